What follows belongs to an exercise in optimizing a design on an open flow for small area and a short achievable clock period; a production flow would make more cautious choices.
The RTL was checked by simulation tests, not by an equivalence proof against the original design.
The runs stand in the order in which they began. Some may have run side by side, so a run need not build on the results above it, and the first need not be the original design.
Some runs may be left out. An edit can pass the tests and still lose a function that they never use.
No activity file was given, so power comes from the tool's default toggle rates.

<file path="flow/run.sh">
#!/bin/bash
# synth_recipe.tcl (not shown) runs the flow's synth.tcl, then flattens the netlist and writes it again
# the make line also repeats each setting of config.mk as NAME=value (left out here)
make -C /OpenROAD-flow-scripts/flow DESIGN_CONFIG=/design/flow/config.mk WORK_HOME=/design/flow/orfs CLKGATE_MAP_FILE= SYNTH_SCRIPT=/design/flow/synth_recipe.tcl finish
</file>
<file path="flow/config.mk">
export PLATFORM = sky130hd
export DESIGN_NAME = mips
export DESIGN_NICKNAME = mips
export VERILOG_FILES = /design/flow/design.v
export SDC_FILE = /design/flow/constraint.sdc
export NUM_CORES = 4
export LEC_CHECK = 0
export CAP_MARGIN = 20
export CORE_MARGIN = 2
export CORE_UTILIZATION = 40
export SLEW_MARGIN = 20
</file>
<file path="flow/constraint.sdc">
create_clock -name core_clock -period 27.0 [get_ports {clk}]
set_input_delay 5.4000 -clock core_clock [delete_from_list [all_inputs] [get_ports {clk}]]
set_output_delay 5.4000 -clock core_clock [all_outputs]
set_load 0.01 [all_outputs]
</file>
<file path="flow/design.v">
`timescale 1ns / 1ps
module fulladder(
    input wire A,
    input wire B,
    input wire Cin,
    output wire Sum,
    output wire Cout
    );
    wire t1, t2, t3;
    xor x1(t1, A, B);
    xor x2(Sum, Cin, t1);
    and a1(t2, t1, Cin);
    and a2(t3, A, B);
    or o1(Cout, t2, t3);
endmodule
`timescale 1ns / 1ps
module adder #(parameter N=32) (
    input wire [N-1:0] A, B,
    input wire Cin,
    output wire [N-1:0] Sum,
    output wire FlagN, FlagC, FlagV
    );
    wire [N:0] carry;
    wire carry0;
    wire carry1;
    wire carry2;
    wire carry3;
    wire carry4;
    wire carry5;
    wire carry6;
    wire carry7;
    wire carry8;
    wire carry9;
    wire carry10;
    wire carry11;
    wire carry12;
    wire carry13;
    wire carry14;
    wire carry15;
    wire carry16;
    wire carry17;
    wire carry18;
    wire carry19;
    wire carry20;
    wire carry21;
    wire carry22;
    wire carry23;
    wire carry24;
    wire carry25;
    wire carry26;
    wire carry27;
    wire carry28;
    wire carry29;
    wire carry30;
    wire carry31;
    wire carry32;
    assign carry0 = Cin;
    assign FlagN = Sum[N-1];
    assign FlagC = carry[N];
    assign FlagV = carry[N] ^ carry[N-1];
    fulladder a0 (A[0], B[0], carry0, Sum[0], carry1);
    fulladder a1 (A[1], B[1], carry1, Sum[1], carry2);
    fulladder a2 (A[2], B[2], carry2, Sum[2], carry3);
    fulladder a3 (A[3], B[3], carry3, Sum[3], carry4);
    fulladder a4 (A[4], B[4], carry4, Sum[4], carry5);
    fulladder a5 (A[5], B[5], carry5, Sum[5], carry6);
    fulladder a6 (A[6], B[6], carry6, Sum[6], carry7);
    fulladder a7 (A[7], B[7], carry7, Sum[7], carry8);
    fulladder a8 (A[8], B[8], carry8, Sum[8], carry9);
    fulladder a9 (A[9], B[9], carry9, Sum[9], carry10);
    fulladder a10 (A[10], B[10], carry10, Sum[10], carry11);
    fulladder a11 (A[11], B[11], carry11, Sum[11], carry12);
    fulladder a12 (A[12], B[12], carry12, Sum[12], carry13);
    fulladder a13 (A[13], B[13], carry13, Sum[13], carry14);
    fulladder a14 (A[14], B[14], carry14, Sum[14], carry15);
    fulladder a15 (A[15], B[15], carry15, Sum[15], carry16);
    fulladder a16 (A[16], B[16], carry16, Sum[16], carry17);
    fulladder a17 (A[17], B[17], carry17, Sum[17], carry18);
    fulladder a18 (A[18], B[18], carry18, Sum[18], carry19);
    fulladder a19 (A[19], B[19], carry19, Sum[19], carry20);
    fulladder a20 (A[20], B[20], carry20, Sum[20], carry21);
    fulladder a21 (A[21], B[21], carry21, Sum[21], carry22);
    fulladder a22 (A[22], B[22], carry22, Sum[22], carry23);
    fulladder a23 (A[23], B[23], carry23, Sum[23], carry24);
    fulladder a24 (A[24], B[24], carry24, Sum[24], carry25);
    fulladder a25 (A[25], B[25], carry25, Sum[25], carry26);
    fulladder a26 (A[26], B[26], carry26, Sum[26], carry27);
    fulladder a27 (A[27], B[27], carry27, Sum[27], carry28);
    fulladder a28 (A[28], B[28], carry28, Sum[28], carry29);
    fulladder a29 (A[29], B[29], carry29, Sum[29], carry30);
    fulladder a30 (A[30], B[30], carry30, Sum[30], carry31);
    fulladder a31 (A[31], B[31], carry31, Sum[31], carry32);
    assign carry[32:0] = {carry32, carry31, carry30, carry29, carry28, carry27, carry26, carry25, carry24, carry23, carry22, carry21, carry20, carry19, carry18, carry17, carry16, carry15, carry14, carry13, carry12, carry11, carry10, carry9, carry8, carry7, carry6, carry5, carry4, carry3, carry2, carry1, carry0};
endmodule
`timescale 1ns / 1ps
module addsub #(parameter N=32) (
    input wire [N-1:0] A, B,
    input wire Subtract,
    output wire [N-1:0] Result,
    output wire FlagN, FlagC, FlagV
    );
    wire [N-1:0] ToBornottoB = {N{Subtract}} ^ B;
    adder #(N) add(A, ToBornottoB, Subtract, Result, FlagN, FlagC, FlagV);
endmodule
`timescale 1ns / 1ps
module logical #(parameter N=32) (
    input wire [N-1:0] A, B,
    input wire [1:0] op,
    output wire [N-1:0] R
    );
    assign R =      (op == 2'b00) ? (A & B) :
                    (op == 2'b01) ? (A | B) :
                    (op == 2'b10) ? (A ^ B) :
                    (op == 2'b11) ? ((A ~^ B) - (A & B)) : {N{1'b1}};
endmodule
`timescale 1ns / 1ps
module comparator(
    input wire FlagN, FlagV, FlagC, bool0,
    output wire comparison
    );
    assign comparison = (bool0 == 1) ? (~FlagC) : (FlagN ^ FlagV);
endmodule
`timescale 1ns / 1ps
module shifter #(parameter N=32) (
    input wire signed [N-1:0] IN,
    input wire [$clog2(N)-1:0] shamt,        
    input wire left, logical,
    output wire [N-1:0] OUT
    );
    assign OUT = left ? (IN << shamt) :
                    (logical ? IN >> shamt : IN >>> shamt);
endmodule
`timescale 1ns / 1ps
module ALU #(parameter N=32) (
    input wire [N-1:0] A, B,
    output wire [N-1:0] R,
    input wire [4:0] ALUfn,
    output wire FlagZ
    );
    wire FlagN, FlagC, FlagV;
    wire subtract, bool1, bool0, shft, math;
    assign {subtract, bool1, bool0, shft, math} = ALUfn[4:0];        
    wire [N-1:0] addsubResult, shiftResult, logicalResult;           
    wire comparatorResult;
    addsub #(N) AS(A, B, subtract, addsubResult, FlagN, FlagC, FlagV);
    shifter #(N) S(B, A[$clog2(N)-1:0], ~bool1, ~bool0, shiftResult);
    logical #(N) L(A, B, {bool1, bool0}, logicalResult);
    comparator C(FlagN, FlagV, FlagC, bool0, comparatorResult);
    assign R = (~shft & math) ? addsubResult :                       
               (shft & ~math) ? shiftResult :
               (~shft & ~math) ? logicalResult : {{(N-1){1'b0}}, comparatorResult};
    assign FlagZ = ~|R;                                                 
endmodule
`timescale 1ns / 1ps
`default_nettype none
module register_file #(
   parameter Nloc = 32,                       
   parameter Dbits = 32                       
)(
   input wire clock,
   input wire wr,                             
   input wire [$clog2(Nloc)-1 : 0] ReadAddr1, ReadAddr2, WriteAddr, 	
   input wire [Dbits-1 : 0] WriteData,        
   output wire [Dbits-1 : 0] ReadData1, ReadData2
   );
   logic [Dbits-1 : 0] rf [Nloc-1 : 0];       
   always_ff @(posedge clock)                 
      if(wr)
         rf[WriteAddr] <= WriteData;
   assign ReadData1 = (ReadAddr1 == 0) ? 0 : rf[ReadAddr1];      
   assign ReadData2 = (ReadAddr2 == 0) ? 0 : rf[ReadAddr2];      
endmodule
`timescale 1ns / 1ps
`default_nettype none
module controller(
   input  wire enable,
   input  wire [5:0] op, 
   input  wire [5:0] func,
   input  wire Z,
   output wire [1:0] pcsel,
   output wire [1:0] wasel, 
   output wire sext,
   output wire bsel,
   output wire [1:0] wdsel, 
   output logic [4:0] alufn,       
   output wire wr,
   output wire werf, 
   output wire [1:0] asel
   ); 
  assign pcsel = ((op == 6'b0) & (func == 6'b 001000)) ? 2'b11    
               : ((op == 6'b 000010) | (op == 6'b 000011)) ? 2'b10      
               : (((op == 6'b 000100) & Z) | ((op == 6'b 000101) & (~Z))) ? 2'b01                                      
               : 2'b00;
  logic [9:0] controls;                 
  wire _werf_, _wr_;                    
  assign werf = _werf_ & enable;        
  assign wr = _wr_ & enable;            
  assign {_werf_, wdsel[1:0], wasel[1:0], asel[1:0], bsel, sext, _wr_} = controls[9:0];
  always_comb
     case(op)                                      
        6'b 100011: controls = 10'b 1_10_01_00_1_1_0;      
        6'b 101011: controls = 10'b 0_00_00_00_1_1_1;      
        6'b 001000,                                         
        6'b 001001,                                         
        6'b 001010,
        6'b 001011: controls = 10'b 1_01_01_00_1_1_0;     
        6'b 001101: controls = 10'b 1_01_01_00_1_0_0;
        6'b 001111: controls = 10'b 1_01_01_10_1_0_0;
        6'b 001100,
        6'b 001110: controls = 10'b 1_01_01_00_1_0_0;
        6'b 000100,
        6'b 000101: controls = 10'b 0_00_00_00_0_1_0;
        6'b 000010: controls = 10'b 0_00_00_00_0_0_0;
        6'b 000011: controls = 10'b 1_00_10_00_0_0_0;
      6'b000000:                                    
         case(func)                               
            6'b 100000,
            6'b 100001,
            6'b 100010,
            6'b 100100,
            6'b 100101,
            6'b 100110,
            6'b 100111,
            6'b 101010,
            6'b 101011,
            6'b 000100: controls = 10'b 1_01_00_00_0_0_0;
            6'b 000000,
            6'b 000010,
            6'b 000011: controls = 10'b 1_01_00_01_0_0_0;
            6'b 001000: controls = 10'b 0_00_00_00_0_0_0;
            default:   controls = 10'b 0_00_00_00_0_0_0;  
         endcase
      default: controls = 10'b 0_00_00_00_0_0_0;          
    endcase
  always_comb
    case(op)                         
        6'b 100011,                           
        6'b 101011,                           
        6'b 001000,                           
        6'b 001001: alufn = 5'b 00001;       
        6'b 001010: alufn = 5'b 10011;       
        6'b 001011: alufn = 5'b 10111;
        6'b 000100,                           
        6'b 000101: alufn = 5'b 10001;              
        6'b 001101: alufn = 5'b 00100;
        6'b 001111: alufn = 5'b 00010;
        6'b 001100: alufn = 5'b 00000;
        6'b 001110: alufn = 5'b 01000;
      6'b000000:                      
         case(func)                  
            6'b 100000,
            6'b 100001: alufn = 5'b 00001;  
            6'b 100010: alufn = 5'b 10001;  
            6'b 100100: alufn = 5'b 00000;
            6'b 100101: alufn = 5'b 00100;
            6'b 100110: alufn = 5'b 01000;
            6'b 100111: alufn = 5'b 01100;
            6'b 101010: alufn = 5'b 10011;
            6'b 101011: alufn = 5'b 10111;
            6'b 000000,
            6'b 000100: alufn = 5'b 00010;
            6'b 000010: alufn = 5'b 01010;
            6'b 000011: alufn = 5'b 01110;
            default:   alufn = 5'b 00000;  
         endcase
      default: alufn = 5'b 00000;          
    endcase
endmodule
`timescale 1ns / 1ps
`default_nettype none
module datapath #(
    parameter Nreg = 32,
    parameter Dbits = 16
)(
    input wire clk,
    input wire reset,
    input wire enable,
    /*verilator lint_off UNUSED*/
    input wire [31:0] instr,
    input wire [1:0] pcsel,
    input wire [1:0] wasel,
    input wire sext,
    input wire bsel,
    input wire [1:0] wdsel,
    input wire [4:0] alufn,
    input wire werf,
    input wire [1:0] asel,
    input wire [31:0] mem_readdata,
    output logic [31:0] pc,
    output wire Z,
    output wire [31 : 0] mem_addr,
    output wire [31:0] mem_writedata
    );
    wire [31:0] JT;
    wire [25:0] J;
    wire [31:0] BT;
    wire [31:0] pcPlus4;
    wire [4:0] Rd, Rt, Rs;
    wire [$clog2(Nreg)-1 : 0] reg_writeaddr;
    wire [Dbits-1:0] reg_writedata;
    wire [Dbits-1:0] ReadData1, ReadData2, alu_result;
    wire [15:0] Imm;
    wire [31:0] signImm;
    wire [Dbits-1:0] aluA, aluB;
    wire [4:0] shamt;
    wire [31:0] newPC; 
    assign newPC = (pcsel == 2'b00) ? pcPlus4:
                   (pcsel == 2'b01) ? BT:
                   (pcsel == 2'b10) ? {pc[31:28], J[25:0], 2'b00}:
                    JT;  
    assign J = instr[25:0];
    assign pcPlus4 = pc + 4;
    assign Rd = instr[15:11];
    assign Rt = instr[20:16];
    assign Rs = instr[25:21];
    assign reg_writeaddr = (wasel == 2'b00) ? Rd:
                           (wasel == 2'b01) ? Rt:
                           (wasel == 2'b10) ? 5'b 11111 :  
                           5'b 00000;
    assign Imm = instr[15:0];
    assign signImm = sext ? {{16{Imm[15]}}, Imm} : {{16{1'b0}}, Imm};
    assign JT = ReadData1;
    assign BT = pcPlus4 + (signImm << 2);
    assign shamt[4:0] = instr[10:6];
    assign aluA = (asel == 2'b00) ? ReadData1:
                  (asel == 2'b01) ? {27'b0, shamt}:
                   32'b 0000_0001_0000;  
    assign aluB = bsel ? signImm : ReadData2;
    assign mem_addr = alu_result;
    assign reg_writedata = (wdsel == 2'b00) ? pcPlus4:
                           (wdsel == 2'b01) ? alu_result:
                           (wdsel == 2'b10) ? mem_readdata:
                            32'b0;
    assign mem_writedata = ReadData2;
    always_ff@(posedge clk)
        pc <= reset ? 32'h00400000:
                (~enable) ? pc:  
                    newPC;
    register_file #(.Nloc(Nreg), .Dbits(Dbits)) RF (
        .clock(clk), 
        .wr(werf), 
        .ReadAddr1(Rs), 
        .ReadAddr2(Rt),
        .WriteAddr(reg_writeaddr),
        .WriteData(reg_writedata),
        .ReadData1(ReadData1),
        .ReadData2(ReadData2)
    );
    ALU #(.N(Dbits)) ALU (
        .A(aluA),
        .B(aluB),
        .R(alu_result),
        .ALUfn(alufn),
        .FlagZ(Z)
    );
endmodule
`timescale 1ns / 1ps
`default_nettype none
module mips#(
    parameter Dbits=32,                         
    parameter Nreg=32                           
)(
    input wire clk, 
    input wire reset,
    input wire enable,
    output wire [31:0] pc, 
    input wire [31:0] instr, 
    output wire mem_wr, 
    output wire [31:0] mem_addr,
    output wire [31:0] mem_writedata, 
    input wire [31:0] mem_readdata,
    output wire werf
    );
   wire [1:0] pcsel;
   wire [1:0] wdsel, wasel;
   wire [4:0] alufn;
   wire Z, sext, bsel;  
   wire [1:0] asel; 
   controller c(.enable(enable), .op(instr[31:26]), .func(instr[5:0]), .Z(Z),
                  .pcsel(pcsel), .wasel(wasel[1:0]), .sext(sext), .bsel(bsel), 
                  .wdsel(wdsel), .alufn(alufn), .wr(mem_wr), .werf(werf), .asel(asel));
   datapath #(.Nreg(Nreg), .Dbits(Dbits)) dp(.clk(clk), .reset(reset), .enable(enable),
                  .pc(pc), .instr(instr),
                  .pcsel(pcsel), .wasel(wasel[1:0]), .sext(sext), .bsel(bsel), 
                  .wdsel(wdsel), .alufn(alufn), .werf(werf), .asel(asel),
                  .Z(Z), .mem_addr(mem_addr), .mem_writedata(mem_writedata), .mem_readdata(mem_readdata));
endmodule
</file>
==> results.sh, run 1 <==
export IMPL_outcome="finished clean"
export IMPL_path_class="in2out"
export IMPL_place_congestion=1.061
export IMPL_max_clock_freq_mhz=37.69
export IMPL_vias=47263
export IMPL_cp_arrival_ns=21.13
export IMPL_instances_no_fill=7051
export IMPL_cp_required_ns=21.60
export IMPL_die_width_um=397.7
export IMPL_final_common_cell="edfxtp_1"
export IMPL_relSlewSlack_pct=17.74
export IMPL_ys_seq_area_share_pct=50.63
export IMPL_multi_input_area_um2=29100
export IMPL_viasPerCell=6.703
export IMPL_globalRouteOverflowTotal=0
export IMPL_grt_pass1_vias=46002
export IMPL_start_util_pct=40.24
export IMPL_portBuffers=164
export IMPL_ir_drop_v=0.00004488
export IMPL_path_common_cell="fa_2"
export IMPL_synth_ff_type="edfxtp_1"
export IMPL_regArea_um2=31390
export IMPL_drcViolationCount=0
export IMPL_htreeDepth=3
export IMPL_timing_rr_end="dp.pc[22]"
export IMPL_cap_violations=0
export IMPL_critPathMaxStageDelay_ns=0.53
export IMPL_place_inst=6848
export IMPL_fp_dieH_um=397.7
export IMPL_path_clk_slew_ns=0.06
export IMPL_layout_common_cells="edfxtp_1, mux2i_1, mux4_2, buf_4, nand2_1"
export IMPL_cts_buffers=106
export IMPL_core_area_um2=154000
export IMPL_area_growth_pct=14.88
export IMPL_leakage_uw=0.02506
export IMPL_final_util_pct=46.23
export IMPL_cp_max_fo=11
export IMPL_worst_slew_pin_slew_ns=1.224
export IMPL_r2r_slack_ns=7.69
export IMPL_clock_sinks=1056
export IMPL_syn_nets=4894
export IMPL_synth_warnings=3
export IMPL_synthArstFlopShare_pct=0
export IMPL_ant_nets=0
export IMPL_clk_latency_ns=0.75
export IMPL_reg2reg_depth=57
export IMPL_final_max_slew_viol_count=0
export IMPL_place_hpwl_um=173600
export IMPL_p_total_uw=4255
export IMPL_cts_root_buf="clkbuf_16"
export IMPL_final_setup_viol_count=0
export IMPL_syn_area_um2=61990
export IMPL_hold_path_class="reg2reg"
export IMPL_crit_path_end="mem_addr[31]"
export IMPL_fin_crit_sh_pct=98.25
export IMPL_firstDrtPassIters=9
export IMPL_fin_nets=5141
export IMPL_cts_buffer_depth=3
export IMPL_drt_iter0_drc=6500
export IMPL_ys_seq_elements=1056
export IMPL_synth_cells=4668
export IMPL_drive_gt1_share_pct=22.16
export IMPL_fill_cells=13673
export IMPL_die_area_um2=158100
export IMPL_reg2reg_from="dp.RF.rf[7][0]"
export IMPL_hold_slack_ns=0.5103
export IMPL_hold_violations=0
export IMPL_synth_edf_count=1024
export IMPL_netlist_cell_type_count=103
export IMPL_rows=144
export IMPL_tns_ns=0
export IMPL_grt_max_degree=120
export IMPL_grtUsageTotal_pct=32.27
export IMPL_end_kind="primary output"
export IMPL_post_drt_wl_per_cell_um=36.89
export IMPL_min_period_ns=26.53
export IMPL_wirelength_um=260100
export IMPL_critPathSlowestCell="mux4_2"
export IMPL_antenna_found_initial=14
export IMPL_num_io_pins=165
export IMPL_cts_tree="yes"
export IMPL_crit_start="instr[16]"
export IMPL_start_kind="primary input"
export IMPL_powerDensity_nw_per_um2=59.74
export IMPL_finClkSkew_ns=0.04725
export IMPL_rsz0062_at_grt="false"
export IMPL_grt_pass1_wl_um=358200
export IMPL_synth_area_per_cell_um2=13.28
-- cell families after synthesis --
| group | synth area share (%) |
|---|---|
| fa+ha+maj | 3.609 |
| flops | 50.63 |
| simple gates | 7.191 |
| mux | 21.11 |
| xor+xnor | 1.483 |
| compound gates | 12.46 |
| buf+inv | 3.520 |
-- cell type report --
| cell class | count | share of cell area [%] |
|---|---|---|
| Timing Repair Buffer | 485 | 5.822 |
| Multi-Input combinational cell | 3139 | 40.85 |
| Antenna cell | 3 | 0.01054 |
| Tap cell | 2044 | 3.591 |
| Inverter | 127 | 0.6693 |
| Sequential cell | 1056 | 44.08 |
| Clock inverter | 71 | 1.075 |
| Clock buffer | 126 | 3.902 |
-- state kept, by name, summed over array words and instances (netlist names) --
| register | count |
|---|---|
| dp.pc | 32 |
| dp.RF.rf | 1024 |
-- worst min path at each step --
stage	start	end	slack [ns]	cells after the start
floorplan	dp.pc[31]	dp.pc[31]	0.50	2
global placement	dp.pc[31]	dp.pc[31]	0.49	2
detailed placement	dp.pc[31]	dp.pc[31]	0.50	2
CTS	dp.pc[31]	dp.pc[31]	0.51	2
global route	dp.pc[31]	dp.pc[31]	0.54	2
finish	dp.pc[31]	dp.pc[31]	0.51	2
-- critical path, delay by kind of cell --
family          cells  cell delay (ns)
mux                 3             1.17
compound gates      5             0.69
simple gates        3             0.56
buf+inv             5             0.76
fa+ha+maj          31            12.54
-- synth_stat cells (all sizes together), types with 15 or more instances --
master	count	area (um2)
a211o	16	140.1
a211oi	35	282.8
a21o	18	135.1
a21oi	229	1191
a221oi	44	410.4
a22o	22	192.7
a22oi	238	1873
a31oi	37	237.7
and3	22	142.6
buf	166	1030
clkbuf	180	675.7
dfxtp	32	640.6
edfxtp	1024	30750
fa	33	660.6
ha	126	1577
inv	127	476.7
mux2	64	720.7
mux2i	469	4706
mux4	340	7657
nand2	272	1021
nand2b	21	131.4
nand3	90	450.4
nand4	24	156.4
nor2	235	902.1
nor2b	42	262.8
nor3	72	365.3
nor4	19	131.4
o211ai	38	290.3
o21a	15	112.6
o21ai	129	645.6
o221ai	38	332.8
o22ai	54	344.1
o31ai	19	142.6
or2	27	168.9
or3	40	250.2
xnor2	71	621.9
xor2	34	297.8
-- power breakdown --
part	switching [uW]	internal [uW]	total, uW
Sequential	3.25	1810	1810
Clock	660	855	1510
Combinational	605	325	931
Total	1270	2990	4250
-- repair_timing --
action                                  CTS  global route
setup buffers                             1             0
cloned                                    0             0
pin swaps                                 1             2
endpoints found under the setup margin    3             2
hold buffers                              0             0
resized for setup                         9            11
-- routing by layer --
layer / GRT usage, % / vias up / wire length, um
met3: 8.202 / 718 / 28660
li1: - / 19212 / -
met1: 40.18 / 24125 / 93990
met4: 19.60 / 12 / 18210
met2: 50.61 / 3196 / 119100
met5: 0 / - / 87
-- metrics by stage --
step / worst slack [ns] / area, um2
floorplan: 0.001968 / 62120
global placement: -0.6430 / 67520
detailed placement: -0.6874 / 67530
CTS: 0.03735 / 71110
global route: 0.04176 / 71220
finish: 0.4712 / 71220
==> inputs of run 2 (changes only) <==
==> flow/design.v (replaced) <==
`timescale 1ns / 1ps
`default_nettype none
module mips #(
    parameter Dbits = 32,
    parameter Nreg  = 32
)(
    input  wire        clk,
    input  wire        reset,
    input  wire        enable,
    output wire [31:0] pc,
    input  wire [31:0] instr,
    output wire        mem_wr,
    output wire [31:0] mem_addr,
    output wire [31:0] mem_writedata,
    input  wire [31:0] mem_readdata,
    output wire        werf
    );
    wire [5:0]  op  = instr[31:26];
    wire [5:0]  fn  = instr[5:0];
    wire [4:0]  rs  = instr[25:21];
    wire [4:0]  rt  = instr[20:16];
    wire [4:0]  rd  = instr[15:11];
    wire [4:0]  sh  = instr[10:6];
    wire [15:0] imm = instr[15:0];
    wire rtype  = (op == 6'b000000);
    wire r_add  = rtype & (fn[5:1] == 5'b10000);      
    wire r_sub  = rtype & (fn == 6'b100010);
    wire r_and  = rtype & (fn == 6'b100100);
    wire r_or   = rtype & (fn == 6'b100101);
    wire r_xor  = rtype & (fn == 6'b100110);
    wire r_nor  = rtype & (fn == 6'b100111);
    wire r_slt  = rtype & (fn == 6'b101010);
    wire r_sltu = rtype & (fn == 6'b101011);
    wire r_sll  = rtype & (fn == 6'b000000);
    wire r_srl  = rtype & (fn == 6'b000010);
    wire r_sra  = rtype & (fn == 6'b000011);
    wire r_sllv = rtype & (fn == 6'b000100);
    wire r_jr   = rtype & (fn == 6'b001000);
    wire i_addi  = (op[5:1] == 5'b00100);             
    wire i_slti  = (op == 6'b001010);
    wire i_sltiu = (op == 6'b001011);
    wire i_andi  = (op == 6'b001100);
    wire i_ori   = (op == 6'b001101);
    wire i_xori  = (op == 6'b001110);
    wire i_lui   = (op == 6'b001111);
    wire i_lw    = (op == 6'b100011);
    wire i_sw    = (op == 6'b101011);
    wire i_beq   = (op == 6'b000100);
    wire i_bne   = (op == 6'b000101);
    wire i_j     = (op == 6'b000010);
    wire i_jal   = (op == 6'b000011);
    wire r_alu   = r_add | r_sub | r_and | r_or | r_xor | r_nor | r_slt | r_sltu |
                   r_sll | r_srl | r_sra | r_sllv;
    wire i_alu   = i_addi | i_slti | i_sltiu | i_andi | i_ori | i_xori | i_lui;
    wire wr_en   = r_alu | i_alu | i_lw | i_jal;
    assign werf   = wr_en & enable;
    assign mem_wr = i_sw & enable;
    wire use_imm = ~rtype & ~i_beq & ~i_bne;          
    wire sub     = r_sub | r_slt | r_sltu | i_slti | i_sltiu | i_beq | i_bne;
    wire [31:0] simm = {{16{imm[15]}}, imm};
    wire [31:0] zimm = {16'b0, imm};
    wire [4:0] wa = i_jal ? 5'd31 : (rtype ? rd : rt);
    wire [31:0] wd;
    reg  [31:0] rf [1:31];
    wire [31:0] rdA, rdB;
    genvar k;
    generate
        for (k = 1; k < 32; k = k + 1) begin : g_rf
            always @(posedge clk)
                if (werf && wa == k) rf[k] <= wd;
        end
    endgenerate
    wire [31:0] selA, selB;
    wire [31:0] termA [0:31];
    wire [31:0] termB [0:31];
    assign termA[0] = 32'b0;
    assign termB[0] = 32'b0;
    generate
        for (k = 1; k < 32; k = k + 1) begin : g_rd
            assign selA[k] = (rs == k);
            assign selB[k] = (rt == k);
            assign termA[k] = termA[k-1] | ({32{selA[k]}} & rf[k]);
            assign termB[k] = termB[k-1] | ({32{selB[k]}} & rf[k]);
        end
    endgenerate
    assign selA[0] = 1'b0;
    assign selB[0] = 1'b0;
    assign rdA = termA[31];
    assign rdB = termB[31];
    assign mem_writedata = rdB;
    wire [31:0] bop = use_imm ? simm : rdB;
    wire [31:0] badd = bop ^ {32{sub}};
    wire [32:0] sum = {1'b0, rdA} + {1'b0, badd} + {32'b0, sub};
    wire [31:0] s = sum[31:0];
    wire cout = sum[32];
    wire ovf  = (rdA[31] == badd[31]) & (s[31] != rdA[31]);
    wire lt_s = s[31] ^ ovf;
    wire lt_u = ~cout;
    wire eq   = (s == 32'b0);
    assign mem_addr = s;
    wire [31:0] lb = rtype ? rdB : zimm;
    wire [31:0] l_and = rdA & lb;
    wire [31:0] l_or  = rdA | lb;
    wire [31:0] l_xor = rdA ^ lb;
    wire [4:0] samt = r_sllv ? rdA[4:0] : sh;
    wire shl  = r_sll | r_sllv;
    wire fill = r_sra & rdB[31];
    wire [31:0] x0;
    genvar j;
    generate
        for (j = 0; j < 32; j = j + 1) begin : g_rev
            assign x0[j] = shl ? rdB[31-j] : rdB[j];
        end
    endgenerate
    wire [31:0] x1 = samt[0] ? {fill,        x0[31:1]}  : x0;
    wire [31:0] x2 = samt[1] ? {{2{fill}},   x1[31:2]}  : x1;
    wire [31:0] x3 = samt[2] ? {{4{fill}},   x2[31:4]}  : x2;
    wire [31:0] x4 = samt[3] ? {{8{fill}},   x3[31:8]}  : x3;
    wire [31:0] x5 = samt[4] ? {{16{fill}},  x4[31:16]} : x4;
    wire [31:0] shr_res = x5;
    wire [31:0] shl_res;
    generate
        for (j = 0; j < 32; j = j + 1) begin : g_rev2
            assign shl_res[j] = x5[31-j];
        end
    endgenerate
    wire [31:0] pc4 = pc + 32'd4;
    wire is_lt   = r_slt | i_slti;
    wire is_ltu  = r_sltu | i_sltiu;
    wire is_add  = r_add | r_sub | i_addi;
    assign wd = ({32{is_add}}          & s)
              | ({32{r_and | i_andi}}  & l_and)
              | ({32{r_or  | i_ori}}   & l_or)
              | ({32{r_xor | i_xori}}  & l_xor)
              | ({32{r_nor}}           & ~l_or)
              | ({32{shl}}             & shl_res)
              | ({32{r_srl | r_sra}}   & shr_res)
              | ({32{i_lui}}           & {imm, 16'b0})
              | ({32{i_jal}}           & pc4)
              | ({32{i_lw}}            & mem_readdata)
              | {31'b0, (is_lt & lt_s) | (is_ltu & lt_u)};
    wire take = (i_beq & eq) | (i_bne & ~eq);
    wire [31:0] bt = pc4 + {simm[29:0], 2'b00};
    wire [31:0] npc = r_jr        ? rdA :
                      (i_j | i_jal) ? {pc[31:28], instr[25:0], 2'b00} :
                      take        ? bt : pc4;
    reg [31:0] pc_q;
    always @(posedge clk)
        if (reset)       pc_q <= 32'h00400000;
        else if (enable) pc_q <= npc;
    assign pc = pc_q;
endmodule
==> results.sh, run 2 <==
export IMPL_ys_seq_area_share_pct=56.90
export IMPL_powerDensity_nw_per_um2=64.75
export IMPL_synth_edf_count=992
export IMPL_leakage_uw=0.02130
export IMPL_post_drt_wl_per_cell_um=44.05
export IMPL_drive_gt1_share_pct=11.35
export IMPL_fill_cells=12066
export IMPL_largest_register="rf"
export IMPL_switching_power_uw=1150
export IMPL_drt_iter0_drc=12127
export IMPL_grt_pass1_vias=45914
export IMPL_end_kind="primary output"
export IMPL_grtUsageTotal_pct=40.63
export IMPL_path_class="in2out"
export IMPL_fin_nets=4856
export IMPL_synth_ff_type="edfxtp_1"
export IMPL_start_kind="primary input"
export IMPL_portBuffers=164
export IMPL_syn_area_um2=53480
export IMPL_hp_start="pc_q[0]"
export IMPL_final_common_cell="edfxtp_1"
export IMPL_p_total_uw=4009
export IMPL_core_area_um2=133100
export IMPL_post_cts_buffers=0
export IMPL_tns_ns=0
export IMPL_pwr_share_clk_pct=38.5
export IMPL_layout_common_cells="edfxtp_1, a22oi_1, nand2_1, buf_4, nand3_1"
export IMPL_cap_violations=0
export IMPL_globalRouteOverflowTotal=0
export IMPL_rsz0062_at_grt="false"
export IMPL_crit_path_cell_trace="clkdlybuf4s50_1, nand2_1, nor2_4, buf_4, a22oi_1, nand4_1, or4_1, mux2_2, xor2_1, ha_1, and3_1, and3_1, nand3_1, or3b_2, o211ai_1, a31oi_1, o21ai_1, a31oi_1, or3_1, nand2_1, clkdlybuf4s50_1"
export IMPL_max_clock_freq_mhz=52.26
export IMPL_cts_tree="yes"
export IMPL_num_io_pins=165
export IMPL_p_comb_share_pct=17.7
export IMPL_cts_hold_buffers=0
export IMPL_grt_pass1_wl_um=381300
export IMPL_worst_slew_pin_slew_ns=1.254
export IMPL_synth_top_area_share_pct=55.70
export IMPL_syn_nets=4725
export IMPL_rows=134
export IMPL_grt_max_degree=67
export IMPL_ys_seq_elements=1024
export IMPL_outcome="finished clean"
export IMPL_synth_area_per_cell_um2=11.80
export IMPL_area_growth_pct=15.79
export IMPL_place_congestion=1.001
export IMPL_swShare_pct=28.70
export IMPL_reg2reg_from="rf[15][10]"
export IMPL_wirelength_um=287400
export IMPL_drcViolationCount=0
export IMPL_critPathSlowestCell="clkdlybuf4s50_1"
export IMPL_finClkSkew_ns=0.06615
export IMPL_netlist_cell_type_count=94
export IMPL_p_int_uw=2859
export IMPL_path_clk_slew_ns=0.06
export IMPL_final_util_pct=46.51
export IMPL_fin_area_um2=61920
export IMPL_synth_area_leaders="edfxtp_1, a22oi_1, ha_1"
export IMPL_place_area_um2=58280
export IMPL_cts_buffers=109
export IMPL_reg_top3="rf: 992 flops, pc_q: 32 flops"
export IMPL_min_period_ns=19.13
export IMPL_cp_required_ns=21.60
export IMPL_cts_resized=0
export IMPL_synth_top_cells_by_count="edfxtp_1, a22oi_1, nand2_1"
export IMPL_viasPerCell=7.630
export IMPL_clock_sinks=1024
export IMPL_place_hpwl_um=173400
export IMPL_crit_start="instr[16]"
export IMPL_seqPwrFrac_pct=43.8
export IMPL_clk_latency_ns=0.78
export IMPL_synthArstFlopShare_pct=0
export IMPL_hold_violations=0
export IMPL_synth_warnings=2
export IMPL_final_setup_viol_count=0
export IMPL_ant_nets=0
export IMPL_htreeDepth=3
export IMPL_fp_dieH_um=369.6
export IMPL_largest_register_ffs=992
export IMPL_synth_most_common_cell="edfxtp_1"
export IMPL_relSlewSlack_pct=15.73
export IMPL_hold_slack_ns=0.5274
export IMPL_final_max_slew_viol_count=0
export IMPL_die_area_um2=136600
export IMPL_synth_cells=4531
export IMPL_antenna_found_initial=7
export IMPL_vias=49784
export IMPL_die_width_um=369.6
export IMPL_cts_root_buf="clkbuf_16"
export IMPL_fin_crit_sh_pct=70.87
export IMPL_cp_arrival_ns=13.73
export IMPL_start_util_pct=40.17
export IMPL_yosys_area_top_type="edfxtp_1"
export IMPL_cts_buffer_depth=3
export IMPL_critPathMaxStageDelay_ns=0.83
export IMPL_ir_drop_v=0.00005761
export IMPL_cp_max_fo=18
export IMPL_firstDrtPassIters=12
export IMPL_hold_path_class="reg2reg"
run 2: area by class of cell:
| cell class | instances | area (um2) | area share, % |
|---|---|---|---|
| clock inverter | 65 | 778.2 | 1.257 |
| sequential | 1024 | 30430 | 49.14 |
| multi-input combinational | 3058 | 22130 | 35.74 |
| clock buffer | 133 | 2818 | 4.551 |
| inverter | 107 | 401.6 | 0.6486 |
| antenna | 8 | 20.02 | 0.03233 |
| tap | 1768 | 2212 | 3.573 |
| timing repair buffer | 362 | 3131 | 5.056 |
run 2: power by group through the flow:
stage	combinational, uW	sequential, uW	clock (uW)
6_report	711	1760	1540
5_1_grt	730	1760	1590
3_5_place_dp	677	1790	0
2_1_floorplan	341	1790	0
3_3_place_gp	676	1790	0
4_1_cts	679	1760	1540
run 2: cells by family after synthesis:
kind of cell               count (synthesis)  share of synthesized area (%)
muxes                                    128                          2.487
and+or+nand+nor                         1201                          11.21
buffers and inverters                    449                          3.252
xor gates and xnor gates                 106                          1.736
adders and majority gates                127                          2.999
DFF                                     1024                          56.90
AOI/OAI and AO/OA                       1496                          21.42
run 2: routing by layer:
layer  track usage (%)  part of all wire [%]
met5                 0                 0.024
met4             28.81                   9.7
met3             17.57                    17
met2             58.99                    41
met1             48.11                    32
run 2: worst paths after layout:
path	slack [ns]	endpoint	depth (start not counted)
max	7.87	mem_addr[31]	21
min	0.53	pc_q[0]	2
max reg2reg	18.59	pc_q[5]	22
min reg2reg	0.53	pc_q[0]	2
run 2: critical path: cells and delay by family:
family                     cells  cell delay [ns]
xor gates and xnor gates       1             0.07
muxes                          1             0.32
buffers and inverters          3             1.96
and+or+nand+nor               10             4.13
adders and majority gates      1             0.43
AOI/OAI and AO/OA              5             1.38
run 2: stage by stage:
stage               worst slack [ns]  instances
global route                   7.896       6517
detailed placement             8.289       6319
finish                         7.865       6525
CTS                            8.277       6517
global placement               8.353       6318
floorplan                      11.15       4531
==> inputs of run 3 (changes only) <==
--- a/flow/design.v
+++ b/flow/design.v
@@ -99,9 +99,20 @@
     wire eq   = (s == 32'b0);
     assign mem_addr = s;
     wire [31:0] lb = rtype ? rdB : zimm;
-    wire [31:0] l_and = rdA & lb;
-    wire [31:0] l_or  = rdA | lb;
-    wire [31:0] l_xor = rdA ^ lb;
+    wire op_and = r_and | i_andi;
+    wire op_or  = r_or  | i_ori;
+    wire op_xor = r_xor | i_xori;
+    wire [3:0] tt = {op_and | op_or,             
+                     op_or | op_xor,             
+                     op_or | op_xor,             
+                     r_nor};                     
+    wire [31:0] l_res;
+    genvar m;
+    generate
+        for (m = 0; m < 32; m = m + 1) begin : g_log
+            assign l_res[m] = tt[{rdA[m], lb[m]}];
+        end
+    endgenerate
     wire [4:0] samt = r_sllv ? rdA[4:0] : sh;
     wire shl  = r_sll | r_sllv;
     wire fill = r_sra & rdB[31];
@@ -129,10 +140,7 @@
     wire is_ltu  = r_sltu | i_sltiu;
     wire is_add  = r_add | r_sub | i_addi;
     assign wd = ({32{is_add}}          & s)
-              | ({32{r_and | i_andi}}  & l_and)
-              | ({32{r_or  | i_ori}}   & l_or)
-              | ({32{r_xor | i_xori}}  & l_xor)
-              | ({32{r_nor}}           & ~l_or)
+              | l_res
               | ({32{shl}}             & shl_res)
               | ({32{r_srl | r_sra}}   & shr_res)
               | ({32{i_lui}}           & {imm, 16'b0})
==> flow/flow/run.sh (new file) <==
#!/bin/bash
# Standard synthesis and layout, with faster port buffers and a setup margin
# that makes the resizer work on the critical paths.
set -euo pipefail
export BUFFER_PORTS_ARGS="-buffer_cell sky130_fd_sc_hd__buf_4"
MARGIN=$(cat flow/margin.txt)
bash standard.sh SETUP_SLACK_MARGIN=$MARGIN finish > flow_make.log 2>&1
==> flow/flow/margin.txt (new file) <==
12.5
==> flow/standard.sh (new file) <==
#!/bin/bash
# synth_recipe.tcl (not shown) runs the flow's synth.tcl, then flattens the netlist and writes it again
# the make line also repeats each setting of config.mk as NAME=value (left out here)
make -C /OpenROAD-flow-scripts/flow DESIGN_CONFIG=/design/flow/config.mk WORK_HOME=/design/flow/orfs CLKGATE_MAP_FILE= SYNTH_SCRIPT=/design/flow/synth_recipe.tcl "${@:-finish}"
--- a/flow/config.mk
+++ b/flow/config.mk
@@ -5,7 +5,11 @@
 export SDC_FILE = /design/flow/constraint.sdc
 export NUM_CORES = 4
 export LEC_CHECK = 0
+export ABC_AREA = 1
 export CAP_MARGIN = 20
 export CORE_MARGIN = 2
-export CORE_UTILIZATION = 40
+export CORE_UTILIZATION = 70
+export CTS_CLUSTER_DIAMETER = 80
+export CTS_CLUSTER_SIZE = 24
+export PLACE_DENSITY = 0.78
 export SLEW_MARGIN = 20
removed: flow/run.sh
==> results.sh, run 3 <==
export IMPL_outcome="did not finish"
export IMPL_stop_stage="global routing"
export IMPL_stop_error="[ERROR GRT-0116] Global routing finished with congestion. Check the congestion regions in the DRC Viewer."
export IMPL_pre_cts_slack_ns=10.39
export IMPL_syn_area_um2=55160
export IMPL_syn_nets=6211
export IMPL_grt_pass1_wl_um=525700
export IMPL_synth_top_area_share_pct=54.00
export IMPL_cts_root_buf="clkbuf_16"
export IMPL_num_io_pins=165
export IMPL_grt_pass1_vias=65843
export IMPL_synth_ff_type="edfxtp_1"
export IMPL_portBuffers=164
export IMPL_cts_hold_buffers=0
export IMPL_synth_most_common_cell="nand2_1"
export IMPL_place_congestion=1.232
export IMPL_ys_seq_elements=1024
export IMPL_place_hpwl_um=187000
export IMPL_cts_buffer_depth=3
export IMPL_htreeDepth=2
export IMPL_yosys_area_top_type="edfxtp_1"
export IMPL_synth_top_cells_by_count="nand2_1, edfxtp_1, inv_1"
export IMPL_grtUsageTotal_pct=90.41
export IMPL_synth_area_leaders="edfxtp_1, nand2_1, inv_1"
export IMPL_ys_seq_area_share_pct=55.17
export IMPL_synth_cells=6081
export IMPL_synth_warnings=2
export IMPL_globalRouteOverflowTotal=666
export IMPL_grt_max_degree=63
export IMPL_cts_buffers=51
export IMPL_netlist_cell_type_count=60
export IMPL_rows=102
export IMPL_synth_area_per_cell_um2=9.071
export IMPL_synthArstFlopShare_pct=0
export IMPL_clock_sinks=1024
export IMPL_fp_dieH_um=284.7
export IMPL_synth_edf_count=992
export IMPL_die_width_um=284.7
export IMPL_start_util_pct=70.97
[run 3: changes by cell type after synthesis, sizes merged, moves of 56 or more]
cell | before | now
inv | 107 | 864
a222oi | 88 | 0
o22ai | 7 | 299
clkbuf | 265 | 180
a22oi | 614 | 48
a21oi | 114 | 184
and3 | 66 | 10
o21ai | 102 | 443
a22o | 126 | 29
nor2 | 207 | 433
nand3 | 170 | 266
mux2i | 101 | 8
nand2 | 351 | 1425
ha | 125 | 61
[run 3: cells by family after synthesis]
family / Yosys count / synth area share [%]
muxes: 8 / 0.1452
xor gates and xnor gates: 97 / 1.540
AOI/OAI and AO/OA: 1348 / 15.52
DFF: 1024 / 55.17
and+or+nand+nor: 2412 / 18.35
adders and majority gates: 63 / 1.456
buffers and inverters: 1129 / 7.819
[run 3: worst max path at each step]
stage               startpoint           end  slack (ns)
floorplan            instr[20]  mem_addr[30]       12.68
detailed placement   instr[20]  mem_addr[30]       10.39
global placement     instr[20]  mem_addr[30]       10.57
CTS                  instr[18]  mem_addr[30]       12.47
[run 3: what timing repair did]
item	CTS
resized for setup	595
endpoints found under the setup margin	33
setup buffers	215
pin swaps	86
gates cloned	7
[run 3: power by group through the flow]
stage / sequential (uW) / combinational (uW) / clock, uW
2_1_floorplan: 1810 / 324 / 0
3_3_place_gp: 1810 / 609 / 0
3_5_place_dp: 1810 / 617 / 0
4_1_cts: 1770 / 744 / 863
[run 3: metal layers]
metal / track usage, % / GRT overflow
met5: 64.30 / 25
met4: 89.29 / 250
met3: 85.91 / 85
met2: 96.82 / 248
met1: 90.64 / 58
[run 3: metrics by stage]
step | instance area (um2) | instances
floorplan | 55160 | 6081
global placement | 58680 | 7255
detailed placement | 58710 | 7257
CTS | 64590 | 7541
==> inputs of run 4 (changes only) <==
--- a/flow/design.v
+++ b/flow/design.v
@@ -71,22 +71,22 @@
         end
     endgenerate
     wire [31:0] selA, selB;
-    wire [31:0] termA [0:31];
-    wire [31:0] termB [0:31];
-    assign termA[0] = 32'b0;
-    assign termB[0] = 32'b0;
-    generate
-        for (k = 1; k < 32; k = k + 1) begin : g_rd
-            assign selA[k] = (rs == k);
-            assign selB[k] = (rt == k);
-            assign termA[k] = termA[k-1] | ({32{selA[k]}} & rf[k]);
-            assign termB[k] = termB[k-1] | ({32{selB[k]}} & rf[k]);
-        end
-    endgenerate
-    assign selA[0] = 1'b0;
-    assign selB[0] = 1'b0;
-    assign rdA = termA[31];
-    assign rdB = termB[31];
+    genvar b;
+    generate
+        for (k = 0; k < 32; k = k + 1) begin : g_sel
+            assign selA[k] = (k != 0) && (rs == k);
+            assign selB[k] = (k != 0) && (rt == k);
+        end
+        for (b = 0; b < 32; b = b + 1) begin : g_col
+            wire [31:0] col;
+            assign col[0] = 1'b0;
+            for (k = 1; k < 32; k = k + 1) begin : g_c
+                assign col[k] = rf[k][b];
+            end
+            rd_bit RA (.sel(selA[31:1]), .d(col[31:1]), .q(rdA[b]));
+            rd_bit RB (.sel(selB[31:1]), .d(col[31:1]), .q(rdB[b]));
+        end
+    endgenerate
     assign mem_writedata = rdB;
     wire [31:0] bop = use_imm ? simm : rdB;
     wire [31:0] badd = bop ^ {32{sub}};
@@ -97,7 +97,7 @@
     wire lt_s = s[31] ^ ovf;
     wire lt_u = ~cout;
     wire eq   = (s == 32'b0);
-    assign mem_addr = s;
+    ks_add32 AG (.a(rdA), .b(simm), .s(mem_addr));
     wire [31:0] lb = rtype ? rdB : zimm;
     wire op_and = r_and | i_andi;
     wire op_or  = r_or  | i_ori;
@@ -138,8 +138,9 @@
     wire [31:0] pc4 = pc + 32'd4;
     wire is_lt   = r_slt | i_slti;
     wire is_ltu  = r_sltu | i_sltiu;
-    wire is_add  = r_add | r_sub | i_addi;
+    wire is_add  = r_add | r_sub;
     assign wd = ({32{is_add}}          & s)
+              | ({32{i_addi}}          & mem_addr)
               | l_res
               | ({32{shl}}             & shl_res)
               | ({32{r_srl | r_sra}}   & shr_res)
@@ -158,3 +159,103 @@
         else if (enable) pc_q <= npc;
     assign pc = pc_q;
 endmodule
+module rd_bit (
+    input  wire [30:0] sel,
+    input  wire [30:0] d,
+    output wire        q
+    );
+    wire [10:0] n;                                   
+    genvar j;
+    generate
+        for (j = 0; j < 10; j = j + 1) begin : g3
+            g_aoi222 u (.a1(sel[3*j]), .a2(d[3*j]), .b1(sel[3*j+1]), .b2(d[3*j+1]),
+                        .c1(sel[3*j+2]), .c2(d[3*j+2]), .y(n[j]));
+        end
+    endgenerate
+    g_nand2 u10 (.a(sel[30]), .b(d[30]), .y(n[10]));
+    wire [2:0] p;                                    
+    g_nand4 v0 (.a(n[0]), .b(n[1]), .c(n[2]), .d(n[3]), .y(p[0]));
+    g_nand4 v1 (.a(n[4]), .b(n[5]), .c(n[6]), .d(n[7]), .y(p[1]));
+    g_nand3 v2 (.a(n[8]), .b(n[9]), .c(n[10]), .y(p[2]));
+    g_or3   w  (.a(p[0]), .b(p[1]), .c(p[2]), .y(q));
+endmodule
+module g_aoi222 (input wire a1, a2, b1, b2, c1, c2, output wire y);
+    assign y = ~((a1 & a2) | (b1 & b2) | (c1 & c2));
+endmodule
+module g_nand4 (input wire a, b, c, d, output wire y);
+    assign y = ~(a & b & c & d);
+endmodule
+module g_nand3 (input wire a, b, c, output wire y);
+    assign y = ~(a & b & c);
+endmodule
+module g_or3 (input wire a, b, c, output wire y);
+    assign y = a | b | c;
+endmodule
+module ks_add32 (
+    input  wire [31:0] a,
+    input  wire [31:0] b,
+    output wire [31:0] s
+    );
+    wire [31:0] g0, p0, g2, p2, g4, p4;               
+    wire [31:0] g1, p1, g3, p3, g5;                   
+    genvar i;
+    generate
+        for (i = 0; i < 32; i = i + 1) begin : l0
+            g_nand2 ug (.a(a[i]), .b(b[i]), .y(g0[i]));
+            g_xnor2 up (.a(a[i]), .b(b[i]), .y(p0[i]));
+        end
+        for (i = 0; i < 32; i = i + 1) begin : l1
+            if (i >= 1) begin : c
+                g_o21ai ug (.a1(p0[i]), .a2(g0[i-1]), .b1(g0[i]), .y(g1[i]));
+                g_nor2  up (.a(p0[i]), .b(p0[i-1]), .y(p1[i]));
+            end else begin : t
+                g_inv ug (.a(g0[i]), .y(g1[i]));
+                g_inv up (.a(p0[i]), .y(p1[i]));
+            end
+        end
+        for (i = 0; i < 32; i = i + 1) begin : l2
+            if (i >= 2) begin : c
+                g_a21oi ug (.a1(p1[i]), .a2(g1[i-2]), .b1(g1[i]), .y(g2[i]));
+                g_nand2 up (.a(p1[i]), .b(p1[i-2]), .y(p2[i]));
+            end else begin : t
+                g_inv ug (.a(g1[i]), .y(g2[i]));
+                g_inv up (.a(p1[i]), .y(p2[i]));
+            end
+        end
+        for (i = 0; i < 32; i = i + 1) begin : l3
+            if (i >= 4) begin : c
+                g_o21ai ug (.a1(p2[i]), .a2(g2[i-4]), .b1(g2[i]), .y(g3[i]));
+                g_nor2  up (.a(p2[i]), .b(p2[i-4]), .y(p3[i]));
+            end else begin : t
+                g_inv ug (.a(g2[i]), .y(g3[i]));
+                g_inv up (.a(p2[i]), .y(p3[i]));
+            end
+        end
+        for (i = 0; i < 32; i = i + 1) begin : l4
+            if (i >= 8) begin : c
+                g_a21oi ug (.a1(p3[i]), .a2(g3[i-8]), .b1(g3[i]), .y(g4[i]));
+                g_nand2 up (.a(p3[i]), .b(p3[i-8]), .y(p4[i]));
+            end else begin : t
+                g_inv ug (.a(g3[i]), .y(g4[i]));
+                g_inv up (.a(p3[i]), .y(p4[i]));
+            end
+        end
+        for (i = 0; i < 31; i = i + 1) begin : l5
+            if (i >= 16) begin : c
+                g_o21ai ug (.a1(p4[i]), .a2(g4[i-16]), .b1(g4[i]), .y(g5[i]));
+            end else begin : t
+                g_inv ug (.a(g4[i]), .y(g5[i]));
+            end
+        end
+        g_inv us0 (.a(p0[0]), .y(s[0]));
+        for (i = 1; i < 32; i = i + 1) begin : sm
+            g_xnor2 ux (.a(p0[i]), .b(g5[i-1]), .y(s[i]));
+        end
+    endgenerate
+endmodule
+module g_xnor2 (input wire a, b, output wire y);  assign y = ~(a ^ b);        endmodule
+module g_nand2 (input wire a, b, output wire y);  assign y = ~(a & b);        endmodule
+module g_nor2  (input wire a, b, output wire y);  assign y = ~(a | b);        endmodule
+module g_inv   (input wire a, output wire y);     assign y = ~a;              endmodule
+module g_a21oi (input wire a1, a2, b1, output wire y); assign y = ~((a1 & a2) | b1); endmodule
+module g_o21ai (input wire a1, a2, b1, output wire y); assign y = ~((a1 | a2) & b1); endmodule
==> flow/flow/margin.txt (replaced) <==
12.8
==> flow/config.mk (replaced) <==
export PLATFORM = sky130hd
export DESIGN_NAME = mips
export DESIGN_NICKNAME = mips
export VERILOG_FILES = /design/flow/design.v
export SDC_FILE = /design/flow/constraint.sdc
export NUM_CORES = 4
export LEC_CHECK = 0
export CAP_MARGIN = 20
export CORE_MARGIN = 2
export CORE_UTILIZATION = 50
export CTS_CLUSTER_DIAMETER = 80
export CTS_CLUSTER_SIZE = 24
export SLEW_MARGIN = 20
export SYNTH_HIERARCHICAL = 1
==> results.sh, run 4 <==
export IMPL_outcome="finished clean"
export IMPL_globalRouteOverflowTotal=0
export IMPL_min_period_ns=14.71
export IMPL_finClkSkew_ns=0.04198
export IMPL_r2r_slack_ns=18.46
export IMPL_num_io_pins=165
export IMPL_reg2reg_depth=22
export IMPL_cts_buffers=52
export IMPL_yosys_area_top_type="edfxtp_1"
export IMPL_reg2reg_from="rf[13][0]"
export IMPL_synth_top_cells_by_count="edfxtp_1, a222oi_1, nand2_1"
export IMPL_syn_area_um2=52210
export IMPL_antenna_found_initial=11
export IMPL_path_class="in2out"
export IMPL_cts_buffer_depth=3
export IMPL_path_delay_family="simple AND/OR/NAND/NOR gates"
export IMPL_pre_cts_slack_ns=11.41
export IMPL_viasPerCell=7.737
export IMPL_synth_most_common_cell="edfxtp_1"
export IMPL_rows=118
export IMPL_hold_slack_ns=0.5452
export IMPL_regArea_um2=30430
export IMPL_grt_max_degree=84
export IMPL_fill_cells=8224
export IMPL_start_kind="primary input"
export IMPL_synth_edf_count=992
export IMPL_place_congestion=1.080
export IMPL_start_util_pct=50.45
export IMPL_multi_input_area_um2=23660
export IMPL_grt_pass1_vias=42884
export IMPL_hold_path_class="reg2reg"
export IMPL_worst_slew_pin_slew_ns=1.228
export IMPL_drcViolationCount=0
export IMPL_worst_path_buf_inv=4
export IMPL_min_delay_path_depth=2
export IMPL_reg_top3="rf: 992 flops, pc_q: 32 flops"
export IMPL_cts_hold_buffers=0
export IMPL_clock_sinks=1024
export IMPL_grt_pass1_wl_um=330400
export IMPL_core_area_um2=103500
export IMPL_largest_register="rf"
export IMPL_timing_rr_end="pc_q[19]"
export IMPL_ir_drop_v=0.00005439
export IMPL_end_kind="primary output"
export IMPL_drt_iter0_drc=10275
export IMPL_cts_root_buf="clkbuf_16"
export IMPL_ys_seq_elements=1024
export IMPL_fp_dieH_um=327.1
export IMPL_fin_crit_sh_pct=54.48
export IMPL_final_max_slew_viol_count=0
export IMPL_critPathSlowestCell="nand4_1"
export IMPL_ant_nets=0
export IMPL_firstDrtPassIters=13
export IMPL_final_setup_viol_count=0
export IMPL_wirelength_um=246500
export IMPL_portBuffers=164
export IMPL_finalWorstSetupSlack_ns=12.29
export IMPL_powerDensity_nw_per_um2=59.55
export IMPL_cp_max_fo=32
export IMPL_synth_top_area_share_pct=57.06
export IMPL_layout_common_cells="edfxtp_1, a222oi_1, buf_4, nand2_1, nor2_1"
export IMPL_syn_nets=4332
export IMPL_cp_arrival_ns=9.31
export IMPL_htreeDepth=2
export IMPL_synthArstFlopShare_pct=0
export IMPL_die_area_um2=107000
export IMPL_synth_warnings=8
export IMPL_worst_path_stages=16
export IMPL_fin_nets=4773
export IMPL_critPathMaxStageDelay_ns=0.72
export IMPL_crit_path_end="mem_addr[30]"
export IMPL_largest_register_ffs=992
export IMPL_synth_cells=4194
export IMPL_ys_seq_area_share_pct=58.28
export IMPL_vias=46686
export IMPL_max_clock_freq_mhz=67.98
export IMPL_synth_area_per_cell_um2=12.45
export IMPL_synth_ff_type="edfxtp_1"
export IMPL_crit_path_cell_trace="buf_12, or3_4, nor2_4, buf_8, a222oi_1, nand4_1, or3_4, xnor2_4, o21ai_4, a21oi_2, o21ai_2, a21oi_2, buf_4, o21ai_4, xnor2_2, buf_4"
export IMPL_synth_area_leaders="edfxtp_1, a222oi_1, mux2i_1"
export IMPL_netlist_cell_type_count=81
export IMPL_grtUsageTotal_pct=43.82
export IMPL_path_clk_slew_ns=0.08
export IMPL_crit_start="instr[22]"
export IMPL_cp_required_ns=21.60
export IMPL_drive_gt1_share_pct=22.93
export IMPL_hold_violations=0
export IMPL_final_common_cell="edfxtp_1"
export IMPL_cts_tree="yes"
export IMPL_tns_ns=0
export IMPL_post_drt_wl_per_cell_um=40.85
export IMPL_clk_latency_ns=0.72
export IMPL_place_hpwl_um=149400
export IMPL_rsz0062_at_grt="true"
export IMPL_area_growth_pct=19.46
export IMPL_relSlewSlack_pct=18.12
export IMPL_cap_violations=0
export IMPL_die_width_um=327.1
export IMPL_leakage_uw=0.02117
run 4: cell types whose count changed after synthesis, moves of 61 or more:
cell | previous run | this run
nand3_1 | 265 | 134
xnor2_1 | 26 | 116
clkbuf_1 | 180 | 119
o22ai_1 | 299 | 2
o21ai_0 | 401 | 141
a222oi_1 | 0 | 671
mux2i_1 | 8 | 156
a221oi_1 | 129 | 9
inv_1 | 835 | 58
or3_1 | 1 | 78
nand2_1 | 1421 | 384
nor2_1 | 426 | 306
run 4: logic make-up (layout without fill, tap and decap cells):
kind of cell / Yosys count / in the layout / share of synthesized area, %
and+or+nand+nor: 1204 / 1207 / 10.85
AOI/OAI and AO/OA: 1330 / 1330 / 20.86
other: 0 / 5 / 0
muxes: 197 / 197 / 3.925
adders and majority gates: 71 / 71 / 1.730
DFF: 1024 / 1024 / 58.28
buffers and inverters: 193 / 645 / 1.419
xor gates and xnor gates: 175 / 175 / 2.936
run 4: layout make-up:
cell class / count / share of cell area, %
flip-flops and latches: 1024 / 48.79
multi-input cells: 2980 / 37.93
repair buffers: 519 / 7.691
well taps: 1380 / 2.768
clock buffers: 57 / 2.167
inverters: 58 / 0.3531
clock inverters: 11 / 0.2869
diodes: 5 / 0.02006
run 4: worst min-delay path by stage:
stage	start	endpoint	slack (ns)
6_report	pc_q[29]	pc_q[29]	0.55
5_1_grt	pc_q[1]	pc_q[1]	0.57
4_1_cts	pc_q[1]	pc_q[1]	0.54
3_5_place_dp	pc_q[1]	pc_q[1]	0.52
3_3_place_gp	pc_q[1]	pc_q[1]	0.50
2_1_floorplan	pc_q[0]	pc_q[0]	0.54
run 4: stage by stage:
stage | total power (uW) | utilization (%) | std cells | area (um2)
floorplan | 2267 | - | 4194 | 52270
global placement | 2641 | 54.88 | 5772 | 56800
detailed placement | 2642 | 54.88 | 5772 | 56800
CTS | 3617 | 58.86 | 5940 | 60920
global route | 3792 | 60.25 | 6029 | 62360
finish | 3714 | 60.26 | 6034 | 62370
run 4: report_power, final:
part           switching, uW  internal [uW]
sequential              6.48           1790
combinational            672            348
clock                    528            369
total                   1210           2510
run 4: metal layers:
| layer | share of wire [%] | track usage [%] | up-vias |
|---|---|---|---|
| met5 | 0.054 | 0 | - |
| met4 | 9.5 | 34.01 | 18 |
| met3 | 14 | 13.39 | 936 |
| met2 | 44 | 66.50 | 4086 |
| met1 | 32 | 52.23 | 22749 |
| li1 | - | - | 18897 |
run 4: worst min-delay path, delay by kind of cell, from the launching register on:
| family | cells | cell delay (ns) |
|---|---|---|
| DFF | 1 | 0.35 |
| and+or+nand+nor | 1 | 0.11 |
| AOI/OAI and AO/OA | 1 | 0.05 |
run 4: what timing repair did:
action / CTS / global route
buffers inserted: 89 / 77
endpoints found under the setup margin: 32 / 36
endpoints found under the hold margin: 0 / 0
pin swaps: 160 / 110
gates cloned: 11 / 12
gates resized for setup: 334 / 126
run 4: Yosys stat by module (local to each module, per instance), a selection:
| module | copies in the design | cell area, um2 | cells |
|---|---|---|---|
| g_o21ai | 72 | 5.005 | 1 |
| g_nand2 | 137 | 3.754 | 1 |
| g_nand4 | 128 | 6.256 | 1 |
| g_xnor2 | 63 | 8.758 | 1 |
| g_nor2 | 52 | 3.754 | 1 |
| g_nand3 | 64 | 5.005 | 1 |
| g_aoi222 | 640 | 10.01 | 1 |
| g_or3 | 64 | 6.256 | 1 |
==> inputs of run 5 (changes only) <==
--- a/flow/design.v
+++ b/flow/design.v
@@ -71,20 +71,21 @@
         end
     endgenerate
     wire [31:0] selA, selB;
+    wire [31:0] rdAn;                                
     genvar b;
     generate
-        for (k = 0; k < 32; k = k + 1) begin : g_sel
-            assign selA[k] = (k != 0) && (rs == k);
-            assign selB[k] = (k != 0) && (rt == k);
-        end
+    endgenerate
+    dec5 DA (.a(rs), .sel(selA));
+    dec5 DB (.a(rt), .sel(selB));
+    generate
         for (b = 0; b < 32; b = b + 1) begin : g_col
             wire [31:0] col;
             assign col[0] = 1'b0;
             for (k = 1; k < 32; k = k + 1) begin : g_c
                 assign col[k] = rf[k][b];
             end
-            rd_bit RA (.sel(selA[31:1]), .d(col[31:1]), .q(rdA[b]));
-            rd_bit RB (.sel(selB[31:1]), .d(col[31:1]), .q(rdB[b]));
+            rd_bit RA (.sel(selA[31:1]), .d(col[31:1]), .q(rdA[b]), .qn(rdAn[b]));
+            rd_bit RB (.sel(selB[31:1]), .d(col[31:1]), .q(rdB[b]), .qn());
         end
     endgenerate
     assign mem_writedata = rdB;
@@ -97,7 +98,7 @@
     wire lt_s = s[31] ^ ovf;
     wire lt_u = ~cout;
     wire eq   = (s == 32'b0);
-    ks_add32 AG (.a(rdA), .b(simm), .s(mem_addr));
+    ks_add32 AG (.an(rdAn), .b(simm), .s(mem_addr));
     wire [31:0] lb = rtype ? rdB : zimm;
     wire op_and = r_and | i_andi;
     wire op_or  = r_or  | i_ori;
@@ -110,31 +111,23 @@
     genvar m;
     generate
         for (m = 0; m < 32; m = m + 1) begin : g_log
-            assign l_res[m] = tt[{rdA[m], lb[m]}];
+            g_mux4 u (.s1(rdA[m]), .s0(lb[m]), .d(tt), .y(l_res[m]));
         end
     endgenerate
     wire [4:0] samt = r_sllv ? rdA[4:0] : sh;
     wire shl  = r_sll | r_sllv;
     wire fill = r_sra & rdB[31];
-    wire [31:0] x0;
+    wire fill_n = ~fill;
+    wire [31:0] x5;
+    shift_r32 SH (.d(rdB), .rev(shl), .amt(samt), .fill(fill), .fill_n(fill_n), .q(x5));
+    wire [31:0] shl_res;
     genvar j;
-    generate
-        for (j = 0; j < 32; j = j + 1) begin : g_rev
-            assign x0[j] = shl ? rdB[31-j] : rdB[j];
-        end
-    endgenerate
-    wire [31:0] x1 = samt[0] ? {fill,        x0[31:1]}  : x0;
-    wire [31:0] x2 = samt[1] ? {{2{fill}},   x1[31:2]}  : x1;
-    wire [31:0] x3 = samt[2] ? {{4{fill}},   x2[31:4]}  : x2;
-    wire [31:0] x4 = samt[3] ? {{8{fill}},   x3[31:8]}  : x3;
-    wire [31:0] x5 = samt[4] ? {{16{fill}},  x4[31:16]} : x4;
-    wire [31:0] shr_res = x5;
-    wire [31:0] shl_res;
     generate
         for (j = 0; j < 32; j = j + 1) begin : g_rev2
             assign shl_res[j] = x5[31-j];
         end
     endgenerate
+    wire [31:0] shr_res = x5;
     wire [31:0] pc4 = pc + 32'd4;
     wire is_lt   = r_slt | i_slti;
     wire is_ltu  = r_sltu | i_sltiu;
@@ -159,10 +152,57 @@
         else if (enable) pc_q <= npc;
     assign pc = pc_q;
 endmodule
+module shift_r32 (
+    input  wire [31:0] d,
+    input  wire        rev,
+    input  wire [4:0]  amt,
+    input  wire        fill,
+    input  wire        fill_n,
+    output wire [31:0] q
+    );
+    wire [31:0] x0n, x1, x2n, x3, x4n;
+    genvar j;
+    generate
+        for (j = 0; j < 32; j = j + 1) begin : g
+            g_mux2i u0 (.s(rev), .a1(d[31-j]), .a0(d[j]), .y(x0n[j]));
+            g_mux2i u1 (.s(amt[0]), .a1(j + 1  < 32 ? x0n[(j + 1)  % 32] : fill_n), .a0(x0n[j]), .y(x1[j]));
+            g_mux2i u2 (.s(amt[1]), .a1(j + 2  < 32 ? x1[(j + 2)  % 32]  : fill),   .a0(x1[j]),  .y(x2n[j]));
+            g_mux2i u3 (.s(amt[2]), .a1(j + 4  < 32 ? x2n[(j + 4) % 32]  : fill_n), .a0(x2n[j]), .y(x3[j]));
+            g_mux2i u4 (.s(amt[3]), .a1(j + 8  < 32 ? x3[(j + 8)  % 32]  : fill),   .a0(x3[j]),  .y(x4n[j]));
+            g_mux2i u5 (.s(amt[4]), .a1(j + 16 < 32 ? x4n[(j + 16) % 32] : fill_n), .a0(x4n[j]), .y(q[j]));
+        end
+    endgenerate
+endmodule
+module dec5 (
+    input  wire [4:0]  a,
+    output wire [31:0] sel
+    );
+    wire [4:0] an;
+    wire [3:0] lo;                                   
+    wire [7:0] hi;                                   
+    genvar k;
+    generate
+        for (k = 0; k < 5; k = k + 1) begin : g_inv
+            g_inv u (.a(a[k]), .y(an[k]));
+        end
+        for (k = 0; k < 4; k = k + 1) begin : g_lo
+            g_nor2 u (.a(k & 1 ? an[0] : a[0]), .b(k & 2 ? an[1] : a[1]), .y(lo[k]));
+        end
+        for (k = 0; k < 8; k = k + 1) begin : g_hi
+            g_nor3 u (.a(k & 1 ? an[2] : a[2]), .b(k & 2 ? an[3] : a[3]),
+                      .c(k & 4 ? an[4] : a[4]), .y(hi[k]));
+        end
+        assign sel[0] = 1'b0;
+        for (k = 1; k < 32; k = k + 1) begin : g_sel
+            g_and2 u (.a(lo[k & 3]), .b(hi[k >> 2]), .y(sel[k]));
+        end
+    endgenerate
+endmodule
 module rd_bit (
     input  wire [30:0] sel,
     input  wire [30:0] d,
-    output wire        q
+    output wire        q,
+    output wire        qn                            
     );
     wire [10:0] n;                                   
     genvar j;
@@ -178,6 +218,7 @@
     g_nand4 v1 (.a(n[4]), .b(n[5]), .c(n[6]), .d(n[7]), .y(p[1]));
     g_nand3 v2 (.a(n[8]), .b(n[9]), .c(n[10]), .y(p[2]));
     g_or3   w  (.a(p[0]), .b(p[1]), .c(p[2]), .y(q));
+    g_nor3  wn (.a(p[0]), .b(p[1]), .c(p[2]), .y(qn));
 endmodule
 module g_aoi222 (input wire a1, a2, b1, b2, c1, c2, output wire y);
     assign y = ~((a1 & a2) | (b1 & b2) | (c1 & c2));
@@ -192,22 +233,24 @@
     assign y = a | b | c;
 endmodule
 module ks_add32 (
-    input  wire [31:0] a,
+    input  wire [31:0] an,
     input  wire [31:0] b,
     output wire [31:0] s
     );
+    wire [31:0] bn;
     wire [31:0] g0, p0, g2, p2, g4, p4;               
     wire [31:0] g1, p1, g3, p3, g5;                   
     genvar i;
     generate
         for (i = 0; i < 32; i = i + 1) begin : l0
-            g_nand2 ug (.a(a[i]), .b(b[i]), .y(g0[i]));
-            g_xnor2 up (.a(a[i]), .b(b[i]), .y(p0[i]));
+            g_inv   ub (.a(b[i]), .y(bn[i]));
+            g_nor2  ug (.a(an[i]), .b(bn[i]), .y(g0[i]));
+            g_xnor2 up (.a(an[i]), .b(b[i]), .y(p0[i]));
         end
         for (i = 0; i < 32; i = i + 1) begin : l1
             if (i >= 1) begin : c
-                g_o21ai ug (.a1(p0[i]), .a2(g0[i-1]), .b1(g0[i]), .y(g1[i]));
-                g_nor2  up (.a(p0[i]), .b(p0[i-1]), .y(p1[i]));
+                g_a21oi ug (.a1(p0[i]), .a2(g0[i-1]), .b1(g0[i]), .y(g1[i]));
+                g_nand2 up (.a(p0[i]), .b(p0[i-1]), .y(p1[i]));
             end else begin : t
                 g_inv ug (.a(g0[i]), .y(g1[i]));
                 g_inv up (.a(p0[i]), .y(p1[i]));
@@ -215,8 +258,8 @@
         end
         for (i = 0; i < 32; i = i + 1) begin : l2
             if (i >= 2) begin : c
-                g_a21oi ug (.a1(p1[i]), .a2(g1[i-2]), .b1(g1[i]), .y(g2[i]));
-                g_nand2 up (.a(p1[i]), .b(p1[i-2]), .y(p2[i]));
+                g_o21ai ug (.a1(p1[i]), .a2(g1[i-2]), .b1(g1[i]), .y(g2[i]));
+                g_nor2  up (.a(p1[i]), .b(p1[i-2]), .y(p2[i]));
             end else begin : t
                 g_inv ug (.a(g1[i]), .y(g2[i]));
                 g_inv up (.a(p1[i]), .y(p2[i]));
@@ -224,8 +267,8 @@
         end
         for (i = 0; i < 32; i = i + 1) begin : l3
             if (i >= 4) begin : c
-                g_o21ai ug (.a1(p2[i]), .a2(g2[i-4]), .b1(g2[i]), .y(g3[i]));
-                g_nor2  up (.a(p2[i]), .b(p2[i-4]), .y(p3[i]));
+                g_a21oi ug (.a1(p2[i]), .a2(g2[i-4]), .b1(g2[i]), .y(g3[i]));
+                g_nand2 up (.a(p2[i]), .b(p2[i-4]), .y(p3[i]));
             end else begin : t
                 g_inv ug (.a(g2[i]), .y(g3[i]));
                 g_inv up (.a(p2[i]), .y(p3[i]));
@@ -233,8 +276,8 @@
         end
         for (i = 0; i < 32; i = i + 1) begin : l4
             if (i >= 8) begin : c
-                g_a21oi ug (.a1(p3[i]), .a2(g3[i-8]), .b1(g3[i]), .y(g4[i]));
-                g_nand2 up (.a(p3[i]), .b(p3[i-8]), .y(p4[i]));
+                g_o21ai ug (.a1(p3[i]), .a2(g3[i-8]), .b1(g3[i]), .y(g4[i]));
+                g_nor2  up (.a(p3[i]), .b(p3[i-8]), .y(p4[i]));
             end else begin : t
                 g_inv ug (.a(g3[i]), .y(g4[i]));
                 g_inv up (.a(p3[i]), .y(p4[i]));
@@ -242,20 +285,25 @@
         end
         for (i = 0; i < 31; i = i + 1) begin : l5
             if (i >= 16) begin : c
-                g_o21ai ug (.a1(p4[i]), .a2(g4[i-16]), .b1(g4[i]), .y(g5[i]));
+                g_a21oi ug (.a1(p4[i]), .a2(g4[i-16]), .b1(g4[i]), .y(g5[i]));
             end else begin : t
                 g_inv ug (.a(g4[i]), .y(g5[i]));
             end
         end
-        g_inv us0 (.a(p0[0]), .y(s[0]));
+        g_buf us0 (.a(p0[0]), .y(s[0]));
         for (i = 1; i < 32; i = i + 1) begin : sm
             g_xnor2 ux (.a(p0[i]), .b(g5[i-1]), .y(s[i]));
         end
     endgenerate
 endmodule
 module g_xnor2 (input wire a, b, output wire y);  assign y = ~(a ^ b);        endmodule
+module g_and2  (input wire a, b, output wire y);  assign y = a & b;           endmodule
+module g_nor3  (input wire a, b, c, output wire y); assign y = ~(a | b | c);  endmodule
 module g_nand2 (input wire a, b, output wire y);  assign y = ~(a & b);        endmodule
 module g_nor2  (input wire a, b, output wire y);  assign y = ~(a | b);        endmodule
+module g_mux4  (input wire s1, s0, input wire [3:0] d, output wire y); assign y = d[{s1, s0}]; endmodule
+module g_mux2i (input wire s, a1, a0, output wire y); assign y = ~(s ? a1 : a0); endmodule
+module g_buf   (input wire a, output wire y);     assign y = a;               endmodule
 module g_inv   (input wire a, output wire y);     assign y = ~a;              endmodule
 module g_a21oi (input wire a1, a2, b1, output wire y); assign y = ~((a1 & a2) | b1); endmodule
 module g_o21ai (input wire a1, a2, b1, output wire y); assign y = ~((a1 | a2) & b1); endmodule
==> flow/flow/run.sh (replaced) <==
#!/bin/bash
# Standard synthesis and layout, with faster port buffers, a lighter load
# assumed when mapping gates, and a setup margin that makes the resizer work
# on the critical paths.
set -euo pipefail
export BUFFER_PORTS_ARGS="-buffer_cell sky130_fd_sc_hd__buf_4"
MARGIN=$(cat flow/margin.txt)
bash standard.sh ABC_LOAD_IN_FF=1 SETUP_SLACK_MARGIN=$MARGIN finish > flow_make.log 2>&1
==> flow/flow/margin.txt (replaced) <==
12.6
==> results.sh, run 5 <==
export IMPL_rows=117
export IMPL_finClkSkew_ns=0.06947
export IMPL_layout_common_cells="edfxtp_1, a222oi_1, buf_4, nand2_1, mux2i_1"
export IMPL_hold_path_class="reg2reg"
export IMPL_worst_path_stages=17
export IMPL_powerDensity_nw_per_um2=59.07
export IMPL_largest_register="rf"
export IMPL_path_delay_family="simple AND/OR/NAND/NOR gates"
export IMPL_final_setup_viol_count=0
export IMPL_reg_top3="rf: 992 flops, pc_q: 32 flops"
export IMPL_worst_slew_pin_slew_ns=1.290
export IMPL_final_common_cell="edfxtp_1"
export IMPL_grt_pass1_wl_um=328800
export IMPL_largest_register_ffs=992
export IMPL_cts_tree="yes"
export IMPL_die_width_um=325.2
export IMPL_grt_pass1_vias=41128
export IMPL_htreeDepth=2
export IMPL_globalRouteOverflowTotal=0
export IMPL_grt_max_degree=65
export IMPL_rsz0062_at_grt="true"
export IMPL_cts_root_buf="clkbuf_16"
export IMPL_fin_nets=4471
export IMPL_clock_sinks=1024
export IMPL_outcome="finished clean"
export IMPL_leakage_uw=0.02073
export IMPL_tns_ns=0
export IMPL_cp_required_ns=21.60
export IMPL_final_util_pct=59.19
export IMPL_ir_drop_v=0.00006564
export IMPL_worst_path_buf_inv=5
export IMPL_synth_warnings=8
export IMPL_path_common_cell="buf_4"
export IMPL_synth_cells=3924
export IMPL_portBuffers=164
export IMPL_syn_nets=4062
export IMPL_num_io_pins=165
export IMPL_die_area_um2=105700
export IMPL_critPathSlowestCell="and2_4"
export IMPL_grtUsageTotal_pct=44.40
export IMPL_min_period_ns=14.52
export IMPL_post_drt_wl_per_cell_um=42.67
export IMPL_wirelength_um=244300
export IMPL_cp_max_fo=16
export IMPL_cts_buffer_depth=3
export IMPL_drive_gt1_share_pct=20.18
export IMPL_place_congestion=1.022
export IMPL_max_clock_freq_mhz=68.88
export IMPL_clk_latency_ns=0.72
export IMPL_drcViolationCount=0
export IMPL_cap_violations=0
export IMPL_ant_nets=0
export IMPL_hold_violations=0
export IMPL_vias=45031
export IMPL_cp_arrival_ns=9.12
export IMPL_start_util_pct=50.55
export IMPL_crit_path_cell_trace="buf_4, clkinvlp_4, nor3_4, buf_4, and2_4, a222oi_1, nand4_1, nor3_4, buf_12, xnor2_4, nand2_2, nor2_2, nand2_1, nor2_1, a21oi_2, xnor2_2, buf_4"
export IMPL_place_area_um2=55880
export IMPL_viasPerCell=7.864
export IMPL_fp_dieH_um=325.2
export IMPL_syn_area_um2=51580
export IMPL_antenna_found_initial=11
export IMPL_reg2reg_depth=21
export IMPL_path_clk_slew_ns=0.08
export IMPL_path_class="in2out"
export IMPL_synth_area_per_cell_um2=13.15
export IMPL_relSlewSlack_pct=13.24
export IMPL_cts_hold_buffers=0
export IMPL_drt_iter0_drc=10770
export IMPL_place_hpwl_um=156500
export IMPL_fin_crit_sh_pct=53.77
export IMPL_firstDrtPassIters=13
export IMPL_area_growth_pct=17.08
export IMPL_start_kind="primary input"
export IMPL_end_kind="primary output"
export IMPL_fin_area_um2=60390
export IMPL_cts_buffers=52
export IMPL_final_max_slew_viol_count=0
export IMPL_min_delay_path_depth=2
export IMPL_core_area_um2=102000
export IMPL_critPathMaxStageDelay_ns=0.43
## run 5: layout make-up
| type | count | area [um2] |
|---|---|---|
| Timing Repair Buffer | 419 | 3572 |
| Multi-Input combinational cell | 2735 | 22740 |
| Clock inverter | 12 | 191.4 |
| Fill cell | 8198 | 41640 |
| Antenna cell | 13 | 32.53 |
| Inverter | 101 | 390.4 |
| Tap cell | 1368 | 1712 |
| Sequential cell | 1024 | 30430 |
| Clock buffer | 54 | 1330 |
## run 5: final timing paths
kind	startpoint	slack, ns	end
worst max-delay path	instr[25]	12.48	mem_addr[30]
worst min-delay path	pc_q[17]	0.53	pc_q[17]
worst max register to register	rf[10][0]	19.13	pc_q[22]
worst min register to register	pc_q[17]	0.53	pc_q[17]
## run 5: timing repair
item / CTS / global route
buffers inserted: 55 / 38
cloned: 7 / 3
setup endpoints to repair: 31 / 30
pin swaps: 81 / 83
gates resized for setup: 213 / 202
## run 5: layer usage
layer | share of wire, % | global-route usage, %
met1 | 33 | 54.69
met3 | 16 | 15.20
met4 | 9.1 | 31.54
met5 | 0.061 | 0.5435
met2 | 42 | 65.37
## run 5: worst register-to-register path: stages, from the launching register on
cell	delay [ns]
edfxtp_1	0.41
a222oi_1	0.35
nand4_1	0.34
or3_1	0.76
nand3b_1	0.30
and4_1	0.39
nor2_1	0.10
fa_1	0.44
a21o_1	0.22
a221oi_1	0.48
o21ai_0	0.43
a211oi_1	0.60
o31ai_1	0.19
xnor2_1	0.36
nand4_1	0.13
nor4_1	0.40
nand4_1	0.21
nor4b_4	0.34
mux2i_4	0.27
buf_4	0.52
mux2i_1	0.38
o31ai_1	0.09
## run 5: where the power goes
part           switching [uW]  internal (uW)
Combinational             625            304
Clock                     521            364
Sequential               7.84           1740
Total                    1150           2410
## run 5: stage by stage
stage | setup slack [ns] | power [uW] | cells | hold WS (ns)
2_1_floorplan | 13.37 | 2176 | 3924 | 0.5353
3_3_place_gp | 11.48 | 2561 | 5544 | 0.5204
3_5_place_dp | 11.50 | 2558 | 5544 | 0.5218
4_1_cts | 12.54 | 3467 | 5672 | 0.5322
5_1_grt | 12.51 | 3634 | 5713 | 0.5681
6_report | 12.48 | 3567 | 5726 | 0.5338
==> inputs of run 6 (changes only) <==
==> flow/flow/run.sh (replaced) <==
#!/bin/bash
# Standard synthesis and layout, with faster port buffers, a lighter load
# assumed when mapping gates, and a setup margin that makes the resizer work
# on the critical paths.
set -euo pipefail
export BUFFER_PORTS_ARGS="-buffer_cell sky130_fd_sc_hd__buf_2"
MARGIN=$(cat flow/margin.txt)
bash standard.sh ABC_LOAD_IN_FF=1 SETUP_SLACK_MARGIN=$MARGIN finish > flow_make.log 2>&1
--- a/flow/config.mk
+++ b/flow/config.mk
@@ -5,10 +5,10 @@
 export SDC_FILE = /design/flow/constraint.sdc
 export NUM_CORES = 4
 export LEC_CHECK = 0
-export CAP_MARGIN = 20
+export CAP_MARGIN = 10
 export CORE_MARGIN = 2
 export CORE_UTILIZATION = 50
 export CTS_CLUSTER_DIAMETER = 80
 export CTS_CLUSTER_SIZE = 24
-export SLEW_MARGIN = 20
+export SLEW_MARGIN = 10
 export SYNTH_HIERARCHICAL = 1
==> results.sh, run 6 <==
export IMPL_portBuffers=164
export IMPL_synth_area_per_cell_um2=13.15
export IMPL_hold_path_class="reg2reg"
export IMPL_dr_wl_met2_um=101100
export IMPL_fill_cells=8289
export IMPL_final_common_cell="edfxtp_1"
export IMPL_antenna_found_initial=18
export IMPL_hold_violations=0
export IMPL_core_area_um2=102000
export IMPL_worst_slew_pin_slew_ns=1.452
export IMPL_ant_nets=0
export IMPL_num_io_pins=165
export IMPL_drt_iter0_drc=10860
export IMPL_ir_drop_v=0.00005568
export IMPL_powerDensity_nw_per_um2=58.76
export IMPL_max_clock_freq_mhz=68.88
export IMPL_start_kind="primary input"
export IMPL_fin_crit_sh_pct=53.77
export IMPL_viasPerCell=7.851
export IMPL_cap_violations=0
export IMPL_cts_buffer_depth=3
export IMPL_min_period_ns=14.52
export IMPL_drcViolationCount=0
export IMPL_htreeDepth=2
export IMPL_cts_tree="yes"
export IMPL_die_width_um=325.2
export IMPL_synth_cells=3924
export IMPL_cp_required_ns=21.60
export IMPL_die_area_um2=105700
export IMPL_outcome="finished clean"
export IMPL_grt_pass1_wl_um=321700
export IMPL_final_max_slew_viol_count=0
export IMPL_grt_max_degree=65
export IMPL_layout_common_cells="edfxtp_1, a222oi_1, nand2_1, mux2i_1, buf_4"
export IMPL_place_congestion=1.102
export IMPL_leakage_uw=0.02040
export IMPL_relSlewSlack_pct=3.184
export IMPL_reg_top3="rf: 992 flops, pc_q: 32 flops"
export IMPL_tns_ns=0
export IMPL_wl_met1_um=82580
export IMPL_area_growth_pct=14.96
export IMPL_clock_sinks=1024
export IMPL_globalRouteOverflowTotal=0
export IMPL_rows=117
export IMPL_drive_gt1_share_pct=19.04
export IMPL_place_hpwl_um=153800
export IMPL_place_area_um2=55370
export IMPL_largest_register="rf"
export IMPL_cp_max_fo=14
export IMPL_wl_met3_um=37230
export IMPL_fin_area_um2=59300
export IMPL_fp_dieH_um=325.2
export IMPL_fin_nets=4445
export IMPL_clk_latency_ns=0.71
export IMPL_cts_root_buf="clkbuf_16"
export IMPL_cp_arrival_ns=9.12
export IMPL_path_clk_slew_ns=0.08
export IMPL_rsz0062_at_grt="true"
export IMPL_cts_buffers=51
export IMPL_path_class="in2out"
export IMPL_grtUsageTotal_pct=43.44
export IMPL_end_kind="primary output"
export IMPL_finClkSkew_ns=0.04237
export IMPL_wirelength_um=239800
export IMPL_vias=44694
export IMPL_post_drt_wl_per_cell_um=42.11
export IMPL_synth_warnings=8
export IMPL_final_setup_viol_count=0
export IMPL_largest_register_ffs=992
export IMPL_p_total_uw=3484
export IMPL_routed_top_layer="met5"
export IMPL_syn_area_um2=51580
export IMPL_start_util_pct=50.55
export IMPL_firstDrtPassIters=13
export IMPL_syn_nets=4062
export IMPL_cts_hold_buffers=0
export IMPL_grt_pass1_vias=40309
run 6: path summary, 6_finish.rpt:
check,endpoint,depth (start not counted),slack (ns),startpoint
hold reg to reg,pc_q[17],2,0.54,pc_q[17]
hold / removal,pc_q[17],2,0.54,pc_q[17]
setup / recovery,mem_addr[30],17,12.48,instr[23]
setup reg to reg,pc_q[22],21,19.37,rf[7][0]
run 6: per-stage QoR:
step / worst slack (ns) / util [%] / hold slack (ns) / instances
2_1_floorplan: 13.37 / - / 0.5353 / 3924
3_3_place_gp: 11.41 / 54.27 / 0.5206 / 5531
3_5_place_dp: 11.44 / 54.27 / 0.5272 / 5531
4_1_cts: 12.57 / 57.03 / 0.5389 / 5652
5_1_grt: 12.52 / 58.10 / 0.5837 / 5685
6_report: 12.48 / 58.12 / 0.5406 / 5693
run 6: power breakdown:
group	switching [uW]	total (uW)	internal, uW	leakage, uW
clock	513	867	355	0.000700
sequential	7.22	1750	1740	0.00943
combinational	597	865	268	0.0103
run 6: cell type report:
type / count / area (um2) / share of cell area, %
antenna: 8 / 20.02 / 0.03376
clock inverter: 11 / 142.6 / 0.2405
sequential: 1024 / 30430 / 51.31
clock buffer: 52 / 1301 / 2.194
multi-input combinational: 2727 / 22340 / 37.68
inverter: 101 / 392.9 / 0.6625
timing repair buffer: 402 / 2960 / 4.992
tap: 1368 / 1712 / 2.886
run 6: metal layers:
metal | global-route usage (%) | vias up
li1 | - | 17904
met1 | 56.66 | 21878
met2 | 63.72 | 4137
met3 | 13.09 | 759
met4 | 26.68 | 16
met5 | 0 | -
run 6: timing repair:
item / in CTS / in global routing
hold endpoints to repair: 0 / 0
pin swaps: 75 / 82
setup buffers: 56 / 31
gates cloned: 2 / 2
resized for setup: 183 / 179
endpoints found under the setup margin: 31 / 30
run 6: critical path, cell delays in order:
cell,delay (ns)
clkbuf_4,0.20
inv_4,0.14
nor3_4,0.07
buf_4,0.18
and2_4,0.28
buf_4,0.21
a222oi_1,0.36
nand4_1,0.33
nor3_4,0.37
nor2_1,0.14
a21oi_2,0.24
inv_1,0.08
a21oi_1,0.21
o21ai_1,0.15
a21oi_2,0.32
xnor2_4,0.22
buf_2,0.20
==> inputs of run 7 (changes only) <==
--- a/flow/config.mk
+++ b/flow/config.mk
@@ -7,7 +7,7 @@
 export LEC_CHECK = 0
 export CAP_MARGIN = 10
 export CORE_MARGIN = 2
-export CORE_UTILIZATION = 50
+export CORE_UTILIZATION = 55
 export CTS_CLUSTER_DIAMETER = 80
 export CTS_CLUSTER_SIZE = 24
 export SLEW_MARGIN = 10
==> results.sh, run 7 <==
export IMPL_outcome="finished clean"
export IMPL_drive_gt1_share_pct=18.13
export IMPL_rsz0062_at_grt="true"
export IMPL_grtUsageTotal_pct=46.54
export IMPL_final_setup_viol_count=0
export IMPL_start_util_pct=55.35
export IMPL_die_width_um=310.2
export IMPL_tns_ns=0
export IMPL_wirelength_um=228900
export IMPL_cts_root_buf="clkbuf_16"
export IMPL_syn_nets=4062
export IMPL_drt_iter0_drc=10981
export IMPL_cts_tree="yes"
export IMPL_path_clk_slew_ns=0.09
export IMPL_rows=112
export IMPL_place_hpwl_um=152900
export IMPL_worst_slew_pin_slew_ns=1.220
export IMPL_finClkSkew_ns=0.06010
export IMPL_relSlewSlack_pct=18.39
export IMPL_cts_buffer_depth=3
export IMPL_clk_latency_ns=0.72
export IMPL_ant_nets=0
export IMPL_htreeDepth=2
export IMPL_fill_cells=7183
export IMPL_hold_violations=0
export IMPL_grt_pass1_vias=40654
export IMPL_hold_path_class="reg2reg"
export IMPL_cts_hold_buffers=0
export IMPL_cp_max_fo=23
export IMPL_synth_area_per_cell_um2=13.15
export IMPL_syn_area_um2=51580
export IMPL_path_class="in2out"
export IMPL_die_area_um2=96250
export IMPL_core_area_um2=93190
export IMPL_synth_cells=3924
export IMPL_drcViolationCount=0
export IMPL_grt_max_degree=67
export IMPL_area_growth_pct=14.41
export IMPL_start_kind="primary input"
export IMPL_fin_nets=4450
export IMPL_final_max_slew_viol_count=0
export IMPL_r2r_slack_ns=18.78
export IMPL_globalRouteOverflowTotal=0
export IMPL_end_kind="primary output"
export IMPL_final_common_cell="edfxtp_1"
export IMPL_fin_crit_sh_pct=53.80
export IMPL_grt_pass1_wl_um=312100
export IMPL_ir_drop_v=0.00007076
export IMPL_portBuffers=164
export IMPL_multi_input_area_um2=22120
export IMPL_place_congestion=1.060
export IMPL_leakage_uw=0.02035
export IMPL_cp_required_ns=21.60
export IMPL_fp_dieH_um=310.2
export IMPL_synth_warnings=8
export IMPL_firstDrtPassIters=15
export IMPL_hold_slack_ns=0.5356
export IMPL_post_drt_wl_per_cell_um=40.96
export IMPL_vias=44914
export IMPL_layout_common_cells="edfxtp_1, a222oi_1, nand2_1, mux2i_1, buf_4"
export IMPL_cts_buffers=54
export IMPL_cap_violations=0
export IMPL_powerDensity_nw_per_um2=58.95
export IMPL_largest_register_ffs=992
export IMPL_num_io_pins=165
export IMPL_antenna_found_initial=17
export IMPL_clock_sinks=1024
export IMPL_min_period_ns=14.53
export IMPL_largest_register="rf"
export IMPL_viasPerCell=8.036
export IMPL_cp_arrival_ns=9.13
export IMPL_regArea_um2=30430
export IMPL_max_clock_freq_mhz=68.84
export IMPL_reg_top3="rf: 992 flops, pc_q: 32 flops"
run 7: final cells by class:
class | instances | area share (%)
Multi-Input combinational cell | 2727 | 37.48
Tap cell | 1254 | 2.659
Clock buffer | 54 | 2.290
Inverter | 101 | 0.6466
Antenna cell | 11 | 0.04664
Timing Repair Buffer | 404 | 4.923
Clock inverter | 14 | 0.3943
Sequential cell | 1024 | 51.56
run 7: per-layer routing:
layer	vias to the layer above	part of all wire, %	global-route usage (%)
met1	21718	33	59.91
met2	4332	42	68.70
met4	2	8.8	28.94
met5	-	0.0057	0
met3	954	17	14.68
li1	17908	-	-
run 7: repair_timing:
item                       4_1_cts  5_1_grt
setup endpoints to repair       32       30
cloned                           2        0
pin swaps                       70       57
gates resized for setup        159      135
buffers inserted                62       25
run 7: worst max-delay path, cell delays in order:
cell and delay (ns):
buf_2 0.29, nor2_1 0.22, and2_1 0.50, buf_4 0.40, a222oi_1 0.39, nand4_1 0.72
or3_1 0.89, buf_2 0.26
run 7: power breakdown:
part           internal, uW  total [uW]  switching (uW)
combinational           262         822             560
sequential             1740        1750            7.32
clock                   376         905             529
total                  2380        3480            1100
run 7: worst paths after layout:
kind,start,to,cells after the start
max,instr[16],mem_writedata[23],8
min,pc_q[17],pc_q[17],2
min reg2reg,pc_q[17],pc_q[17],2
max reg2reg,rf[4][0],pc_q[22],21
run 7: per-stage QoR:
step	instance area, um2	setup slack (ns)	util, %	cells	power, uW
after floorplan	51580	13.37	-	3924	2176
after global placement	55270	11.48	59.31	5421	2489
after CTS	58130	12.54	62.38	5553	3396
after detailed placement	55270	11.52	59.31	5421	2487
after global routing	58990	12.51	63.30	5578	3550
final	59020	12.47	63.33	5589	3479

what the ideal ports hide:
In the flow no input, the clock included, has a driving cell. The finished layouts below were timed again as built, in two steps.
Step 1 sets driving cells, clkbuf_16 on the clock port and buf_2 on the other inputs (assumed; they add their load-dependent delay and slew).
Step 2 times the ports against the registers' clock, not the clock port: input delays grow and output delays shrink by t, the midpoint of the rising clock arrivals with the driver on.
a / b / c = ideal ports / drivers / drivers and shift; a / b = the first two.
run	t, ns	slack for setup (ns)	clock arrival spread, ns
run 1	0.810	0.471 / 0.263 / 0.263	0.047 / 0.047
run 2	0.824	7.865 / 7.844 / 7.844	0.066 / 0.067
run 4	0.775	12.290 / 12.157 / 12.157	0.042 / 0.042
run 5	0.762	12.483 / 12.456 / 12.456	0.069 / 0.069
run 6	0.763	12.482 / 12.461 / 12.461	0.043 / 0.042
run 7	0.758	12.474 / 12.447 / 12.447	0.061 / 0.062
After both steps setup and hold are still met in every run listed. The setup slack of run 1, which loses most, moves by -0.208 ns with the drivers and by -0.208 ns with both steps.
